This is an optimization exercise on Yosys and OpenROAD, whose aim is small area, not a production implementation.
Where RTL was checked, it was by simulation tests only, not by an equivalence proof against the original.
The runs stand in the order in which they began. Some may have run side by side, so a run need not build on the results above it, and the first need not be the original design.
Some runs may be left out. An edit can pass the tests and still lose a function that they never use.
The RTL of run 2 was laid out without a check of its function.
No activity file was given, so power comes from the tool's default toggle rates.

===== config.mk =====
export PLATFORM = sky130hd
export DESIGN_NAME = stopwatch_01
export DESIGN_NICKNAME = stopwatch_01
export VERILOG_FILES = /design/flow/design.v
export SDC_FILE = /design/flow/constraint.sdc
export NUM_CORES = 4
export LEC_CHECK = 0
export CAP_MARGIN = 20
export CORE_MARGIN = 2
export CORE_UTILIZATION = 40
export SLEW_MARGIN = 20

===== constraint.sdc =====
create_clock -name core_clock -period 10.0 [get_ports {clk}]
set_input_delay 2.0000 -clock core_clock [delete_from_list [all_inputs] [get_ports {clk}]]
set_output_delay 2.0000 -clock core_clock [all_outputs]
set_load 0.01 [all_outputs]

===== design.v =====
module sevenseg (data, ledsegments);
input [3:0] data;
output [6:0] ledsegments;
reg [6:0] ledsegments;
always @ (*)
case(data)
0: ledsegments = 7'b100_0000;
1: ledsegments = 7'b111_1001;
2: ledsegments = 7'b010_0100;
3: ledsegments = 7'b011_0000;
4: ledsegments = 7'b001_1001;
5: ledsegments = 7'b001_0010;
6: ledsegments = 7'b000_0010;
7: ledsegments = 7'b111_1000;
8: ledsegments = 7'b000_0000;
9: ledsegments = 7'b001_0000;
default: ledsegments = 7'b111_1111;    
endcase
endmodule
module Light( in_key,out_key,clk,clr);  
 input in_key,clk,clr;  
 output out_key; 
 reg delay1,delay2,delay3;  
 always@( posedge clk) 
 begin  
    if(clr)  
    begin  
        delay1  <= 0;  
        delay2  <= 0;  
        delay3  <= 0;  
    end  
    else  
    begin  
        delay1  <= ~in_key;   
        delay2  <= delay1;  
        delay3  <= delay2;  
    end  
 end  
 assign out_key = delay1&delay2&delay3;  
endmodule 
module stopwatch_01(clk,rst,key_reset,key_start_pause,key_display_stop,
					hex0,hex1,hex2,hex3,hex4,hex5,
					led0,led1,led2,led3 );
	input clk,rst,key_reset,key_start_pause,key_display_stop;
	output [6:0] hex0,hex1,hex2,hex3,hex4,hex5;
	output led0,led1,led2,led3;
	reg led0,led1,led2;
	assign led3 = 1'b0;
	parameter DELAY_TIME_10MS = 10;
	parameter DEBOUNCE_TIME = 20;
	parameter DELAY_TIME_S = 1000;
	parameter DELAY_TIME_MIN = 60000;
	parameter DELAY_TIME_HOUR = 3600000;
	reg [3:0] minute_display_high;
	reg [3:0] minute_display_low;
	reg [3:0] second_display_high;
	reg [3:0] second_display_low;
	reg [3:0] msecond_display_high;
	reg [3:0] msecond_display_low;
	reg [3:0] minute_counter_high;
	reg [3:0] minute_counter_low;
	reg [3:0] second_counter_high;
	reg [3:0] second_counter_low;
	reg [3:0] msecond_counter_high;
	reg [3:0] msecond_counter_low;
	reg [31:0] counter_50M_10MS;
	reg [31:0] counter_50M_20MS;
	reg [31:0] counter_50M_S;
	reg [41:0] counter_50M_MIN;
	wire reset_1_time; 				  
	wire start_1_time;				 
	wire display_1_time;				   
	reg clr;
	sevenseg LED8_minute_display_high ( minute_display_high, hex5 );
	sevenseg LED8_minute_display_low ( minute_display_low,hex4 );
	sevenseg LED8_second_display_high( second_display_high, hex3 );
	sevenseg LED8_second_display_low ( second_display_low,  hex2 );
	sevenseg LED8_msecond_display_high( msecond_display_high, hex1 );
	sevenseg LED8_msecond_display_low ( msecond_display_low, hex0 );
	Light Segment_key_reset ( key_reset,reset_1_time,clk,clr | rst);
	Light Segment_key_start_pause ( key_start_pause,start_1_time,clk,clr | rst);
	Light Segment_key_display_stop ( key_display_stop,display_1_time,clk,clr | rst);
	always @ (posedge clk)
 		begin
		if (rst)
			begin
			counter_50M_10MS = 0;
			counter_50M_20MS = 0;
			counter_50M_S = 0;
			counter_50M_MIN = 0;
			clr <= 0;
			led0 = 0;
			led1 = 0;
			led2 = 0;
			minute_counter_high = 0;
			minute_counter_low = 0;
			second_counter_high = 0;
			second_counter_low = 0;
			msecond_counter_high = 0;
			msecond_counter_low = 0;
			minute_display_high = 0;
			minute_display_low = 0;
			second_display_high = 0;
			second_display_low = 0;
			msecond_display_high = 0;
			msecond_display_low = 0;
			end
		else
			begin
			counter_50M_10MS = counter_50M_10MS + 1;
			counter_50M_20MS = counter_50M_20MS + 1;
			counter_50M_S = counter_50M_S + 1;
			counter_50M_MIN = counter_50M_MIN + 1;
			if(counter_50M_10MS == DELAY_TIME_10MS+1)
					counter_50M_10MS =0;
			if(counter_50M_20MS == DEBOUNCE_TIME )
					clr <= 1;
			if(counter_50M_20MS == DEBOUNCE_TIME +1 )
				begin
					counter_50M_20MS = 0;
					clr <= 0;
				end
			if(counter_50M_S == DELAY_TIME_S+1)
				counter_50M_S =0;
			if(counter_50M_MIN == DELAY_TIME_MIN+1)
				counter_50M_MIN =0;
			if (start_1_time == 0) 
				begin
				led1 = 0;
				if(counter_50M_10MS == DELAY_TIME_10MS)
						begin
								msecond_counter_low = msecond_counter_low + 1;
								if(msecond_counter_low == 10)
									msecond_counter_low = 0;
								if(msecond_counter_high == 9)
									begin
										if (msecond_counter_low == 0)
											msecond_counter_high = 0;
									end
								else if(msecond_counter_low == 0)
									msecond_counter_high = msecond_counter_high + 1;
						end
				if(counter_50M_S == DELAY_TIME_S)
							begin
								second_counter_low = second_counter_low + 1;
								if(second_counter_low == 10)
									second_counter_low = 0;
								if(second_counter_high == 5) 
									begin
										if (second_counter_low == 0)
											second_counter_high = 0;
									end
								else if(second_counter_low == 0)
									second_counter_high = second_counter_high + 1;
							end
				if(counter_50M_MIN == DELAY_TIME_MIN)
							begin
								minute_counter_low = minute_counter_low + 1;
								if(minute_counter_low == 10)
									minute_counter_low = 0;
								if(minute_counter_high == 5) 
									begin
										if (minute_counter_low == 0)
											minute_counter_high = 0;
									end
								else if(minute_counter_low == 0)
									minute_counter_high = minute_counter_high + 1;
							end
				end
				if (key_display_stop == 0) 
					begin
						led2=1;
					end
				if (display_1_time==0) 
					begin
						led2=0;
						msecond_display_low = msecond_counter_low;
						msecond_display_high = msecond_counter_high;
						second_display_low = second_counter_low;
						second_display_high = second_counter_high;
						minute_display_low = minute_counter_low;
						minute_display_high = minute_counter_high;
					end
				if (reset_1_time==1) 
					begin
						led0=1;
						minute_counter_high = 0;
						minute_counter_low = 0;
						second_counter_high = 0;
						second_counter_low = 0;
						msecond_counter_high = 0;
						msecond_counter_low = 0;
					end
				if (reset_1_time == 0) 
					begin
						led0=0;
					end
				if (start_1_time == 1) 
					begin
						led1 = 1;
					end
			end
		end
endmodule

===== run.sh =====
#!/bin/bash
# synth_recipe.tcl (not shown) runs the flow's synth.tcl, then flattens the netlist and writes it again
# the make line also repeats each setting of config.mk as NAME=value (left out here)
make -C /OpenROAD-flow-scripts/flow DESIGN_CONFIG=/design/flow/config.mk WORK_HOME=/design/flow/orfs CLKGATE_MAP_FILE= SYNTH_SCRIPT=/design/flow/synth_recipe.tcl finish

==> flow_summary.json, run 1 <==
{
  "status": "no timing/DRC/antenna violations",
  "ff2ff_path_depth": 15,
  "initial_utilization": 0.405,
  "drtIter0Drc": 585,
  "ff2ff_setup_slack_ns": 5.09,
  "netlist_instances": 1625,
  "yosys.area.top_type": "dfxtp_1",
  "ys_warn_count": 3,
  "synth_ff_type": "dfxtp_1",
  "rsz0062_at_grt": "no",
  "setup_viol": 0,
  "rows": 67,
  "ys_ff_latch": 241,
  "final_cell_area_um2": 15200,
  "power.leakage_nw": 5.60,
  "finalWirelength_mm": 29.1,
  "tightestPinTransition_ns": 0.969,
  "relSlewSlack": 0.350,
  "drive_gt1_frac": 0.0713,
  "cp_data_required_time_ns": 10.40,
  "async_reset_ff_frac": 0,
  "max_freq_ghz": 0.204,
  "cts_made_buffers": 27,
  "htreeDepth": 1,
  "nFillCells": 3320,
  "reg2reg_to": "hex4[3]",
  "synthTopCellsByCount": "dfxtp_1, nor2_1, nand2_1",
  "antenna_found_initial": 0,
  "p_per_area_nw_per_um2": 133,
  "startpoint_type": "flop",
  "end_kind": "flop",
  "ctsResizeCount": 0,
  "critical_path_arrival_ns": 5.31,
  "syn_nets": 1684,
  "rr_startpoint": "counter_50M_MIN[0]",
  "hold_buffers": 0,
  "worst_skew_pair.late_latency_ns": 0.55,
  "pwr-share-clk": 0.496,
  "drt-vias-per-instance": 5.33,
  "grt_pass1_vias": 10400,
  "die_h_um": 188,
  "dp_hpwl_mm": 20.5,
  "area_growth_pct": 11.7,
  "layout_min_cycle_time_ns": 4.91,
  "power_switching_mw": 0.439,
  "post_cts_buffers": 0,
  "boundaryPins": 51,
  "drt_pass1_iterations": 6,
  "syn-cell-area_um2": 13600,
  "maxCapViolations": 0,
  "intPower_mw": 1.59,
  "p_comb_frac": 0.023,
  "vias": 11100,
  "synth_top_cell_area_share": 0.355,
  "synth_edf_count": 0,
  "fin_nets": 1681,
  "gr-total-overflow": 0,
  "route.detailed.drc": 0,
  "timing.hold.ws_ns": 0.460,
  "period_share": 0.491,
  "p_sw_frac": 0.217,
  "tns_ns": 0,
  "antenna_left": 0,
  "cts_root_buffer": "clkbuf_16",
  "place_congestion": 0.850,
  "coreArea_um2": 33500,
  "cts_sinks": 241,
  "synthTopCellsByArea": "dfxtp_1, nor2_1, xnor2_1, ha_1, xor2_1",
  "ys_seq_area_frac": 0.355,
  "hold_viol_final": 0,
  "clockBufferDepth": 3,
  "cp_max_fo": 12,
  "port_buffers": 49,
  "grt_usage": 0.165,
  "n_antenna_cell": 0,
  "dpl_cell_area_um2": 14300,
  "syn_avg_cell_area_um2": 8.36,
  "fin_util": 0.453,
  "die_x_um": 188,
  "grt_max_degree": 48,
  "finalMaxSlewViolations": 0,
  "fin_skew_ns": 0.0195,
  "crit_end": "hex4[3]",
  "seq_power_share": 0.481,
  "die_area_um2": 35500,
  "post_drt_wl_per_cell_um": 13.9,
  "hold_path_class": "flop to flop",
  "cts_tree": "built",
  "vdd_drop_max_mv": 0.141,
  "grt_pass1_wl_mm": 50.4,
  "startpoint": "counter_50M_MIN[0]",
  "critPathKind": "flop to flop",
  "yosysMostFrequentCell": "dfxtp_1",
  "clkTransAtPathRegs_ns": 0.06,
  "synthDistinctLibCells": 99
}
-- power groups by stage --
stage	Combinational (mW)	Sequential (mW)	Clock, mW
after floorplan	0.0394	0.990	0
after global placement	0.0468	0.995	0
after detailed placement	0.0470	0.996	0
after CTS	0.0470	0.974	1.04
after global routing	0.0530	0.975	1.08
final	0.0461	0.974	1.01
-- critical path, stage by stage, from the launching register on --
cell and delay [ns]:
dfxtp_1 0.53, ha_1 0.34, and4_1 0.47, nand4_4 0.27
nor4_1 0.52, and3_1 0.26, o2111ai_1 0.16, nor4_2 0.21
buf_4 0.21, and3_1 0.40, mux2_2 0.39, a22oi_1 0.41
inv_1 0.13, ha_1 0.23, mux2i_1 0.14, a21oi_1 0.08
-- per-stage QoR --
stage	setup WS, ns	instances	power (mW)
final	5.09	2090	2.03
after global routing	4.69	2090	2.11
after CTS	5.14	2090	2.06
after detailed placement	5.16	2041	1.04
after global placement	5.33	2041	1.04
after floorplan	5.78	1625	1.03
-- layout by cell type (no fill, tap or decap), types with 6 or more instances in the layout --
cell and n:
nor4_1 22, and3_1 48, nand2b_1 7, a211oi_1 7, nand3_1 85, clkbuf_1 6
nor2b_1 9, o22ai_1 8, clkbuf_8 8, or2_2 8, nand2_1 127, or3_1 10
mux2i_1 41, dfxtp_1 241, o21a_1 8, nor2_1 231, or4_1 7, a21oi_1 45
and2_1 27, inv_2 7, nand4_1 48, nor4_2 6, a2bb2oi_1 7, xnor2_1 94
clkbuf_16 27, clkdlybuf4s50_1 48, buf_4 7, xor2_1 59, a31oi_1 27, ha_1 54
a21o_1 10, inv_1 67, nor3_1 53, and4_1 19, o31a_1 6, o21ai_0 26
-- sequential cells by signal, summed over array words and instances, names as in the netlist, 7 cells and up --
name              cells
counter_50M_10MS     32
counter_50M_20MS     32
counter_50M_MIN      42
counter_50M_S        32
hex0                  7
hex1                  7
hex2                  7
hex3                  7
hex4                  7
hex5                  7
-- worst min-delay path by stage --
stage | start | endpoint | cells after the start
2_1_floorplan | Segment_key_reset.delay2 | Segment_key_reset.delay3 | 1
3_3_place_gp | Segment_key_start_pause.delay2 | Segment_key_start_pause.delay3 | 1
5_1_grt | Segment_key_reset.delay1 | Segment_key_reset.delay2 | 1
3_5_place_dp | Segment_key_reset.delay1 | Segment_key_reset.delay2 | 1
6_report | Segment_key_start_pause.delay1 | Segment_key_start_pause.delay2 | 1
4_1_cts | Segment_key_reset.delay1 | Segment_key_reset.delay2 | 1
-- metal layers --
metal | global-route usage | routed length [um] | up-vias
met5 | 0 | 0 | -
met4 | 0.0463 | 682 | 0
met3 | 0.0227 | 1100 | 46
met2 | 0.275 | 13300 | 196
met1 | 0.223 | 14000 | 5198
li1 | - | - | 5702
-- cell families (layout without fill, tap and decap cells) --
logic type / after synthesis / after routing / synth area share
and+or+nand+nor: 754 / 754 / 0.292
AOI/OAI and AO/OA: 216 / 216 / 0.120
xor gates and xnor gates: 153 / 153 / 0.0986
buffers and inverters: 162 / 179 / 0.0518
adders and majority gates: 54 / 54 / 0.0497
other: 1 / 1 / 0.000276
muxes: 44 / 44 / 0.0330
DFF: 241 / 241 / 0.355
-- final cells by class --
type | instances | area [um^2] | area share
Multi-Input combinational cell | 1222 | 8070 | 0.532
Sequential cell | 241 | 4820 | 0.318
Clock buffer | 41 | 808 | 0.0533
Tap cell | 448 | 561 | 0.0369
Timing Repair Buffer | 56 | 538 | 0.0354
Inverter | 74 | 278 | 0.0183
Clock inverter | 8 | 96.3 | 0.00635
==> run 2, diff against run 1 <==
==> design.v (replaced) <==
module sevenseg (data, ledsegments);
input [3:0] data;
output [6:0] ledsegments;
wire w = data[3], x = data[2], y = data[1], z = data[0];
wire sa = w | y | (x & z) | (~x & ~z);
wire sb = ~x | (~y & ~z) | (y & z);
wire sc = x | ~y | z;
wire sd = w | (~x & ~z) | (y & ~z) | (~x & y) | (x & ~y & z);
wire se = (~x & ~z) | (y & ~z);
wire sf = w | (~y & ~z) | (x & ~y) | (x & ~z);
wire sg = w | (~x & y) | (x & ~y) | (y & ~z);
assign ledsegments = ~{sg, sf, se, sd, sc, sb, sa};
endmodule
module Light(in_key, out_key, clk, clr);
  input in_key, clk, clr;
  output out_key;
  reg [1:0] cnt;
  always @(posedge clk)
    if (clr | in_key) cnt <= 2'd0;
    else if (cnt != 2'd3) cnt <= cnt + 2'd1;
  assign out_key = (cnt == 2'd3);
endmodule
module stopwatch_01(clk,rst,key_reset,key_start_pause,key_display_stop,
					hex0,hex1,hex2,hex3,hex4,hex5,
					led0,led1,led2,led3 );
	input clk,rst,key_reset,key_start_pause,key_display_stop;
	output [6:0] hex0,hex1,hex2,hex3,hex4,hex5;
	output led0,led1,led2,led3;
	reg led0,led1,led2;
	assign led3 = 1'b0;
	reg [1:0] m3;
	reg [2:0] m7;
	reg [3:0] m11;
	reg [3:0] m13;
	reg [15:0] m60001;
	wire tick_h = (m11 == 4'd9);                                    
	wire tick_s = (m7 == 3'd5) & (m11 == 4'd9) & (m13 == 4'd11);    
	wire tick_m = (m60001 == 16'd59999);                            
	wire clr    = (m3 == 2'd2) & (m7 == 3'd6);                      
	always @(posedge clk)
		if (rst) begin
			m3 <= 0; m7 <= 0; m11 <= 0; m13 <= 0; m60001 <= 0;
		end else begin
			m3 <= (m3 == 2'd2) ? 2'd0 : m3 + 2'd1;
			m7 <= (m7 == 3'd6) ? 3'd0 : m7 + 3'd1;
			m11 <= (m11 == 4'd10) ? 4'd0 : m11 + 4'd1;
			m13 <= (m13 == 4'd12) ? 4'd0 : m13 + 4'd1;
			m60001 <= (m60001 == 16'd60000) ? 16'd0 : m60001 + 16'd1;
		end
	wire reset_1_time, start_1_time, display_1_time;
	Light Segment_key_reset ( key_reset,reset_1_time,clk,clr | rst);
	Light Segment_key_start_pause ( key_start_pause,start_1_time,clk,clr | rst);
	Light Segment_key_display_stop ( key_display_stop,display_1_time,clk,clr | rst);
	reg [3:0] ms_lo, ms_hi, s_lo, m_lo;
	reg [2:0] s_hi, m_hi;
	reg [3:0] d_ms_lo, d_ms_hi, d_s_lo, d_m_lo;
	reg [2:0] d_s_hi, d_m_hi;
	reg [3:0] n_ms_lo, n_ms_hi, n_s_lo, n_m_lo;
	reg [2:0] n_s_hi, n_m_hi;
	wire run = ~start_1_time;
	always @(*) begin
		n_ms_lo = ms_lo; n_ms_hi = ms_hi;
		n_s_lo = s_lo; n_s_hi = s_hi;
		n_m_lo = m_lo; n_m_hi = m_hi;
		if (run & tick_h) begin
			if (ms_lo == 4'd9) begin
				n_ms_lo = 0;
				n_ms_hi = (ms_hi == 4'd9) ? 4'd0 : ms_hi + 4'd1;
			end else n_ms_lo = ms_lo + 4'd1;
		end
		if (run & tick_s) begin
			if (s_lo == 4'd9) begin
				n_s_lo = 0;
				n_s_hi = (s_hi == 3'd5) ? 3'd0 : s_hi + 3'd1;
			end else n_s_lo = s_lo + 4'd1;
		end
		if (run & tick_m) begin
			if (m_lo == 4'd9) begin
				n_m_lo = 0;
				n_m_hi = (m_hi == 3'd5) ? 3'd0 : m_hi + 3'd1;
			end else n_m_lo = m_lo + 4'd1;
		end
	end
	always @(posedge clk)
		if (rst) begin
			led0 <= 0; led1 <= 0; led2 <= 0;
			ms_lo <= 0; ms_hi <= 0; s_lo <= 0; s_hi <= 0; m_lo <= 0; m_hi <= 0;
			d_ms_lo <= 0; d_ms_hi <= 0; d_s_lo <= 0; d_s_hi <= 0; d_m_lo <= 0; d_m_hi <= 0;
		end else begin
			led0 <= reset_1_time;
			led1 <= start_1_time;
			led2 <= display_1_time & (led2 | ~key_display_stop);
			if (!display_1_time) begin
				d_ms_lo <= n_ms_lo; d_ms_hi <= n_ms_hi; d_s_lo <= n_s_lo;
				d_s_hi <= n_s_hi; d_m_lo <= n_m_lo; d_m_hi <= n_m_hi;
			end
			if (reset_1_time) begin
				ms_lo <= 0; ms_hi <= 0; s_lo <= 0; s_hi <= 0; m_lo <= 0; m_hi <= 0;
			end else begin
				ms_lo <= n_ms_lo; ms_hi <= n_ms_hi; s_lo <= n_s_lo;
				s_hi <= n_s_hi; m_lo <= n_m_lo; m_hi <= n_m_hi;
			end
		end
	sevenseg LED8_minute_display_high ( {1'b0, d_m_hi}, hex5 );
	sevenseg LED8_minute_display_low ( d_m_lo, hex4 );
	sevenseg LED8_second_display_high( {1'b0, d_s_hi}, hex3 );
	sevenseg LED8_second_display_low ( d_s_lo, hex2 );
	sevenseg LED8_msecond_display_high( d_ms_hi, hex1 );
	sevenseg LED8_msecond_display_low ( d_ms_lo, hex0 );
endmodule
==> flow_summary.json, run 2 <==
{
  "status": "no timing/DRC/antenna violations",
  "post_drt_wl_per_cell_um": 12.0,
  "netlist_instances": 492,
  "route.detailed.drc": 0,
  "synth_top_cell_area_share": 0.392,
  "gr-total-overflow": 0,
  "p_per_area_nw_per_um2": 123,
  "fin_nets": 554,
  "n_antenna_cell": 0,
  "end_kind": "output pin",
  "period_share": 0.393,
  "relSlewSlack": 0.589,
  "ys_seq_area_frac": 0.392,
  "cp_data_required_time_ns": 8.00,
  "cts_sinks": 82,
  "hold_buffers": 0,
  "grt_usage": 0.150,
  "die_area_um2": 11300,
  "fin_skew_ns": 0.0103,
  "grt_pass1_vias": 3069,
  "timing.final.ws_setup_ns": 6.07,
  "vias": 3484,
  "worst_skew_pair.late_latency_ns": 0.35,
  "cp_cell_sequence": "nand2b_1, or2_2, a21oi_1, clkdlybuf4s50_1",
  "clockBufferDepth": 2,
  "tns_ns": 0,
  "startpoint_type": "flop",
  "critical_path.slowest_cell": "clkdlybuf4s50_1",
  "ys_warn_count": 2,
  "seq_power_share": 0.553,
  "tightestPinTransition_ns": 0.614,
  "synthDistinctLibCells": 58,
  "layout_min_cycle_time_ns": 3.93,
  "critical_path_arrival_ns": 1.93,
  "yosysMostFrequentCell": "dfxtp_1",
  "grt_max_degree": 42,
  "yosys.area.top_type": "dfxtp_1",
  "boundaryPins": 51,
  "dp_hpwl_mm": 5.81,
  "synthTopCellsByArea": "dfxtp_1, nor2_1, ha_1, xor2_1, a21oi_1",
  "power_switching_mw": 0.143,
  "power.leakage_nw": 1.87,
  "largest_reg_flops": 16,
  "die_x_um": 106,
  "cts_root_buffer": "clkbuf_8",
  "seqCellArea_um2": 1640,
  "syn-cell-area_um2": 4190,
  "final_common_cell": "dfxtp_1",
  "p_sw_frac": 0.232,
  "pwr-share-clk": 0.389,
  "synth_ff_type": "dfxtp_1",
  "drt_pass1_iterations": 4,
  "pre_cts_slack_ns": 6.35,
  "rows": 37,
  "ys_ff_latch": 82,
  "vdd_drop_max_mv": 0.0986,
  "synth_edf_count": 0,
  "clkTransAtPathRegs_ns": 0.09,
  "mostFrequentLayoutCells": "dfxtp_1, nor2_1, clkdlybuf4s50_1",
  "initial_utilization": 0.410,
  "fin_util": 0.487,
  "finalWirelength_mm": 8.09,
  "area_growth_pct": 18.9,
  "drive_gt1_frac": 0.0634,
  "grt_pass1_wl_mm": 14.1,
  "hold_viol_final": 0,
  "intPower_mw": 0.473,
  "antenna_left": 0,
  "hold_path_class": "flop to flop",
  "htreeDepth": 3,
  "cp_max_fo": 7,
  "synthTopCellsByCount": "dfxtp_1, nor2_1, a21oi_1",
  "maxCapViolations": 0,
  "max_stage_delay_ns": 0.55,
  "finalMaxSlewViolations": 0,
  "ctsResizeCount": 0,
  "place_congestion": 0.719,
  "antenna_found_initial": 0,
  "syn_nets": 515,
  "nFillCells": 1003,
  "rsz0062_at_grt": "no",
  "multi_input_area_um2": 2360,
  "max_freq_ghz": 0.254,
  "drtIter0Drc": 177,
  "p_comb_frac": 0.058,
  "async_reset_ff_frac": 0,
  "port_buffers": 49,
  "syn_avg_cell_area_um2": 8.52,
  "fin_total_pwr_mw": 0.616,
  "die_h_um": 106,
  "cts_tree": "built",
  "post_cts_buffers": 0,
  "setup_viol": 0,
  "coreArea_um2": 10200,
  "critPathKind": "flop to output pin",
  "drt-vias-per-instance": 5.18,
  "cts_made_buffers": 9
}
==> run 2: layer usage <==
metal / vias up / part of all wire / GRT usage
met5: - / 0 / 0
met4: 0 / 0.015 / 0.0536
met3: 10 / 0.033 / 0.0282
met2: 55 / 0.45 / 0.234
met1: 1595 / 0.50 / 0.206
li1: 1824 / - / -
==> run 2: path summary, 6_finish.rpt <==
check                                                    start         to  slack (ns)  cells after the start
worst max register to register  Segment_key_start_pause.cnt[0]  d_s_hi[1]        7.55                      5
worst min register to register                           m3[0]      m3[0]        0.42                      1
worst max-delay path                                 d_m_lo[1]    hex4[3]        6.07                      4
worst min-delay path                                     m3[0]      m3[0]        0.42                      1
==> run 2: layout make-up <==
type	instances	area share
multi-input cells	364	0.474
flip-flops and latches	82	0.329
repair buffers	52	0.107
well taps	136	0.0341
clock buffers	12	0.0291
inverters	22	0.0166
clock inverters	4	0.0103
==> run 2: critical path: cells and delay by family (launching register included) <==
family,cells,cell delay (ns)
buf+inv,1,0.55
simple gates,2,0.49
flops,1,0.37
compound gates,1,0.17
==> run 2: metrics by stage <==
stage / instance area [um^2] / hold WS (ns) / instances
after CTS: 4990 / 0.424 / 672
after detailed placement: 4790 / 0.414 / 656
after global routing: 4990 / 0.445 / 672
final: 4990 / 0.420 / 672
after floorplan: 4190 / 0.401 / 492
after global placement: 4760 / 0.409 / 655
==> run 2: logic make-up after synthesis <==
family,synth area share
AND/OR/NAND/NOR,0.280
AO/OA/AOI/OAI,0.148
flip-flops,0.392
buffers and inverters,0.0448
XOR/XNOR,0.0668
adder cells (fa/ha/maj),0.0537
multiplexers,0.0143
other,0.000894
==> run 2: power by group through the flow <==
stage,registers (mW),clock network (mW),logic (mW)
3_5_place_dp,0.348,0,0.0361
3_3_place_gp,0.348,0,0.0346
4_1_cts,0.341,0.248,0.0365
2_1_floorplan,0.346,0,0.0253
5_1_grt,0.342,0.265,0.0409
6_report,0.340,0.240,0.0355
==> run 3, diff against run 2 <==
--- a/design.v
+++ b/design.v
@@ -28,24 +28,26 @@
 	output led0,led1,led2,led3;
 	reg led0,led1,led2;
 	assign led3 = 1'b0;
-	reg [1:0] m3;
-	reg [2:0] m7;
-	reg [3:0] m11;
-	reg [3:0] m13;
-	reg [15:0] m60001;
-	wire tick_h = (m11 == 4'd9);                                    
-	wire tick_s = (m7 == 3'd5) & (m11 == 4'd9) & (m13 == 4'd11);    
-	wire tick_m = (m60001 == 16'd59999);                            
-	wire clr    = (m3 == 2'd2) & (m7 == 3'd6);                      
+	reg [1:0] m3;     
+	reg [2:0] m7;     
+	reg [3:0] m11;    
+	reg [3:0] m13;    
+	reg [15:0] m60001;  
+	wire t11 = (m11 == 4'b1001);           
+	wire t13 = (m13 == 4'b1101);           
+	wire tick_h = t11;                                   
+	wire tick_s = (m7 == 3'b110) & t11 & t13;            
+	wire tick_m = (m60001 == 16'hc008);                  
+	wire clr    = m3[1] & (m7 == 3'b100);                
 	always @(posedge clk)
 		if (rst) begin
-			m3 <= 0; m7 <= 0; m11 <= 0; m13 <= 0; m60001 <= 0;
+			m3 <= 2'b00; m7 <= 3'b001; m11 <= 4'b0111; m13 <= 4'b0110; m60001 <= 16'h0021;
 		end else begin
-			m3 <= (m3 == 2'd2) ? 2'd0 : m3 + 2'd1;
-			m7 <= (m7 == 3'd6) ? 3'd0 : m7 + 3'd1;
-			m11 <= (m11 == 4'd10) ? 4'd0 : m11 + 4'd1;
-			m13 <= (m13 == 4'd12) ? 4'd0 : m13 + 4'd1;
-			m60001 <= (m60001 == 16'd60000) ? 16'd0 : m60001 + 16'd1;
+			m3 <= {m3[0], ~(m3[1] | m3[0])};
+			m7 <= {m7[1:0], m7[2] ^ m7[1]};
+			m11 <= {m11[2:0], m11[3] ^ m11[0] ^ t11};
+			m13 <= {m13[2:0], m13[3] ^ m13[0] ^ t13};
+			m60001 <= {m60001[14:0], m60001[15] ^ m60001[11] ^ m60001[5] ^ m60001[0] ^ tick_m};
 		end
 	wire reset_1_time, start_1_time, display_1_time;
 	Light Segment_key_reset ( key_reset,reset_1_time,clk,clr | rst);
--- a/config.mk
+++ b/config.mk
@@ -7,5 +7,7 @@
 export LEC_CHECK = 0
 export CAP_MARGIN = 20
 export CORE_MARGIN = 2
-export CORE_UTILIZATION = 40
+export CORE_UTILIZATION = 70
+export CTS_BUF_LIST = sky130_fd_sc_hd__clkbuf_8
+export CTS_CLUSTER_SIZE = 40
 export SLEW_MARGIN = 20
==> flow_summary.json, run 3 <==
{
  "status": "no timing/DRC/antenna violations",
  "antenna_left": 0,
  "p_per_area_nw_per_um2": 148,
  "grt-busiest-layer": "met2",
  "async_reset_ff_frac": 0,
  "cp_max_fo": 5,
  "hold_buffers": 0,
  "drive_gt1_frac": 0.0991,
  "syn-cell-area_um2": 3700,
  "synthTopCellsByArea": "dfxtp_1, nor2b_1, nor2_1, xnor2_1, xor2_1",
  "yosys.area.top_type": "dfxtp_1",
  "fin_cells": 524,
  "critPathKind": "flop to output pin",
  "hold_viol_final": 0,
  "pre_cts_slack_ns": 6.42,
  "cts_root_buffer": "clkbuf_8",
  "fin_nets": 461,
  "met2_usage": 0.463,
  "rr_startpoint": "Segment_key_start_pause.cnt[0]",
  "period_share": 0.397,
  "fin_skew_ns": 0.0124,
  "area_growth_pct": 20.0,
  "tns_ns": 0,
  "synthDistinctLibCells": 48,
  "die_x_um": 76.7,
  "ys_ff_latch": 82,
  "mostFrequentLayoutCells": "dfxtp_1, nor2_1, clkdlybuf4s50_1",
  "n_antenna_cell": 0,
  "worst_skew_pair.late_latency_ns": 0.35,
  "place_congestion": 0.802,
  "ys_seq_area_frac": 0.444,
  "path_buf_inv": 2,
  "max_stage_delay_ns": 0.53,
  "cp_data_required_time_ns": 8.00,
  "seqCellArea_um2": 1640,
  "use_met1": 0.324,
  "dp_hpwl_mm": 4.81,
  "synthTopCellsByCount": "dfxtp_1, nor2_1, nor2b_1",
  "yosysMostFrequentCell": "dfxtp_1",
  "coreArea_um2": 5110,
  "gr-total-overflow": 0,
  "initial_utilization": 0.724,
  "max_freq_ghz": 0.252,
  "die_area_um2": 5880,
  "die_h_um": 76.7,
  "rows": 26,
  "cts_made_buffers": 9,
  "drt_pass1_iterations": 4,
  "setup_viol": 0,
  "hold_path_class": "flop to flop",
  "clockBufferDepth": 2,
  "critical_path_arrival_ns": 1.97,
  "grt_pass1_vias": 2762,
  "reg2reg_to": "d_m_hi[1]",
  "critical_path.slowest_cell": "clkdlybuf4s50_1",
  "maxCapViolations": 0,
  "cts_sinks": 82,
  "vias": 2949,
  "vdd_drop_max_mv": 0.147,
  "crit_family": "buffers and inverters",
  "rsz0062_at_grt": "no",
  "holdPathStages": 1,
  "tightestPinTransition_ns": 0.614,
  "synth_ff_type": "dfxtp_1",
  "grt_usage": 0.268,
  "post_cts_buffers": 0,
  "relSlewSlack": 0.590,
  "final_common_cell": "dfxtp_1",
  "drt-vias-per-instance": 5.63,
  "post_drt_wl_per_cell_um": 14.1,
  "startpoint_type": "flop",
  "finalWirelength_mm": 7.40,
  "cts_tree": "built",
  "htreeDepth": 3,
  "ff2ff_setup_slack_ns": 7.95,
  "largest_reg_flops": 16,
  "timing.final.ws_setup_ns": 6.03,
  "cp_cell_sequence": "inv_1, ha_1, a21oi_1, and2_1, clkdlybuf4s50_1",
  "crit_cells": 5,
  "netlist_instances": 411,
  "ff2ff_path_depth": 5,
  "route.detailed.drc": 0,
  "multi_input_area_um2": 1930,
  "use_met3": 0.0529,
  "hp-start": "m3[0]",
  "antenna_found_initial": 0,
  "synth_top_cell_area_share": 0.444,
  "ctsResizeCount": 0,
  "fin_total_pwr_mw": 0.657,
  "syn_avg_cell_area_um2": 8.99,
  "port_buffers": 49,
  "timing.hold.ws_ns": 0.411,
  "end_kind": "output pin",
  "startpoint": "d_s_hi[1]",
  "boundaryPins": 51,
  "layout_min_cycle_time_ns": 3.97,
  "clkTransAtPathRegs_ns": 0.08,
  "min_to": "m3[0]",
  "nFillCells": 282,
  "finalMaxSlewViolations": 0,
  "synth_edf_count": 0,
  "place_inst": 508,
  "grt_pass1_wl_mm": 12.8,
  "syn_nets": 423,
  "grt_max_degree": 50,
  "drtIter0Drc": 123,
  "power.leakage_nw": 1.73,
  "ys_warn_count": 2
}
==> run 3: worst max path at each step <==
stage               endpoint  slack [ns]
finish               hex3[3]        6.03
CTS                  hex3[3]        6.02
detailed placement   hex3[3]        6.42
global route         hex3[3]        5.90
floorplan            hex1[3]        6.97
global placement     hex3[3]        6.49
==> run 3: final cells by class <==
cell class | instances | share of cell area
Clock buffer | 9 | 0.0279
Clock inverter | 7 | 0.0279
Inverter | 9 | 0.00762
Multi-Input combinational cell | 297 | 0.434
Sequential cell | 82 | 0.370
Tap cell | 70 | 0.0197
Timing Repair Buffer | 50 | 0.112
==> run 3: metal layers <==
metal | vias up | routed length (um)
li1 | 1463 | -
met1 | 1378 | 3270
met2 | 86 | 3610
met3 | 22 | 349
met4 | 0 | 170
met5 | - | 0
==> run 3: power breakdown <==
group / switching, mW / internal (mW) / total, mW
clock: 0.120 / 0.168 / 0.288
sequential: 0.00697 / 0.334 / 0.341
combinational: 0.0132 / 0.0143 / 0.0275
==> run 3: logic make-up after synthesis <==
kind of cell    share of synthesized area
simple gates                        0.289
buf+inv                            0.0345
flops                               0.444
other cells                       0.00101
mux                                0.0325
xor+xnor                           0.0687
fa+ha+maj                          0.0237
compound gates                      0.106
==> run 3: through the flow <==
step	cell area [um^2]	util
after floorplan	3700	-
after global placement	4190	0.820
after detailed placement	4190	0.820
after CTS	4440	0.868
after global routing	4440	0.868
final	4440	0.868
==> run 4, diff against run 3 <==
--- a/config.mk
+++ b/config.mk
@@ -8,6 +8,7 @@
 export CAP_MARGIN = 20
 export CORE_MARGIN = 2
 export CORE_UTILIZATION = 70
-export CTS_BUF_LIST = sky130_fd_sc_hd__clkbuf_8
-export CTS_CLUSTER_SIZE = 40
+export CTS_BUF_LIST = sky130_fd_sc_hd__clkbuf_16
+export CTS_CLUSTER_DIAMETER = 200
+export CTS_CLUSTER_SIZE = 90
 export SLEW_MARGIN = 20
==> flow_summary.json, run 4 <==
{
  "status": "no timing/DRC/antenna violations",
  "place_inst": 508,
  "critical_path_arrival_ns": 1.93,
  "cts_sinks": 82,
  "max_freq_ghz": 0.254,
  "die_h_um": 76.7,
  "p_per_area_nw_per_um2": 165,
  "drt-vias-per-instance": 5.69,
  "route.detailed.drc": 0,
  "relSlewSlack": 0.578,
  "cts_root_buffer": "clkbuf_16",
  "maxCapViolations": 0,
  "post_cts_buffers": 0,
  "setup_viol": 0,
  "ctsResizeCount": 0,
  "n_antenna_cell": 0,
  "yosysMostFrequentCell": "dfxtp_1",
  "nFillCells": 248,
  "vias": 2981,
  "syn_avg_cell_area_um2": 8.99,
  "clockBufferDepth": 2,
  "grt-busiest-layer": "met2",
  "met2_usage": 0.466,
  "boundaryPins": 51,
  "htreeDepth": 3,
  "grt_pass1_wl_mm": 13.1,
  "fin_total_pwr_mw": 0.749,
  "cp_data_required_time_ns": 8.00,
  "drt_pass1_iterations": 4,
  "clkTransAtPathRegs_ns": 0.06,
  "critPathKind": "flop to output pin",
  "rsz0062_at_grt": "no",
  "worst_skew_pair.late_latency_ns": 0.34,
  "synth_edf_count": 0,
  "cts_made_buffers": 9,
  "drtIter0Drc": 198,
  "use_met3": 0.0588,
  "netlist_instances": 411,
  "grt_pass1_vias": 2822,
  "synthDistinctLibCells": 48,
  "vdd_drop_max_mv": 0.165,
  "period_share": 0.393,
  "ys_warn_count": 2,
  "layout_min_cycle_time_ns": 3.93,
  "power.leakage_nw": 1.78,
  "synth_ff_type": "dfxtp_1",
  "use_met1": 0.341,
  "finalMaxSlewViolations": 0,
  "largest_reg_flops": 16,
  "synthTopCellsByCount": "dfxtp_1, nor2_1, nor2b_1",
  "syn_nets": 423,
  "fin_nets": 461,
  "synth_top_cell_area_share": 0.444,
  "hold_buffers": 0,
  "port_buffers": 49,
  "fin_util": 0.888,
  "mostFrequentLayoutCells": "dfxtp_1, nor2_1, clkdlybuf4s50_1",
  "die_area_um2": 5880,
  "tns_ns": 0,
  "initial_utilization": 0.724,
  "cts_tree": "built",
  "yosys.area.top_type": "dfxtp_1",
  "area_growth_pct": 22.7,
  "hold_viol_final": 0,
  "grt_max_degree": 50,
  "tightestPinTransition_ns": 0.631,
  "hold_path_class": "flop to flop",
  "syn-cell-area_um2": 3700,
  "antenna_found_initial": 0,
  "cp_max_fo": 5,
  "timing.hold.ws_ns": 0.407,
  "finalWirelength_mm": 7.61,
  "rows": 26,
  "place_congestion": 0.802,
  "drive_gt1_frac": 0.0991,
  "post_drt_wl_per_cell_um": 14.5,
  "die_x_um": 76.7,
  "coreArea_um2": 5110,
  "startpoint_type": "flop",
  "fin_cells": 524,
  "synthTopCellsByArea": "dfxtp_1, nor2b_1, nor2_1, xnor2_1, xor2_1",
  "final_common_cell": "dfxtp_1",
  "ys_ff_latch": 82,
  "fin_skew_ns": 0.00914,
  "end_kind": "output pin",
  "gr-total-overflow": 0,
  "ys_seq_area_frac": 0.444,
  "antenna_left": 0,
  "dp_hpwl_mm": 4.81,
  "async_reset_ff_frac": 0,
  "grt_usage": 0.274
}
run 4: stage by stage:
| stage | instance area, um^2 | worst slack (ns) |
|---|---|---|
| after floorplan | 3700 | 6.97 |
| after global placement | 4190 | 6.49 |
| after detailed placement | 4190 | 6.42 |
| after CTS | 4540 | 6.07 |
| after global routing | 4540 | 5.95 |
| final | 4540 | 6.07 |
run 4: critical path: stages (launching register included):
cell and delay [ns]:
dfxtp_1 0.42, inv_1 0.12, ha_1 0.23, a21oi_1 0.14, and2_1 0.15, clkdlybuf4s50_1 0.53
run 4: worst paths after layout:
kind	from	endpoint	slack, ns	cells after the start
max	d_s_hi[1]	hex3[3]	6.07	5
min	m3[0]	m3[0]	0.41	1
max reg2reg	Segment_key_start_pause.cnt[0]	d_m_hi[2]	8.12	5
min reg2reg	m3[0]	m3[0]	0.41	1
run 4: kinds of logic after synthesis:
kind of cell / after synthesis / synth area share
simple gates: 186 / 0.289
flops: 82 / 0.444
compound gates: 62 / 0.106
buf+inv: 32 / 0.0345
xor+xnor: 29 / 0.0687
mux: 12 / 0.0325
fa+ha+maj: 7 / 0.0237
other cells: 1 / 0.00101
run 4: final cells by class:
class                   count  area [um^2]  share of cell area
repair buffers             50          498               0.110
flip-flops and latches     82         1640               0.362
clock inverters             7          124              0.0273
multi-input cells         297         1930               0.425
well taps                  70         87.6              0.0193
clock buffers               9          225              0.0496
inverters                   9         33.8             0.00745
run 4: metal layers:
metal / wire [um] / up-vias
li1: - / 1460
met3: 349 / 18
met2: 3720 / 101
met1: 3400 / 1402
met4: 146 / 0
met5: 0 / -
run 4: where the power goes:
part           leakage (nW)  switching [mW]  total, mW  internal (mW)
clock                 0.167           0.134      0.380          0.246
combinational         0.941          0.0133     0.0276         0.0143
sequential            0.667         0.00696      0.342          0.335
total                  1.78           0.154      0.749          0.595
==> run 5, diff against run 4 <==
==> flow/run.sh (new file) <==
#!/bin/bash
# Layout flow: standard.sh (ORFS) with
#  - the standard synthesis, unchanged, then the combinational logic between
#    the registers re-mapped by ABC for area (registers and their names kept);
#  - buf_1 port buffers;
#  - a clock tree without dummy loads.
# Every tool's output goes to a log file of its own in this folder.
set -euo pipefail
RES=orfs/results/sky130hd/stopwatch_01/base
LIB=$FLOW_HOME/platforms/sky130hd/lib/sky130_fd_sc_hd__tt_025C_1v80.lib
export BUFFER_PORTS_ARGS="-buffer_cell sky130_fd_sc_hd__buf_1"
export CTS_ARGS="-sink_clustering_enable -repair_clock_nets -dont_use_dummy_load -buf_list sky130_fd_sc_hd__clkbuf_8"

bash standard.sh synth > standard_synth.log 2>&1
cp $RES/1_2_yosys.v synth_standard.v
yosys -c flow/remap.tcl > remap.log 2>&1
cp synth_remapped.v $RES/1_2_yosys.v
rm -f $RES/1_synth.odb $RES/1_synth.sdc
bash standard.sh > standard_finish.log 2>&1
==> flow/area.abc (new file) <==
strash; dch -f; amap; topo
==> flow/remap.tcl (new file) <==
# Re-map the combinational logic of the standard synthesis for area.
# Flip-flops and tie cells are kept as they are (same instances, same names).
yosys -import
set lib $::env(FLOW_HOME)/platforms/sky130hd/lib/sky130_fd_sc_hd__tt_025C_1v80.lib
read_liberty -ignore_miss_func $lib
blackbox sky130_fd_sc_hd__dfxtp_1 sky130_fd_sc_hd__conb_1
read_verilog synth_standard.v
hierarchy -top $::env(FLOW_TOP)
flatten
opt_clean
abc -liberty $lib -dont_use *lpflow* -dont_use *probe* -script flow/area.abc
opt_clean
tee -o remap_stat.txt stat -liberty $lib
write_verilog -noattr -noexpr -nohex -nodec synth_remapped.v
==> standard.sh (new file) <==
#!/bin/bash
# synth_recipe.tcl (not shown) runs the flow's synth.tcl, then flattens the netlist and writes it again
# the make line also repeats each setting of config.mk as NAME=value (left out here)
make -C /OpenROAD-flow-scripts/flow DESIGN_CONFIG=/design/flow/config.mk WORK_HOME=/design/flow/orfs CLKGATE_MAP_FILE= SYNTH_SCRIPT=/design/flow/synth_recipe.tcl "${@:-finish}"
--- a/config.mk
+++ b/config.mk
@@ -8,7 +8,6 @@
 export CAP_MARGIN = 20
 export CORE_MARGIN = 2
 export CORE_UTILIZATION = 70
-export CTS_BUF_LIST = sky130_fd_sc_hd__clkbuf_16
-export CTS_CLUSTER_DIAMETER = 200
-export CTS_CLUSTER_SIZE = 90
+export CTS_BUF_LIST = sky130_fd_sc_hd__clkbuf_8
+export CTS_CLUSTER_SIZE = 40
 export SLEW_MARGIN = 20
removed: run.sh
==> flow_summary.json, run 5 <==
{
  "status": "no timing/DRC/antenna violations",
  "max_freq_ghz": 0.285,
  "setup_viol": 0,
  "timing.hold.ws_ns": 0.413,
  "startpoint_type": "flop",
  "fin_skew_ns": 0.0181,
  "hold_buffers": 0,
  "tightestPinTransition_ns": 0.740,
  "grt_usage": 0.255,
  "ys_warn_count": 2,
  "port_buffers": 49,
  "critPathKind": "flop to output pin",
  "critical_path_arrival_ns": 1.51,
  "grt_pass1_wl_mm": 10.2,
  "clkTransAtPathRegs_ns": 0.06,
  "seqCellArea_um2": 1640,
  "die_h_um": 70.6,
  "dp_hpwl_mm": 4.48,
  "route.detailed.drc": 0,
  "layout_min_cycle_time_ns": 3.51,
  "initial_utilization": 0.718,
  "vdd_drop_max_mv": 0.145,
  "finalWirelength_mm": 6.14,
  "rows": 24,
  "cts_made_buffers": 9,
  "antenna_found_initial": 0,
  "syn_nets": 397,
  "syn_avg_cell_area_um2": 7.92,
  "multi_input_area_um2": 1260,
  "vias": 2830,
  "gr-total-overflow": 0,
  "period_share": 0.351,
  "boundaryPins": 51,
  "ctsResizeCount": 0,
  "cts_tree": "built",
  "cts_root_buffer": "clkbuf_8",
  "syn-cell-area_um2": 3110,
  "final_common_cell": "nor2_1",
  "die_x_um": 70.6,
  "p_per_area_nw_per_um2": 152,
  "fin_nets": 458,
  "mostFrequentLayoutCells": "nor2_1, dfxtp_1, clkinv_1",
  "htreeDepth": 3,
  "cp_max_fo": 5,
  "largest_reg_flops": 16,
  "drtIter0Drc": 146,
  "hold_viol_final": 0,
  "drive_gt1_frac": 0.0222,
  "die_area_um2": 4990,
  "rsz0062_at_grt": "no",
  "antenna_left": 0,
  "netlist_instances": 392,
  "coreArea_um2": 4320,
  "cts_sinks": 82,
  "relSlewSlack": 0.506,
  "drt-vias-per-instance": 5.63,
  "power.leakage_nw": 1.26,
  "area_growth_pct": 12.2,
  "cp_data_required_time_ns": 8.00,
  "post_drt_wl_per_cell_um": 12.2,
  "maxCapViolations": 0,
  "clockBufferDepth": 2,
  "n_antenna_cell": 0,
  "tns_ns": 0,
  "worst_skew_pair.late_latency_ns": 0.34,
  "grt_max_degree": 31,
  "place_congestion": 0.802,
  "nFillCells": 299,
  "grt_pass1_vias": 2539,
  "finalMaxSlewViolations": 0,
  "post_cts_buffers": 0,
  "end_kind": "output pin",
  "hold_path_class": "flop to flop",
  "drt_pass1_iterations": 4
}
-- run 5: final timing paths --
| check | endpoint | cells after the start | slack, ns | from |
|---|---|---|---|---|
| worst min register to register | m3[0] | 1 | 0.41 | m3[0] |
| worst max register to register | d_m_hi[1] | 7 | 7.72 | m60001[8] |
| worst min-delay path | m3[0] | 1 | 0.41 | m3[0] |
| worst max-delay path | hex0[3] | 5 | 6.49 | d_ms_lo[2] |
-- run 5: layout make-up --
class | count | area share
clock buffers | 9 | 0.0355
inverters | 53 | 0.0571
multi-input cells | 257 | 0.363
flip-flops and latches | 82 | 0.471
well taps | 52 | 0.0187
repair buffers | 50 | 0.0549
-- run 5: where the power goes --
group	internal (mW)	switching (mW)	leakage [nW]
logic	0.00543	0.0110	0.524
registers	0.334	0.00406	0.667
clock network	0.0804	0.0952	0.0647
-- run 5: layer usage --
layer / global-route usage / vias up / share of wire / wire (um)
met5: 0 / - / 0 / 0
met4: 0.136 / 0 / 0.024 / 150
met3: 0.0413 / 15 / 0.042 / 258
met2: 0.449 / 72 / 0.49 / 3040
met1: 0.298 / 1286 / 0.44 / 2700
li1: - / 1457 / - / -
-- run 5: critical path, stage by stage (launching register included) --
cell and delay, ns:
dfxtp_1 0.37, clkinv_1 0.14, nor2_1 0.27, nor2_1 0.10, nor3_1 0.14, buf_1 0.17
-- run 5: metrics by stage --
| step | instances | util | total power [mW] | setup slack [ns] | instance area, um^2 |
|---|---|---|---|---|---|
| final | 503 | 0.806 | 0.530 | 6.49 | 3490 |
| after floorplan | 392 | - | 0.355 | 6.80 | 3110 |
| after CTS | 503 | 0.806 | 0.532 | 6.49 | 3490 |
| after detailed placement | 494 | 0.777 | 0.361 | 6.49 | 3360 |
| after global routing | 503 | 0.806 | 0.545 | 6.29 | 3490 |
| after global placement | 494 | 0.777 | 0.360 | 6.57 | 3360 |
==> run 6, diff against run 5 <==
--- a/flow/run.sh
+++ b/flow/run.sh
@@ -9,7 +9,7 @@
 RES=orfs/results/sky130hd/stopwatch_01/base
 LIB=$FLOW_HOME/platforms/sky130hd/lib/sky130_fd_sc_hd__tt_025C_1v80.lib
 export BUFFER_PORTS_ARGS="-buffer_cell sky130_fd_sc_hd__buf_1"
-export CTS_ARGS="-sink_clustering_enable -repair_clock_nets -dont_use_dummy_load -buf_list sky130_fd_sc_hd__clkbuf_8"
+export CTS_ARGS="-sink_clustering_enable -repair_clock_nets -dont_use_dummy_load -buf_list sky130_fd_sc_hd__clkbuf_4"
 
 bash standard.sh synth > standard_synth.log 2>&1
 cp $RES/1_2_yosys.v synth_standard.v
==> flow_summary.json, run 6 <==
{
  "status": "no timing/DRC/antenna violations",
  "ys_warn_count": 2,
  "post_cts_buffers": 0,
  "ff2ff_setup_slack_ns": 7.72,
  "cp_max_fo": 6,
  "place_congestion": 0.802,
  "place_inst": 494,
  "finalWirelength_mm": 6.08,
  "grt_max_degree": 31,
  "vias": 2807,
  "die_x_um": 70.6,
  "period_share": 0.358,
  "power.leakage_nw": 1.23,
  "die_area_um2": 4990,
  "cp_data_required_time_ns": 8.00,
  "critical_path_arrival_ns": 1.58,
  "use_met1": 0.302,
  "post_drt_wl_per_cell_um": 12.1,
  "hold_viol_final": 0,
  "route.detailed.drc": 0,
  "grt_usage": 0.252,
  "cts_tree": "built",
  "coreArea_um2": 4320,
  "end_kind": "output pin",
  "drive_gt1_frac": 0.0222,
  "gr-total-overflow": 0,
  "antenna_left": 0,
  "grt_pass1_wl_mm": 10.1,
  "drt-vias-per-instance": 5.58,
  "syn_avg_cell_area_um2": 7.92,
  "max_freq_ghz": 0.279,
  "port_buffers": 49,
  "vdd_drop_max_mv": 0.138,
  "mostFrequentLayoutCells": "nor2_1, dfxtp_1, clkinv_1",
  "drt_pass1_iterations": 5,
  "ff2ff_path_depth": 7,
  "rr_startpoint": "m60001[8]",
  "layout_min_cycle_time_ns": 3.58,
  "startpoint_type": "flop",
  "fin_cells": 503,
  "tightestPinTransition_ns": 0.741,
  "htreeDepth": 3,
  "antenna_found_initial": 0,
  "rows": 24,
  "ctsResizeCount": 0,
  "die_h_um": 70.6,
  "cts_root_buffer": "clkbuf_4",
  "syn-cell-area_um2": 3110,
  "rsz0062_at_grt": "no",
  "final_common_cell": "nor2_1",
  "syn_nets": 397,
  "clkTransAtPathRegs_ns": 0.10,
  "fin_nets": 458,
  "fin_util": 0.793,
  "startpoint": "d_ms_hi[0]",
  "drtIter0Drc": 116,
  "grt-busiest-layer": "met2",
  "clockBufferDepth": 2,
  "netlist_instances": 392,
  "use_met3": 0.0427,
  "p_per_area_nw_per_um2": 142,
  "dp_hpwl_mm": 4.48,
  "timing.hold.ws_ns": 0.416,
  "largest_reg_flops": 16,
  "grt_pass1_vias": 2533,
  "maxCapViolations": 0,
  "tns_ns": 0,
  "met2_usage": 0.431,
  "initial_utilization": 0.718,
  "reg2reg_to": "d_m_hi[1]",
  "crit_end": "hex1[3]",
  "finalMaxSlewViolations": 0,
  "hold_path_class": "flop to flop",
  "cts_made_buffers": 9,
  "setup_viol": 0,
  "n_antenna_cell": 0,
  "cts_sinks": 82,
  "hold_buffers": 0,
  "critPathKind": "flop to output pin",
  "boundaryPins": 51,
  "relSlewSlack": 0.505,
  "fin_skew_ns": 0.0285,
  "nFillCells": 312,
  "worst_skew_pair.late_latency_ns": 0.41,
  "area_growth_pct": 10.4
}
==> run 6: worst max-delay path, stage by stage (launching register included) <==
cell and delay [ns]:
dfxtp_1 0.44, o22ai_1 0.14, a2111oi_0 0.42, buf_1 0.19
==> run 6: worst min path at each step <==
| stage | startpoint | endpoint | slack [ns] | cells past startpoint |
|---|---|---|---|---|
| after global routing | m13[2] | m13[3] | 0.44 | 2 |
| after global placement | m3[0] | m3[0] | 0.40 | 1 |
| after floorplan | m3[0] | m3[0] | 0.39 | 1 |
| after CTS | m3[0] | m3[0] | 0.42 | 1 |
| after detailed placement | m3[0] | m3[0] | 0.41 | 1 |
| final | m3[0] | m3[0] | 0.42 | 1 |
==> run 6: stage by stage <==
stage	setup slack, ns	instance area, um^2	power (mW)
2_1_floorplan	6.80	3110	0.355
6_report	6.42	3430	0.487
4_1_cts	6.41	3430	0.488
5_1_grt	6.21	3430	0.501
3_5_place_dp	6.49	3360	0.361
3_3_place_gp	6.57	3360	0.360
==> run 6: final cells by class <==
cell class / instances / area [um^2] / share of cell area
multi-input cells: 257 / 1260 / 0.369
repair buffers: 50 / 191 / 0.0558
flip-flops and latches: 82 / 1640 / 0.479
inverters: 53 / 199 / 0.0580
clock buffers: 9 / 67.6 / 0.0197
well taps: 52 / 65.1 / 0.0190
==> run 6: report_power, final <==
| group | total [mW] | switching, mW | internal [mW] |
|---|---|---|---|
| clock | 0.133 | 0.0909 | 0.0419 |
| sequential | 0.338 | 0.00399 | 0.334 |
| combinational | 0.0164 | 0.0109 | 0.00543 |
| total | 0.487 | 0.106 | 0.381 |
==> run 6: metal layers <==
metal	share of wire	vias to the layer above
li1	-	1457
met1	0.44	1277
met5	0	-
met2	0.50	64
met4	0.013	0
met3	0.047	9
==> run 7, diff against run 6 <==
==> design.v (replaced) <==
module sevenseg (data, ledsegments);
input [3:0] data;
output [6:0] ledsegments;
assign ledsegments[0] = (~data[0] & ~data[1] & data[2]) | (data[0] & ~data[1] & ~data[2] & ~data[3]);
assign ledsegments[1] = (data[0] & ~data[1] & data[2]) | (~data[0] & data[1] & data[2]);
assign ledsegments[2] = (~data[0] & data[1] & ~data[2]);
assign ledsegments[3] = (~data[0] & ~data[1] & data[2]) | (data[0] & data[1] & data[2]) | (data[0] & ~data[1] & ~data[2] & ~data[3]);
assign ledsegments[4] = data[0] | (~data[1] & data[2]);
assign ledsegments[5] = (data[1] & ~data[2]) | (data[0] & data[1]) | (data[0] & ~data[2] & ~data[3]);
assign ledsegments[6] = (data[0] & data[1] & data[2]) | (~data[1] & ~data[2] & ~data[3]);
endmodule
module sevenseg6 (data, ledsegments);
input [2:0] data;
output [6:0] ledsegments;
assign ledsegments[0] = (~data[0] & data[2]) | (data[0] & ~data[1] & ~data[2]);
assign ledsegments[1] = (data[0] & data[2]);
assign ledsegments[2] = (~data[0] & data[1]);
assign ledsegments[3] = (~data[0] & data[2]) | (data[0] & ~data[1] & ~data[2]);
assign ledsegments[4] = data[2] | data[0];
assign ledsegments[5] = (data[0] & ~data[2]) | data[1];
assign ledsegments[6] = (~data[1] & ~data[2]);
endmodule
module digit10 (c, s, last);
input [3:0] c;
output [3:0] s;
output last;
assign s[0] = ~c[0];
assign s[1] = (c[0] & ~c[1] & ~c[3]) | (~c[0] & c[1]);
assign s[2] = (~c[0] & c[2]) | (~c[1] & c[2]) | (c[0] & c[1] & ~c[2]);
assign s[3] = (~c[0] & c[3]) | (c[0] & c[1] & c[2]);
assign last = (c[0] & c[3]);
endmodule
module digit6 (c, s, last);
input [2:0] c;
output [2:0] s;
output last;
assign s[0] = ~c[0];
assign s[1] = (~c[0] & c[1]) | (c[0] & ~c[1] & ~c[2]);
assign s[2] = (~c[0] & c[2]) | (c[0] & c[1]);
assign last = (c[0] & c[2]);
endmodule
module Light(in_key, out_key, clk, clr);
  input in_key, clk, clr;
  output out_key;
  reg [1:0] cnt;
  always @(posedge clk)
    if (clr | in_key) cnt <= 2'd0;
    else if (cnt != 2'd3) cnt <= cnt + 2'd1;
  assign out_key = (cnt == 2'd3);
endmodule
module stopwatch_01(clk,rst,key_reset,key_start_pause,key_display_stop,
					hex0,hex1,hex2,hex3,hex4,hex5,
					led0,led1,led2,led3 );
	input clk,rst,key_reset,key_start_pause,key_display_stop;
	output [6:0] hex0,hex1,hex2,hex3,hex4,hex5;
	output led0,led1,led2,led3;
	reg led0,led1,led2;
	assign led3 = 1'b0;
	reg [1:0] m3;     
	reg [2:0] m7;     
	reg [3:0] m11;    
	reg [3:0] m13;    
	reg [15:0] m60001;  
	localparam [2:0] P7 = 3'b010;
	localparam [3:0] P4 = 4'b1010;
	localparam [15:0] P16 = 16'haaaa;
	wire [2:0] s7 = m7 ^ P7;
	wire [3:0] s11 = m11 ^ P4;
	wire [3:0] s13 = m13 ^ P4;
	wire [15:0] s60001 = m60001 ^ P16;
	wire t11 = (s11 == 4'b1001);           
	wire t13 = (s13 == 4'b1101);           
	wire tick_h = t11;                                   
	wire tick_s = (s7 == 3'b110) & t11 & t13;            
	wire tick_m = (s60001 == 16'hc008);                  
	wire clr    = ~m3[1] & (s7 == 3'b100);               
	always @(posedge clk)
		if (rst) begin
			m3 <= 2'b10; m7 <= 3'b001 ^ P7; m11 <= 4'b0111 ^ P4; m13 <= 4'b0110 ^ P4; m60001 <= 16'h0021 ^ P16;
		end else begin
			m3 <= {~m3[0], ~(~m3[1] | m3[0])};
			m7 <= {s7[1:0], s7[2] ^ s7[1]} ^ P7;
			m11 <= {s11[2:0], s11[3] ^ s11[0] ^ t11} ^ P4;
			m13 <= {s13[2:0], s13[3] ^ s13[0] ^ t13} ^ P4;
			m60001 <= {s60001[14:0], s60001[15] ^ s60001[11] ^ s60001[5] ^ s60001[0] ^ tick_m} ^ P16;
		end
	wire reset_1_time, start_1_time, display_1_time;
	Light Segment_key_reset ( key_reset,reset_1_time,clk,clr | rst);
	Light Segment_key_start_pause ( key_start_pause,start_1_time,clk,clr | rst);
	Light Segment_key_display_stop ( key_display_stop,display_1_time,clk,clr | rst);
	localparam [3:0] Z10 = 4'd0;
	localparam [2:0] Z6 = 3'd0;
	reg [3:0] ms_lo, ms_hi, s_lo, m_lo;
	reg [2:0] s_hi, m_hi;
	reg [3:0] d_ms_lo, d_ms_hi, d_s_lo, d_m_lo;
	reg [2:0] d_s_hi, d_m_hi;
	wire [3:0] sc_ms_lo, sc_ms_hi, sc_s_lo, sc_m_lo;
	wire [2:0] sc_s_hi, sc_m_hi;
	wire l_ms_lo, l_ms_hi, l_s_lo, l_m_lo, l_s_hi, l_m_hi;
	digit10 u_ms_lo (ms_lo, sc_ms_lo, l_ms_lo);
	digit10 u_ms_hi (ms_hi, sc_ms_hi, l_ms_hi);
	digit10 u_s_lo (s_lo, sc_s_lo, l_s_lo);
	digit6  u_s_hi (s_hi, sc_s_hi, l_s_hi);
	digit10 u_m_lo (m_lo, sc_m_lo, l_m_lo);
	digit6  u_m_hi (m_hi, sc_m_hi, l_m_hi);
	wire run = ~start_1_time;
	wire i_ms_lo = run & tick_h;
	wire i_ms_hi = i_ms_lo & l_ms_lo;
	wire i_s_lo = run & tick_s;
	wire i_s_hi = i_s_lo & l_s_lo;
	wire i_m_lo = run & tick_m;
	wire i_m_hi = i_m_lo & l_m_lo;
	wire [3:0] n_ms_lo = i_ms_lo ? sc_ms_lo : ms_lo;
	wire [3:0] n_ms_hi = i_ms_hi ? sc_ms_hi : ms_hi;
	wire [3:0] n_s_lo = i_s_lo ? sc_s_lo : s_lo;
	wire [2:0] n_s_hi = i_s_hi ? sc_s_hi : s_hi;
	wire [3:0] n_m_lo = i_m_lo ? sc_m_lo : m_lo;
	wire [2:0] n_m_hi = i_m_hi ? sc_m_hi : m_hi;
	always @(posedge clk)
		if (rst) begin
			led0 <= 0; led1 <= 0; led2 <= 0;
			ms_lo <= Z10; ms_hi <= Z10; s_lo <= Z10; s_hi <= Z6; m_lo <= Z10; m_hi <= Z6;
			d_ms_lo <= Z10; d_ms_hi <= Z10; d_s_lo <= Z10; d_s_hi <= Z6; d_m_lo <= Z10; d_m_hi <= Z6;
		end else begin
			led0 <= reset_1_time;
			led1 <= start_1_time;
			led2 <= display_1_time & (led2 | ~key_display_stop);
			if (!display_1_time) begin
				d_ms_lo <= n_ms_lo; d_ms_hi <= n_ms_hi; d_s_lo <= n_s_lo;
				d_s_hi <= n_s_hi; d_m_lo <= n_m_lo; d_m_hi <= n_m_hi;
			end
			if (reset_1_time) begin
				ms_lo <= Z10; ms_hi <= Z10; s_lo <= Z10; s_hi <= Z6; m_lo <= Z10; m_hi <= Z6;
			end else begin
				ms_lo <= n_ms_lo; ms_hi <= n_ms_hi; s_lo <= n_s_lo;
				s_hi <= n_s_hi; m_lo <= n_m_lo; m_hi <= n_m_hi;
			end
		end
	sevenseg6 LED8_minute_display_high ( d_m_hi, hex5 );
	sevenseg  LED8_minute_display_low ( d_m_lo, hex4 );
	sevenseg6 LED8_second_display_high( d_s_hi, hex3 );
	sevenseg  LED8_second_display_low ( d_s_lo, hex2 );
	sevenseg  LED8_msecond_display_high( d_ms_hi, hex1 );
	sevenseg  LED8_msecond_display_low ( d_ms_lo, hex0 );
endmodule
==> flow/area.abc (replaced) <==
strash; dch -f; amap; strash; dch -f; amap; topo
==> flow_summary.json, run 7 <==
{
  "status": "no timing/DRC/antenna violations",
  "max_freq_ghz": 0.263,
  "grt_pass1_vias": 2023,
  "layout_min_cycle_time_ns": 3.81,
  "tightestPinTransition_ns": 0.716,
  "cts_tree": "built",
  "cp_cell_sequence": "buf_1, clkinv_1, nand2_1, o21ai_0",
  "min_to": "m60001[10]",
  "antenna_found_initial": 0,
  "cts_made_buffers": 9,
  "dp_hpwl_mm": 3.80,
  "fin_nets": 423,
  "drive_gt1_frac": 0.0216,
  "hp-start": "m60001[9]",
  "ff2ff_path_depth": 12,
  "fin_skew_ns": 0.0244,
  "gr-total-overflow": 0,
  "ys_warn_count": 2,
  "setup_viol": 0,
  "die_area_um2": 4700,
  "drt-vias-per-instance": 5.41,
  "mostFrequentLayoutCells": "dfxtp_1, nor2_1, buf_1",
  "n_antenna_cell": 0,
  "syn_nets": 363,
  "hold_path_class": "flop to flop",
  "cts_root_buffer": "clkbuf_4",
  "antenna_left": 0,
  "clockBufferDepth": 2,
  "place_congestion": 0.782,
  "power.leakage_nw": 1.20,
  "drtIter0Drc": 106,
  "route.detailed.drc": 0,
  "netlist_instances": 358,
  "worst_skew_pair.late_latency_ns": 0.40,
  "rsz0062_at_grt": "no",
  "maxCapViolations": 0,
  "largest_reg_flops": 16,
  "seqCellArea_um2": 1640,
  "hold_buffers": 0,
  "timing.hold.ws_ns": 0.381,
  "coreArea_um2": 4000,
  "boundaryPins": 51,
  "path_buf_inv": 2,
  "die_h_um": 68.6,
  "tns_ns": 0,
  "rr_startpoint": "Segment_key_start_pause.cnt[0]",
  "startpoint_type": "primary input",
  "cp_data_required_time_ns": 10.25,
  "use_met1": 0.268,
  "rows": 23,
  "multi_input_area_um2": 1120,
  "clkTransAtPathRegs_ns": 0.12,
  "nFillCells": 269,
  "period_share": 0.381,
  "crit_family": "buffers and inverters",
  "hold_viol_final": 0,
  "grt_pass1_wl_mm": 8.22,
  "area_growth_pct": 10.8,
  "ctsResizeCount": 0,
  "ff2ff_setup_slack_ns": 7.80,
  "grt_max_degree": 23,
  "max_stage_delay_ns": 0.72,
  "relSlewSlack": 0.521,
  "port_buffers": 49,
  "cts_sinks": 82,
  "critPathKind": "primary input to flop",
  "die_x_um": 68.6,
  "finalWirelength_mm": 5.20,
  "p_per_area_nw_per_um2": 150,
  "met2_usage": 0.416,
  "grt-busiest-layer": "met2",
  "initial_utilization": 0.729,
  "vdd_drop_max_mv": 0.131,
  "reg2reg_to": "d_s_hi[2]",
  "holdPathStages": 1,
  "critical_path_arrival_ns": 4.06,
  "critical_path.slowest_cell": "nand2_1",
  "syn_avg_cell_area_um2": 8.15,
  "syn-cell-area_um2": 2920,
  "use_met3": 0.0487,
  "finalMaxSlewViolations": 0,
  "drt_pass1_iterations": 4,
  "end_kind": "flop",
  "cp_max_fo": 22,
  "post_cts_buffers": 0,
  "grt_usage": 0.238,
  "vias": 2521,
  "post_drt_wl_per_cell_um": 11.2,
  "htreeDepth": 3
}
==> run 7: cell type report <==
type,instances,area share
sequential,82,0.508
multi-input combinational,235,0.347
timing repair buffer,49,0.0569
inverter,41,0.0476
clock buffer,9,0.0209
tap,50,0.0194
==> run 7: per-layer routing <==
metal  vias up  share of wire
li1       1332              -
met1      1129           0.47
met2        51           0.47
met3         9          0.038
met4         0          0.021
met5         -              0
==> run 7: metrics by stage <==
step | cell area (um^2) | util | worst slack (ns) | power [mW] | std cells
final | 3230 | 0.808 | 6.19 | 0.485 | 466
after global routing | 3230 | 0.808 | 5.90 | 0.506 | 466
after CTS | 3230 | 0.808 | 6.17 | 0.488 | 466
after detailed placement | 3160 | 0.791 | 5.79 | 0.362 | 457
after global placement | 3160 | 0.791 | 5.87 | 0.361 | 457
after floorplan | 2920 | - | 7.00 | 0.356 | 358
==> run 7: power by group <==
| group | total (mW) | switching [mW] | internal [mW] |
|---|---|---|---|
| Combinational | 0.0156 | 0.0103 | 0.00528 |
| Clock | 0.130 | 0.0883 | 0.0419 |
| Sequential | 0.339 | 0.00461 | 0.334 |
| Total | 0.485 | 0.103 | 0.381 |
==> run 7: worst max path at each step <==
stage / slack [ns] / depth (start not counted) / start / endpoint
floorplan: 7.00 / 3 / rst / d_m_hi[1]
global placement: 5.87 / 4 / rst / d_m_hi[0]
detailed placement: 5.79 / 4 / rst / d_m_lo[1]
CTS: 6.17 / 4 / rst / d_m_lo[3]
global route: 5.90 / 4 / rst / d_ms_lo[3]
finish: 6.19 / 4 / rst / d_m_lo[3]
==> run 8, diff against run 7 <==
--- a/flow/run.sh
+++ b/flow/run.sh
@@ -9,7 +9,7 @@
 RES=orfs/results/sky130hd/stopwatch_01/base
 LIB=$FLOW_HOME/platforms/sky130hd/lib/sky130_fd_sc_hd__tt_025C_1v80.lib
 export BUFFER_PORTS_ARGS="-buffer_cell sky130_fd_sc_hd__buf_1"
-export CTS_ARGS="-sink_clustering_enable -repair_clock_nets -dont_use_dummy_load -buf_list sky130_fd_sc_hd__clkbuf_4"
+export CTS_ARGS="-sink_clustering_enable -repair_clock_nets -dont_use_dummy_load -buf_list sky130_fd_sc_hd__clkbuf_16 -sink_clustering_size 100 -sink_clustering_max_diameter 500"
 
 bash standard.sh synth > standard_synth.log 2>&1
 cp $RES/1_2_yosys.v synth_standard.v
==> flow_summary.json, run 8 <==
{
  "status": "no timing/DRC/antenna violations",
  "maxCapViolations": 0,
  "ctsResizeCount": 0,
  "grt_pass1_wl_mm": 9.13,
  "tightestPinTransition_ns": 0.749,
  "drtIter0Drc": 115,
  "syn-cell-area_um2": 2920,
  "cts_made_buffers": 9,
  "power.leakage_nw": 1.26,
  "syn_nets": 363,
  "cts_tree": "built",
  "end_kind": "flop",
  "route.detailed.drc": 0,
  "largest_reg_flops": 16,
  "mostFrequentLayoutCells": "dfxtp_1, nor2_1, buf_1",
  "startpoint_type": "primary input",
  "clkTransAtPathRegs_ns": 0.05,
  "dp_hpwl_mm": 3.80,
  "timing.final.ws_setup_ns": 6.00,
  "place_congestion": 0.782,
  "cts_root_buffer": "clkbuf_16",
  "grt_usage": 0.263,
  "htreeDepth": 3,
  "fin_nets": 423,
  "fin_total_pwr_mw": 0.621,
  "seqCellArea_um2": 1640,
  "max_freq_ghz": 0.250,
  "finalWirelength_mm": 5.92,
  "critical_path_arrival_ns": 4.16,
  "drt_pass1_iterations": 5,
  "layout_min_cycle_time_ns": 4.00,
  "hold_buffers": 0,
  "syn_avg_cell_area_um2": 8.15,
  "hold_path_class": "flop to flop",
  "ys_warn_count": 2,
  "cp_max_fo": 22,
  "final_cell_area_um2": 3390,
  "cts_sinks": 82,
  "rsz0062_at_grt": "no",
  "period_share": 0.400,
  "die_x_um": 68.6,
  "multi_input_area_um2": 1120,
  "coreArea_um2": 4000,
  "post_drt_wl_per_cell_um": 12.7,
  "fin_skew_ns": 0.0125,
  "area_growth_pct": 16.2,
  "pre_cts_slack_ns": 5.79,
  "grt_pass1_vias": 2148,
  "antenna_left": 0,
  "place_inst": 457,
  "netlist_instances": 358,
  "p_per_area_nw_per_um2": 183,
  "nFillCells": 228,
  "drt-vias-per-instance": 5.53,
  "antenna_found_initial": 0,
  "grt_max_degree": 23,
  "cp_data_required_time_ns": 10.16,
  "post_cts_buffers": 0,
  "finalMaxSlewViolations": 0,
  "vdd_drop_max_mv": 0.180,
  "rows": 23,
  "critPathKind": "primary input to flop",
  "hold_viol_final": 0,
  "setup_viol": 0,
  "initial_utilization": 0.729,
  "dpl_cell_area_um2": 3160,
  "port_buffers": 49,
  "worst_skew_pair.late_latency_ns": 0.32,
  "die_area_um2": 4700,
  "n_antenna_cell": 0,
  "clockBufferDepth": 2,
  "fin_cells": 466,
  "boundaryPins": 51,
  "drive_gt1_frac": 0.0216,
  "vias": 2579,
  "relSlewSlack": 0.501,
  "gr-total-overflow": 0,
  "die_h_um": 68.6,
  "tns_ns": 0
}
run 8: routing by layer:
metal / up-vias / global-route usage / wire (um)
met5: - / 0 / 0
li1: 1326 / - / -
met4: 0 / 0.123 / 85
met3: 10 / 0.0601 / 275
met1: 1172 / 0.298 / 2540
met2: 71 / 0.466 / 3020
run 8: stage by stage:
stage               hold slack (ns)   util
global placement              0.367  0.791
floorplan                     0.361      -
detailed placement            0.372  0.791
finish                        0.389  0.847
CTS                           0.391  0.847
global route                  0.400  0.847
run 8: worst max-delay path: stages:
cell      delay, ns
buf_1          0.55
clkinv_1       0.63
nand2_1        0.75
o21ai_0        0.23
run 8: path summary, 6_finish.rpt:
kind | slack, ns | cells after the start | to | start
max reg2reg | 7.78 | 12 | d_s_hi[2] | Segment_key_start_pause.cnt[0]
min | 0.39 | 1 | m11[3] | m11[2]
max | 6.00 | 4 | d_m_lo[3] | rst
min reg2reg | 0.39 | 1 | m11[3] | m11[2]
run 8: power by group:
part	internal, mW	leakage, nW	switching [mW]
Combinational	0.00529	0.486	0.0111
Clock	0.158	0.111	0.107
Sequential	0.335	0.667	0.00499
Total	0.498	1.26	0.123
run 8: layout make-up:
cell class              count  share of cell area
flip-flops and latches     82               0.484
clock buffers               9              0.0664
well taps                  50              0.0185
multi-input cells         235               0.331
inverters                  41              0.0454
repair buffers             49              0.0543
==> run 9, diff against run 8 <==
--- a/design.v
+++ b/design.v
@@ -1,43 +1,43 @@
 module sevenseg (data, ledsegments);
 input [3:0] data;
 output [6:0] ledsegments;
-assign ledsegments[0] = (~data[0] & ~data[1] & data[2]) | (data[0] & ~data[1] & ~data[2] & ~data[3]);
-assign ledsegments[1] = (data[0] & ~data[1] & data[2]) | (~data[0] & data[1] & data[2]);
-assign ledsegments[2] = (~data[0] & data[1] & ~data[2]);
-assign ledsegments[3] = (~data[0] & ~data[1] & data[2]) | (data[0] & data[1] & data[2]) | (data[0] & ~data[1] & ~data[2] & ~data[3]);
-assign ledsegments[4] = data[0] | (~data[1] & data[2]);
-assign ledsegments[5] = (data[1] & ~data[2]) | (data[0] & data[1]) | (data[0] & ~data[2] & ~data[3]);
-assign ledsegments[6] = (data[0] & data[1] & data[2]) | (~data[1] & ~data[2] & ~data[3]);
+assign ledsegments[0] = (~data[0] & ~data[3]);
+assign ledsegments[1] = (data[0] & data[3]);
+assign ledsegments[2] = (data[0] & ~data[1] & ~data[3]);
+assign ledsegments[3] = (data[2] & ~data[3]) | (~data[0] & ~data[3]);
+assign ledsegments[4] = (~data[0] & ~data[3]) | (~data[1] & data[2]) | (data[1] & ~data[3]);
+assign ledsegments[5] = (~data[1] & ~data[3]) | (data[0] & ~data[3]);
+assign ledsegments[6] = (~data[0] & ~data[2]) | (data[0] & data[1] & data[2]);
 endmodule
 module sevenseg6 (data, ledsegments);
 input [2:0] data;
 output [6:0] ledsegments;
-assign ledsegments[0] = (~data[0] & data[2]) | (data[0] & ~data[1] & ~data[2]);
-assign ledsegments[1] = (data[0] & data[2]);
-assign ledsegments[2] = (~data[0] & data[1]);
-assign ledsegments[3] = (~data[0] & data[2]) | (data[0] & ~data[1] & ~data[2]);
-assign ledsegments[4] = data[2] | data[0];
-assign ledsegments[5] = (data[0] & ~data[2]) | data[1];
+assign ledsegments[0] = (data[0] & ~data[1]) | (~data[0] & data[1]);
+assign ledsegments[1] = (~data[1] & data[2]);
+assign ledsegments[2] = (data[1] & ~data[2]);
+assign ledsegments[3] = (data[0] & ~data[1]) | (~data[0] & data[1]);
+assign ledsegments[4] = (data[0] & ~data[1]) | data[2];
+assign ledsegments[5] = data[0];
 assign ledsegments[6] = (~data[1] & ~data[2]);
 endmodule
 module digit10 (c, s, last);
 input [3:0] c;
 output [3:0] s;
 output last;
-assign s[0] = ~c[0];
-assign s[1] = (c[0] & ~c[1] & ~c[3]) | (~c[0] & c[1]);
-assign s[2] = (~c[0] & c[2]) | (~c[1] & c[2]) | (c[0] & c[1] & ~c[2]);
-assign s[3] = (~c[0] & c[3]) | (c[0] & c[1] & c[2]);
-assign last = (c[0] & c[3]);
+assign s[0] = (~c[0] & ~c[3]) | (~c[1] & ~c[3]) | (c[0] & c[3]);
+assign s[1] = c[0];
+assign s[2] = c[1];
+assign s[3] = c[2];
+assign last = (~c[0] & ~c[1] & c[2]);
 endmodule
 module digit6 (c, s, last);
 input [2:0] c;
 output [2:0] s;
 output last;
-assign s[0] = ~c[0];
-assign s[1] = (~c[0] & c[1]) | (c[0] & ~c[1] & ~c[2]);
-assign s[2] = (~c[0] & c[2]) | (c[0] & c[1]);
-assign last = (c[0] & c[2]);
+assign s[0] = ~c[2];
+assign s[1] = c[0];
+assign s[2] = c[1];
+assign last = (~c[1] & c[2]);
 endmodule
 module Light(in_key, out_key, clk, clr);
   input in_key, clk, clr;
@@ -56,10 +56,10 @@
 	output led0,led1,led2,led3;
 	reg led0,led1,led2;
 	assign led3 = 1'b0;
-	reg [1:0] m3;     
-	reg [2:0] m7;     
-	reg [3:0] m11;    
-	reg [3:0] m13;    
+	reg [1:0] m3;       
+	reg [2:0] m7;       
+	reg [3:0] m11;      
+	reg [3:0] m13;      
 	reg [15:0] m60001;  
 	localparam [2:0] P7 = 3'b010;
 	localparam [3:0] P4 = 4'b1010;
@@ -68,27 +68,31 @@
 	wire [3:0] s11 = m11 ^ P4;
 	wire [3:0] s13 = m13 ^ P4;
 	wire [15:0] s60001 = m60001 ^ P16;
-	wire t11 = (s11 == 4'b1001);           
-	wire t13 = (s13 == 4'b1101);           
+	wire t11 = s11[3] & s11[0];                          
+	wire t13 = ~s13[3] & s13[1] & ~s13[0];               
 	wire tick_h = t11;                                   
-	wire tick_s = (s7 == 3'b110) & t11 & t13;            
-	wire tick_m = (s60001 == 16'hc008);                  
-	wire clr    = ~m3[1] & (s7 == 3'b100);               
+	wire tick_s = s7[2] & s7[0] & t11 & t13;             
+	wire tick_m = (s60001 == 16'h7993);                  
+	wire clr    = ~m3[1] & s7[1] & s7[0];                
+	wire f7 = ~(s7[2] ^ s7[0]);
+	wire f11 = (~s11[2] & ~s11[3]) | (~s11[0] & ~s11[1] & s11[3]);
+	wire f13 = (s13[0] & ~s13[2] & s13[3]) | (~s13[0] & ~s13[3]) | (s13[1] & ~s13[3]);
+	wire f60001 = tick_m | (s60001[15] ^ s60001[6]);
 	always @(posedge clk)
 		if (rst) begin
-			m3 <= 2'b10; m7 <= 3'b001 ^ P7; m11 <= 4'b0111 ^ P4; m13 <= 4'b0110 ^ P4; m60001 <= 16'h0021 ^ P16;
+			m3 <= 2'b10; m7 <= 3'b110 ^ P7; m11 <= 4'b0101 ^ P4; m13 <= 4'b1010 ^ P4; m60001 <= 16'he64f ^ P16;
 		end else begin
 			m3 <= {~m3[0], ~(~m3[1] | m3[0])};
-			m7 <= {s7[1:0], s7[2] ^ s7[1]} ^ P7;
-			m11 <= {s11[2:0], s11[3] ^ s11[0] ^ t11} ^ P4;
-			m13 <= {s13[2:0], s13[3] ^ s13[0] ^ t13} ^ P4;
-			m60001 <= {s60001[14:0], s60001[15] ^ s60001[11] ^ s60001[5] ^ s60001[0] ^ tick_m} ^ P16;
+			m7 <= {s7[1:0], f7} ^ P7;
+			m11 <= {s11[2:0], f11} ^ P4;
+			m13 <= {s13[2:0], f13} ^ P4;
+			m60001 <= {s60001[14:0], f60001} ^ P16;
 		end
 	wire reset_1_time, start_1_time, display_1_time;
 	Light Segment_key_reset ( key_reset,reset_1_time,clk,clr | rst);
 	Light Segment_key_start_pause ( key_start_pause,start_1_time,clk,clr | rst);
 	Light Segment_key_display_stop ( key_display_stop,display_1_time,clk,clr | rst);
-	localparam [3:0] Z10 = 4'd0;
+	localparam [3:0] Z10 = 4'd8;
 	localparam [2:0] Z6 = 3'd0;
 	reg [3:0] ms_lo, ms_hi, s_lo, m_lo;
 	reg [2:0] s_hi, m_hi;
==> flow/run.sh (replaced) <==
#!/bin/bash
# Layout flow: standard.sh (ORFS) with
#  - the standard synthesis, unchanged, then the combinational logic between
#    the registers re-mapped by ABC for area with a few scripts, keeping the
#    smallest netlist (registers, their names and cell types kept);
#  - buf_1 port buffers;
#  - a clock tree of clkbuf_4 without dummy loads.
# Every tool's output goes to a log file of its own in this folder.
set -euo pipefail
RES=orfs/results/sky130hd/stopwatch_01/base
export BUFFER_PORTS_ARGS="-buffer_cell sky130_fd_sc_hd__buf_1"
export CTS_ARGS="-sink_clustering_enable -repair_clock_nets -dont_use_dummy_load -buf_list sky130_fd_sc_hd__clkbuf_4"

bash standard.sh synth > standard_synth.log 2>&1
cp $RES/1_2_yosys.v synth_standard.v
best=""; bestarea=""
for s in flow/abc_*.script; do
  n=$(basename $s .script)
  if ABC_SCRIPT=$s OUT=remap_$n.v yosys -c flow/remap.tcl > remap_$n.log 2>&1; then
    a=$(grep "Chip area" remap_$n.v.stat | awk '{print $NF}')
    echo "$n $a" >> remap_areas.log
    if [ -z "$best" ] || awk "BEGIN{exit !($a < $bestarea)}"; then best=$n; bestarea=$a; fi
  fi
done
echo "picked $best $bestarea" >> remap_areas.log
cp remap_$best.v $RES/1_2_yosys.v
rm -f $RES/1_synth.odb $RES/1_synth.sdc
bash standard.sh > standard_finish.log 2>&1
==> flow/abc_a.script (new file) <==
strash; dch -f; amap; topo
==> flow/abc_b.script (new file) <==
strash; dc2; dch -f; amap; topo
==> flow/abc_c.script (new file) <==
strash; dch -f; amap; strash; dch -f; amap; topo
==> flow/abc_d.script (new file) <==
strash; dch -f; map -a; topo
==> flow/remap.tcl (replaced) <==
# Re-map the combinational logic of the standard synthesis for area with the
# ABC script $ABC_SCRIPT, writing $OUT. Flip-flops and tie cells are kept as
# they are (same instances, same names, same cell types).
yosys -import
set lib $::env(FLOW_HOME)/platforms/sky130hd/lib/sky130_fd_sc_hd__tt_025C_1v80.lib
read_liberty -ignore_miss_func $lib
blackbox sky130_fd_sc_hd__dfxtp_1 sky130_fd_sc_hd__conb_1
read_verilog synth_standard.v
hierarchy -top $::env(FLOW_TOP)
flatten
opt_clean
abc -liberty $lib -dont_use *lpflow* -dont_use *probe* -script $::env(ABC_SCRIPT)
opt_clean
tee -o $::env(OUT).stat stat -liberty $lib
write_verilog -noattr -noexpr -nohex -nodec $::env(OUT)
removed: flow/area.abc
==> flow_summary.json, run 9 <==
{
  "status": "no timing/DRC/antenna violations",
  "setup_viol": 0,
  "netlist_instances": 312,
  "initial_utilization": 0.740,
  "die_h_um": 66.7,
  "n_antenna_cell": 0,
  "layout_min_cycle_time_ns": 3.85,
  "vdd_drop_max_mv": 0.124,
  "syn_nets": 317,
  "critical_path_arrival_ns": 4.19,
  "die_x_um": 66.7,
  "cts_sinks": 82,
  "worst_skew_pair.late_latency_ns": 0.42,
  "drt-vias-per-instance": 5.66,
  "final_cell_area_um2": 3060,
  "rsz0062_at_grt": "no",
  "top_layer": "met4",
  "nFillCells": 260,
  "hold_path_class": "flop to flop",
  "drive_gt1_frac": 0.0243,
  "fin_cells": 418,
  "critPathKind": "primary input to flop",
  "boundaryPins": 51,
  "clockBufferDepth": 2,
  "multi_input_area_um2": 977,
  "drt-met1-wl_mm": 2.36,
  "antenna_left": 0,
  "gr-total-overflow": 0,
  "grt_pass1_vias": 2047,
  "die_area_um2": 4450,
  "cts_root_buffer": "clkbuf_4",
  "mostFrequentLayoutCells": "dfxtp_1, nor2_1, buf_1",
  "place_inst": 409,
  "hold_buffers": 0,
  "startpoint_type": "primary input",
  "syn_avg_cell_area_um2": 8.81,
  "antenna_found_initial": 0,
  "p_per_area_nw_per_um2": 166,
  "grt_usage": 0.277,
  "relSlewSlack": 0.420,
  "syn-cell-area_um2": 2750,
  "port_buffers": 49,
  "wl_met3_um": 327,
  "rows": 22,
  "cp_data_required_time_ns": 10.34,
  "hold_viol_final": 0,
  "htreeDepth": 3,
  "end_kind": "flop",
  "tightestPinTransition_ns": 0.862,
  "max_freq_ghz": 0.260,
  "place_congestion": 0.763,
  "ctsResizeCount": 0,
  "post_drt_wl_per_cell_um": 13.2,
  "vias": 2366,
  "area_growth_pct": 11.3,
  "post_cts_buffers": 0,
  "period_share": 0.385,
  "cts_tree": "built",
  "dp_hpwl_mm": 4.05,
  "grt_max_degree": 23,
  "drt_pass1_iterations": 4,
  "maxCapViolations": 0,
  "clkTransAtPathRegs_ns": 0.11,
  "largest_reg_flops": 16,
  "fin_nets": 377,
  "tns_ns": 0,
  "route.detailed.drc": 0,
  "route.met2.wl_mm": 2.70,
  "cts_made_buffers": 9,
  "ys_warn_count": 2,
  "seqCellArea_um2": 1640,
  "grt_pass1_wl_mm": 8.94,
  "dpl_cell_area_um2": 2990,
  "finalMaxSlewViolations": 0,
  "cp_max_fo": 22,
  "drtIter0Drc": 154,
  "finalWirelength_mm": 5.50,
  "power.leakage_nw": 1.13,
  "fin_skew_ns": 0.0211,
  "final_common_cell": "dfxtp_1",
  "coreArea_um2": 3720
}
==> run 9: final cells by class <==
| cell class | instances | area share |
|---|---|---|
| clock buffer | 9 | 0.0221 |
| inverter | 35 | 0.0429 |
| multi-input combinational | 195 | 0.319 |
| sequential | 82 | 0.536 |
| tap | 48 | 0.0196 |
| timing repair buffer | 49 | 0.0601 |
==> run 9: through the flow <==
stage	hold WS [ns]	utilization	power, mW	worst slack, ns
6_report	0.399	0.824	0.507	6.15
5_1_grt	0.414	0.824	0.524	5.95
4_1_cts	0.401	0.824	0.508	6.22
3_5_place_dp	0.376	0.806	0.382	5.77
3_3_place_gp	0.372	0.806	0.380	5.87
2_1_floorplan	0.366	-	0.371	6.92
==> run 9: path summary, 6_finish.rpt <==
kind	startpoint	endpoint	slack [ns]	cells after the start
hold / removal	m11[1]	m11[2]	0.40	1
hold reg to reg	m11[1]	m11[2]	0.40	1
setup reg to reg	m60001[6]	d_m_hi[2]	6.84	10
setup / recovery	rst	d_m_lo[3]	6.15	5
==> run 9: power by group <==
group	internal [mW]	total (mW)	switching, mW	leakage [nW]
Sequential	0.339	0.348	0.00920	0.671
Combinational	0.00906	0.0269	0.0178	0.419
Clock	0.0418	0.132	0.0906	0.0414
Total	0.390	0.507	0.118	1.13
==> run 9: worst max-delay path: stages <==
cell and delay [ns]:
buf_1 0.54, clkinv_1 0.61, nand2_1 0.75, nor3_1 0.14, a21oi_1 0.15
==> run 9: routing by layer <==
layer,up-vias,GRT usage
met1,1068,0.318
met5,-,0
met2,72,0.471
li1,1215,-
met4,0,0.153
met3,11,0.0659

[separate check: timing with driven ports]
The results above use ideal ports. As a check the final layouts listed here were re-extracted and re-timed, cells and wires unchanged.
Step 1, drivers: a clkbuf_16 drives clk and a buf_2 each remaining input, both assumed.
Step 2 moves the port delays by t, midway between the first and last clock arrival at a register: inputs arrive t later, outputs are due t later. That takes back most of the time a late clock gives input paths.
a / b / c = no drivers / after step 1 / after step 2; a / b = the first two.
| run | t, ns | setup WS [ns] | worst data-port slew with drivers (ns) |
|---|---|---|---|
| run 1 | 0.588 | 5.088 / 5.088 / 5.088 | 0.03 |
| run 2 | 0.376 | 6.068 / 6.034 / 6.329 | 0.03 |
| run 3 | 0.376 | 6.029 / 6.001 / 6.377 | 0.03 |
| run 4 | 0.366 | 6.068 / 6.034 / 6.401 | 0.03 |
| run 5 | 0.358 | 6.488 / 6.460 / 6.490 | 0.04 |
| run 6 | 0.425 | 6.416 / 6.390 / 6.492 | 0.04 |
| run 7 | 0.416 | 6.193 / 6.192 / 5.775 | 0.03 |
| run 8 | 0.344 | 5.995 / 6.001 / 5.657 | 0.03 |
| run 9 | 0.439 | 6.153 / 6.154 / 5.715 | 0.03 |
After both steps setup and hold are still met in every run listed. For run 9, which loses most, drivers alone change the setup slack by +0.001 ns; drivers and shift together by -0.438 ns.
